Background: an optimization exercise with open tools, aiming at small area, a short achievable clock period and few clock cycles per item. Do not read the settings as production practice. Only simulation tests tie the RTL to the original design; equivalence was not proved. The runs stand in the order in which they began. Some may have run side by side, so a run need not build on the results above it, and the first need not be the original design. Some runs may be left out. An edit can pass the tests and still lose a function that they never use. No activity file was given, so power comes from the tool's default toggle rates.

==> design.v <==
module behave1p_mem
  #(parameter depth=256,
    parameter width=8,
    parameter addr_sz=$clog2(depth))
  ( 
  d_out,
  wr_en, rd_en, clk, d_in, addr
  );
  input        wr_en, rd_en, clk;
  input [width-1:0] d_in;
  input [addr_sz-1:0]     addr;
  output [width-1:0]     d_out;
  reg [addr_sz-1:0] r_addr;
  reg [width-1:0]            array[0:depth-1];
  always @(posedge clk)
    begin
      if (wr_en)
        begin
          array[addr] <= d_in;
        end
      else if (rd_en)
        begin
          r_addr <= addr;
        end
    end  
  assign d_out = array[r_addr];
endmodule
module sd_input
  #(parameter width = 8)
  (
   input              clk,
   input              reset,
   input              c_srdy,
   output reg         c_drdy,
   input [width-1:0]  c_data,
   output reg         ip_srdy,
   input              ip_drdy,
   output reg [width-1:0] ip_data
   );
  reg 	  load;
  reg 	  drain;
  reg 	  occupied, nxt_occupied;
  reg [width-1:0] hold, nxt_hold;
  reg 		  nxt_c_drdy;
  always @*
    begin
      nxt_hold = hold;
      nxt_occupied = occupied;
      drain = occupied & ip_drdy;
      load = c_srdy & c_drdy & (!ip_drdy | drain);
      if (occupied)
	ip_data = hold;
      else
	ip_data = c_data;
      ip_srdy = (c_srdy & c_drdy) | occupied;
      if (load)
	begin
	  nxt_hold = c_data;
	  nxt_occupied =  1;
	end
      else if (drain)
	nxt_occupied = 0;
      nxt_c_drdy = (!occupied & !load) | (drain & !load);
    end
  always @(posedge clk)
    begin
      hold <=  nxt_hold;  
      if (reset)
	begin
	  occupied <=  0;
	  c_drdy   <=  0;
	end
      else
	begin
	  occupied <=  nxt_occupied;
	  c_drdy   <=  nxt_c_drdy;
	end  
    end  
endmodule
module sd_output
  #(parameter width = 8)
  (
   input              clk,
   input              reset,
   input              ic_srdy,
   output reg         ic_drdy,
   input [width-1:0]  ic_data,
   output reg         p_srdy,
   input              p_drdy,
   output reg [width-1:0] p_data
   );
    assign ic_drdy = ~p_srdy | p_drdy;
    always @(posedge clk) begin
        if (reset) 
            p_srdy <= 1'b0;
        else if (ic_srdy)
            p_srdy <= 1'b1;
        else if (ic_drdy)
            p_srdy <= 1'b0;
    end
    always @(posedge clk) begin
        if (ic_srdy & ic_drdy)
            p_data <= ic_data;
    end
endmodule  
module sd_scoreboard_fsm
  #(parameter width=8,
    parameter items=64,
    parameter use_txid=0,
    parameter use_mask=0,
    parameter txid_sz=2,
    parameter asz=6)   
  (input      clk,
   input      reset,
   input      ip_srdy,
   output reg     ip_drdy,
   input      ip_req_type,  
   input [txid_sz-1:0] ip_txid,
   input [width-1:0] ip_mask,
   input [width-1:0] ip_data,
   input [asz-1:0]   ip_itemid,
   output reg     ic_srdy,
   input      ic_drdy,
   output reg [txid_sz-1:0] ic_txid,
   output reg [width-1:0]   ic_data,
   input [width-1:0]    d_out,
   output reg               wr_en,
   output reg               rd_en,
   output reg [width-1:0]   d_in,
   output reg [asz-1:0]     addr
   );
  localparam s_idle = 0, s_read = 1, s_rdmod = 2;
  reg [2:0]                 state, nxt_state;
  reg [txid_sz-1:0]         txid, nxt_txid;
  always @*
    begin
      ip_drdy = 0;
      ic_srdy = 0;
      ic_data = 0;
      wr_en = 0;
      rd_en = 0;
      d_in = 0;
      addr = ip_itemid;
      nxt_state = state;
      nxt_txid  = txid;
      if (use_txid)
        ic_txid = txid;
      else
        ic_txid = 0;
      nxt_state[s_read] = 0;
      if (state[s_idle])
        begin
	  if (state[s_read] & !ic_drdy)
	    begin
	    end
          else if (ip_srdy & (ip_req_type==1))
            begin
              if ((use_mask==0) | (ip_mask=={width{1'b1}}))
                begin
                  ip_drdy = 1;
                  wr_en   = 1;
                  d_in    = ip_data;
                end
              else
                begin
                  rd_en = 1;
                  nxt_state[s_rdmod] = 1;
                  nxt_state[s_idle]  = 0;
                end
            end
          else if (ip_srdy & (ip_req_type==0))
            begin
              rd_en = 1;
              nxt_state[s_read] = 1;
              nxt_txid  = ip_txid;
              ip_drdy   = 1;
            end
        end  
      if (state[s_read])
        begin
          ic_srdy = 1;
          ic_data = d_out;
          if (!ic_drdy)
            begin
              nxt_state[s_read] = 1;
            end
        end  
      if (state[s_rdmod])
        begin
          ip_drdy = 1;
          d_in = (d_out & ~ip_mask) | (ip_data & ip_mask);
          wr_en   = 1;
          nxt_state[s_rdmod] = 0;
          nxt_state[s_idle]  = 1;
        end
    end  
  always @(posedge clk)
    begin
      if (reset)
        begin
          state <=  1;
        end
      else
        begin
          state <=  nxt_state;
        end
    end  
  generate
    if (use_txid != 0)
      begin : gen_txid_hold
        always @(posedge clk)
          begin
            if (reset)
              begin
                txid  <=  0;
              end
            else
              begin
                txid  <=  nxt_txid;
              end
          end  
      end  
  endgenerate
endmodule  
module sd_scoreboard
  #(parameter width=8,
    parameter items=64,
    parameter use_txid=0,
    parameter use_mask=0,
    parameter txid_sz=2,
    parameter asz=6)   
  (input      clk,
   input      reset,
   input      c_srdy,
   output     c_drdy,
   input      c_req_type,  
   input [txid_sz-1:0] c_txid,
   input [width-1:0] c_mask,
   input [width-1:0] c_data,
   input [asz-1:0]   c_itemid,
   output     p_srdy,
   input      p_drdy,
   output [txid_sz-1:0] p_txid,
   output [width-1:0]   p_data
   );
  localparam tot_in_sz = ((use_mask)?width*2:width)+
                         ((use_txid)?txid_sz:0)+asz+1;
  wire                  ip_req_type;  
  wire [txid_sz-1:0]    ip_txid;
  wire [width-1:0]      ip_mask;
  wire [width-1:0]      ip_data;
  wire [asz-1:0]        ip_itemid;
  wire [txid_sz-1:0]    ic_txid;
  wire [width-1:0]      ic_data;
  wire [(asz)-1:0]      addr;                    
  wire [(width)-1:0]    d_in;                    
  wire [(width)-1:0]    d_out;                   
  wire                  ic_drdy;                 
  wire                  ic_srdy;                 
  wire                  ip_drdy;                 
  wire                  ip_srdy;                 
  wire                  rd_en;                   
  wire                  wr_en;                   
  wire [tot_in_sz-1:0]  c_hold_data, p_hold_data;
  generate if ((use_txid == 1) && (use_mask == 1))
    begin : txid_and_mask
      assign c_hold_data = {c_txid,c_req_type,c_itemid,c_mask,c_data};
      assign {ip_txid,ip_req_type,ip_itemid,ip_mask,ip_data} = p_hold_data;
    end
  else if ((use_txid == 0) && (use_mask == 1))
    begin : no_txid_and_mask
      assign c_hold_data = {c_req_type,c_itemid,c_mask,c_data};
      assign {ip_req_type,ip_itemid,ip_mask,ip_data} = p_hold_data;
      assign ip_txid = 0;
    end
  else if ((use_txid == 1) && (use_mask == 0))
    begin : txid_and_no_mask
      assign c_hold_data = {c_txid,c_req_type,c_itemid,c_data};
      assign {ip_txid,ip_req_type,ip_itemid,ip_data} = p_hold_data;
      assign ip_mask = 0;
    end
  else if ((use_txid == 0) && (use_mask == 0))
    begin : no_txid_no_mask
      assign c_hold_data = {c_req_type,c_itemid,c_data};
      assign {ip_req_type,ip_itemid,ip_data} = p_hold_data;
      assign ip_mask = 0;
      assign ip_txid = 0;
    end
  endgenerate
  sd_input #(.width(tot_in_sz)) inhold
    (
     .c_data     (c_hold_data),
     .ip_data    (p_hold_data),
     .c_drdy                            (c_drdy),
     .ip_srdy                           (ip_srdy),
     .clk                               (clk),
     .reset                             (reset),
     .c_srdy                            (c_srdy),
     .ip_drdy                           (ip_drdy));
  behave1p_mem #(.depth(items),
                 .addr_sz               (asz),  
                 .width                 (width)) sb_mem
    (
     .addr                              (addr[asz-1:0]),
     .d_out                             (d_out[(width)-1:0]),
     .wr_en                             (wr_en),
     .rd_en                             (rd_en),
     .clk                               (clk),
     .d_in                              (d_in[(width)-1:0]));
  sd_scoreboard_fsm #( 
                      .width            (width),
                      .items            (items),
                      .use_txid         (use_txid),
                      .use_mask         (use_mask),
                      .txid_sz          (txid_sz),
                      .asz              (asz)) fsm
    ( 
     .ip_drdy                           (ip_drdy),
     .ic_srdy                           (ic_srdy),
     .ic_txid                           (ic_txid[(txid_sz)-1:0]),
     .ic_data                           (ic_data[(width)-1:0]),
     .wr_en                             (wr_en),
     .rd_en                             (rd_en),
     .d_in                              (d_in[(width)-1:0]),
     .addr                              (addr[(asz)-1:0]),
     .clk                               (clk),
     .reset                             (reset),
     .ip_srdy                           (ip_srdy),
     .ip_req_type                       (ip_req_type),
     .ip_txid                           (ip_txid[(txid_sz)-1:0]),
     .ip_mask                           (ip_mask[(width)-1:0]),
     .ip_data                           (ip_data[(width)-1:0]),
     .ip_itemid                         (ip_itemid[(asz)-1:0]),
     .ic_drdy                           (ic_drdy),
     .d_out                             (d_out[(width)-1:0]));
  sd_output #(.width(width+txid_sz)) outhold
    (
     .p_data                            ({p_txid,p_data}),
     .ic_data                           ({ic_txid,ic_data}),
     .ic_drdy                           (ic_drdy),
     .p_srdy                            (p_srdy),
     .clk                               (clk),
     .reset                             (reset),
     .ic_srdy                           (ic_srdy),
     .p_drdy                            (p_drdy));
endmodule  
module sd_scoreboard_top
  (input         clk,
   input         reset,
   input         c_srdy,
   output        c_drdy,
   input         c_req_type,  
   input  [3:0]  c_txid,
   input  [31:0] c_mask,
   input  [31:0] c_data,
   input  [5:0]  c_itemid,
   output        p_srdy,
   input         p_drdy,
   output [3:0]  p_txid,
   output [31:0] p_data
   );
  sd_scoreboard #(.width(32), .items(64), .use_txid(1), .use_mask(1),
                  .txid_sz(4), .asz(6)) sb
    (.clk(clk), .reset(reset),
     .c_srdy(c_srdy), .c_drdy(c_drdy), .c_req_type(c_req_type),
     .c_txid(c_txid), .c_mask(c_mask), .c_data(c_data), .c_itemid(c_itemid),
     .p_srdy(p_srdy), .p_drdy(p_drdy), .p_txid(p_txid), .p_data(p_data));
endmodule
==> run.sh <==
#!/bin/bash
# synth_recipe.tcl (not shown) runs the flow's synth.tcl, then flattens the netlist and writes it again
# the make line also repeats each setting of config.mk as NAME=value (left out here)
make -C /OpenROAD-flow-scripts/flow DESIGN_CONFIG=/design/flow/config.mk WORK_HOME=/design/flow/orfs CLKGATE_MAP_FILE= SYNTH_SCRIPT=/design/flow/synth_recipe.tcl finish
==> config.mk <==
export PLATFORM = sky130hd
export DESIGN_NAME = sd_scoreboard_top
export DESIGN_NICKNAME = sd_scoreboard_top
export VERILOG_FILES = /design/flow/design.v
export SDC_FILE = /design/flow/constraint.sdc
export NUM_CORES = 4
export LEC_CHECK = 0
export CAP_MARGIN = 20
export CORE_MARGIN = 2
export CORE_UTILIZATION = 40
export SLEW_MARGIN = 20
==> constraint.sdc <==
create_clock -name core_clock -period 5.0 [get_ports {clk}]
set_input_delay 1.0000 -clock core_clock [delete_from_list [all_inputs] [get_ports {clk}]]
set_output_delay 1.0000 -clock core_clock [all_outputs]
set_load 0.01 [all_outputs]
==> impl_metrics.yaml, run 1 <==
outcome:
  status: "timing/DRC/antenna clean"
setup_path:
  arrival_ns: 5.04
  path_max_fanout: 48
  required_ns: 5.56
  criticalPathCategory: "flip-flop to flip-flop"
  endpoint_kind: "flip-flop"
  worstSetupStartpointType: "flip-flop"
place:
  dp_slack_ns: 0.253
  io_buffer_count: 116
  gp_congestion: 0.856
  dpl_cell_area_um2: 91800
  hpwl_um: 133000
synthesis:
  synth_top_area_cell: "edfxtp_1"
  synth_nets: 3876
  avgSynthCellArea_um2: 22.1
  synth_ff_type: "edfxtp_1"
  synthCells: 3797
  synth.area.top_cells: "edfxtp_1, mux4_2, mux2i_1, mux2_2, nor2_1"
  seq_area_frac_synth_pct: 77.7
  yosysTopAreaCellShare_pct: 77.3
  ys_async_sr_fraction_pct: 0
  synth_edf_count: 2165
  ys_warn_count: 5
  netlist_area_um2: 84100
  synth-seq-cells: 2181
  yosys.cell_types.count: 43
die:
  rows: 168
  core_area_um2: 209000
  dieArea_um2: 214000
  io-pin-count: 117
  start_util_pct: 40.2
  fp.dieH_um: 462
  die_w_um: 462
timing:
  hold_violations: 0
  fin_ws_ns: 0.525
  max_slew_margin_pct: 26.2
  fin_tns_setup_ns: 0
  final_max_slew_viol_count: 0
  finalClockSkew_ns: 0.0546
  period_share_pct: 89.5
  rsz0062_at_grt: "false"
  worstMarginPinSlew_ns: 1.10
  hold_ws_ns: 0.430
  setup_viol: 0
  fin_crit_ns: 4.48
  max_freq_mhz: 223
clocking:
  clockBufferDepth: 3
  insertion_delay_ns: 0.86
  cts.clk_slew.worst_paths_ns: 0.06
  cts.hold.buffers_added: 0
  ctsResizeCount: 0
  cts_root_buf: "clkbuf_16"
  post_cts_buffers: 0
  clock_sinks: 2181
  cts_tree: "built"
  numCtsBuffers: 208
  htreeDepth: 4
final_layout:
  drive_gt1_share_pct: 30.3
  final_common_cell: "edfxtp_1"
  multi_input_area_um2: 18500
  fin_nets: 4284
  fillers: 17100
  seq_area_um2: 65400
  mostFrequentLayoutCells: "edfxtp_1, mux4_2, clkbuf_16"
  finalInstanceArea_um2: 98400
  area_delta_synth_final_pct: 17.1
route:
  final_antenna_net_count: 0
  remaining_drc_errors: 0
  wl_per_cell_um: 30.4
  dr.pass1.iters: 6
  num_vias: 41000
  vias_per_cell: 5.71
  routed_wirelength_um: 218000
  drt_iter0_markers: 5035
grt:
  grt_pass1_wl_um: 308000
  antenna_found_initial: 14
  grt_pass1_vias: 40800
  grt_max_degree: 76
  grt_use_total_pct: 20.1
  overflow: 0
pwr:
  ir_worst_vdd_uv: 372
  powerDensity_nw_per_um2: 421
  p_leak_nw: 31.1
flow_run:
  drv_cap: 0
min_path:
  hp-class: "flip-flop to flip-flop"
per-stage QoR:
step	instances	power (mW)	util, %
final	7181	41.4	47.1
after global routing	7180	42.7	47.1
after CTS	7179	41.7	47.1
after detailed placement	6800	26.5	43.9
after global placement	6800	26.4	43.9
after floorplan	3797	23.9	-
logic make-up after synthesis:
group           count (synthesis)  synth area share, %
compound gates                247                 1.97
buf+inv                       211                 1.07
flops                        2181                 77.7
mux                           792                 17.2
simple gates                  366                 2.02
per-layer routing:
metal	track usage, %	part of all wire, %
met1	28.5	41
met2	32.4	49
met3	3.33	7.2
met4	5.48	2.7
met5	0	0
cells in the mapped netlist (all sizes together), types with 2 or more instances:
cell        n
nand4       9
and2       35
a21oi      45
nor3       58
clkbuf     94
o21ai      37
o22ai      65
inv        10
mux2      122
or3         2
o21bai      8
edfxtp   2165
o221ai      2
nand2      79
dfxtp      16
buf       107
a22oi      45
mux4      512
nor2b       4
mux2i     158
nor2      112
a22o        5
nand2b      7
a221oi     34
or2        12
o2111ai     2
nand3      43
path summary, 6_finish.rpt:
check	slack, ns	from	cells after the start	to
max	0.52	flip-flop	10	sb.sb_mem.array[12][25]
min	0.43	sb.fsm.txid[1]	0	sb.outhold.p_data[33]
max reg2reg	0.52	flip-flop	10	sb.sb_mem.array[12][25]
min reg2reg	0.43	sb.fsm.txid[1]	0	sb.outhold.p_data[33]
worst max-delay path: stages (launching register included):
cell and delay [ns]:
dfxtp_4 0.47, buf_12 0.29, buf_4 0.38, mux4_2 0.28, mux2i_1 0.06, o21ai_0 0.52, nand2_1 0.33, nor3_1 0.91
nand3_1 0.22, nand2_2 0.12, buf_4 0.48
where the power goes:
part / internal [mW] / leakage [nW] / switching [mW]
clock network: 8.63 / 3.23 / 6.78
logic: 2.37 / 7.73 / 3.37
registers: 20.2 / 20.1 / 0.103
registers in the layout, summed over array words and instances, names as in the netlist, named ones only:
| register | count |
|---|---|
| sb.fsm.state | 3 |
| sb.fsm.txid | 4 |
| sb.inhold.c_drdy | 1 |
| sb.inhold.hold | 75 |
| sb.inhold.occupied | 1 |
| sb.outhold.p_data | 36 |
| sb.outhold.p_srdy | 1 |
| sb.sb_mem.array | 2048 |
| sb.sb_mem.r_addr | 6 |
layout make-up:
type,count,share of cell area [%]
sequential,2181,66.4
multi-input combinational,1405,18.8
timing repair buffer,399,4.47
tap,2805,3.57
clock inverter,131,1.23
antenna,2,0.00508
inverter,10,0.0381
clock buffer,248,5.49
Testbench counts, summed over its fixed seeds: cycles 15,724, requests 12,000.
==> run 2: changes to the inputs <==
==> design.v (replaced) <==
module sd_scoreboard_top
  (input         clk,
   input         reset,
   input         c_srdy,
   output reg    c_drdy,
   input         c_req_type,  
   input  [3:0]  c_txid,
   input  [31:0] c_mask,
   input  [31:0] c_data,
   input  [5:0]  c_itemid,
   output reg    p_srdy,
   input         p_drdy,
   output reg [3:0]  p_txid,
   output reg [31:0] p_data
   );
  reg        q_v;
  reg        q_wr;
  reg [3:0]  q_txid;
  reg [31:0] q_mask;
  reg [31:0] q_data;
  reg [5:0]  q_item;
  reg [63:0] q_sel;
  reg        q_fwd;    
  wire       take = c_srdy & c_drdy;
  wire       q_wv = q_v & q_wr;
  always @(posedge clk) begin
    if (reset) q_v <= 1'b0;
    else       q_v <= take;
    q_wr   <= c_req_type;
    q_txid <= c_txid;
    q_mask <= c_mask;
    q_data <= c_data;
    q_item <= c_itemid;
    q_sel  <= 64'd1 << c_itemid;
    q_fwd  <= q_wv & (c_itemid == q_item);
  end
  reg [31:0] mem [0:63];
  reg [63:0] w_sel;     
  reg [31:0] w_data;
  integer i;
  reg [31:0] rd_raw;
  always @* begin
    rd_raw = 32'd0;
    for (i = 0; i < 64; i = i + 1)
      rd_raw = rd_raw | (mem[i] & {32{q_sel[i]}});
  end
  wire [31:0] old    = q_fwd ? w_data : rd_raw;
  wire [31:0] merged = (old & ~q_mask) | (q_data & q_mask);
  always @(posedge clk) begin
    w_sel  <= q_sel & {64{q_wv & ~reset}};
    w_data <= merged;
  end
  always @(posedge clk)
    for (i = 0; i < 64; i = i + 1)
      if (w_sel[i]) mem[i] <= w_data;
  wire        push = q_v & ~q_wr;
  wire        pop  = p_srdy & p_drdy;
  wire [35:0] nw   = {q_txid, old};
  reg         v1, v2;
  reg  [35:0] e1, e2;
  always @(posedge clk) begin
    if ((p_srdy & ~pop) == 1'b0)
      {p_txid, p_data} <= v1 ? e1 : nw;
    if ((v1 & ~pop) == 1'b0)
      e1 <= v2 ? e2 : nw;
    if ((v2 & ~pop) == 1'b0)
      e2 <= nw;
  end
  wire [1:0] cnt  = {1'b0, p_srdy} + {1'b0, v1} + {1'b0, v2};
  wire [1:0] cnt_n = cnt + {1'b0, push} - {1'b0, pop};
  always @(posedge clk) begin
    if (reset) begin
      p_srdy <= 1'b0;
      v1     <= 1'b0;
      v2     <= 1'b0;
      c_drdy <= 1'b1;
    end else begin
      p_srdy <= cnt_n != 2'd0;
      v1     <= cnt_n[1];
      v2     <= cnt_n == 2'd3;
      c_drdy <= ({1'b0, cnt_n} + {2'b0, take & ~c_req_type}) <= 3'd2;
    end
  end
endmodule
==> run 2 against run 1 <==
Total power is 3.3% higher. First-iteration DRC count is 110% higher. Die area is 0.27% higher. Global-route usage is 7.7 points higher. Worst hold slack better by 0.014 ns. Sequential power is 16% higher. Synthesized cell count is 16% higher. Largest power group unchanged. Design area is 2.3% lower. Combinational power is 68% lower. Register-to-register slack better by 1.1 ns. Maximum frequency is 34% higher. Clock skew is 0.0016 ns higher.
==> impl_metrics.yaml, run 2 <==
outcome:
  status: "timing/DRC/antenna clean"
timing:
  rsz0062_at_grt: "false"
  max_freq_mhz: 299
  finalClockSkew_ns: 0.0562
  worstMarginPinSlew_ns: 1.29
  fin_crit_ns: 3.34
  max_slew_margin_pct: 14.2
  setup_viol: 0
  hold_violations: 0
  final_max_slew_viol_count: 0
  fin_tns_setup_ns: 0
  period_share_pct: 66.8
die:
  core_area_um2: 210000
  io-pin-count: 117
  fp.dieH_um: 463
  dieArea_um2: 214000
  die_w_um: 463
  rows: 168
  start_util_pct: 40.2
setup_path:
  criticalPathCategory: "flip-flop to flip-flop"
  path_max_fanout: 19
  worstSetupStartpointType: "flip-flop"
  arrival_ns: 3.90
  required_ns: 5.56
  endpoint_kind: "flip-flop"
route:
  wl_per_cell_um: 40.1
  met2_length_um: 135000
  vias_per_cell: 6.59
  wl_met1_um: 110000
  remaining_drc_errors: 0
  drt_iter0_markers: 10400
  dr.pass1.iters: 7
  dr_wl_met3_um: 46300
  routed_wirelength_um: 306000
  num_vias: 50300
  final_antenna_net_count: 0
  top_layer: "met5"
final_layout:
  drive_gt1_share_pct: 15.0
  regMostFlops: "mem"
  final_common_cell: "edfxtp_1"
  top_regs: "mem (2048), q_sel (64), w_sel (64)"
  mostFrequentLayoutCells: "edfxtp_1, a22oi_1, clkbuf_16"
  largest_reg_flops: 2048
  area_delta_synth_final_pct: 14.1
  fin_nets: 4704
synthesis:
  synth_ff_type: "edfxtp_1"
  synth_top_area_cell: "edfxtp_1"
  yosys.cell_types.count: 40
  synth.area.top_cells: "edfxtp_1, dfxtp_1, a22oi_1, a22o_1, a221oi_1"
  netlist_area_um2: 84300
  avgSynthCellArea_um2: 19.1
  synth_most_common_cell: "edfxtp_1"
  synth_edf_count: 2156
  yosys-top-cells-count: "edfxtp_1, a22oi_1, dfxtp_1"
  synthCells: 4408
  ys_async_sr_fraction_pct: 0
  synth_nets: 4493
  seq_area_frac_synth_pct: 82.5
  ys_warn_count: 2
  synth-seq-cells: 2397
  yosysTopAreaCellShare_pct: 76.8
place:
  hpwl_um: 161000
  gp_congestion: 0.850
  io_buffer_count: 116
clocking:
  post_cts_buffers: 0
  cts.hold.buffers_added: 0
  htreeDepth: 4
  clock_sinks: 2397
  insertion_delay_ns: 0.90
  clockBufferDepth: 3
  cts_tree: "built"
  cts_root_buf: "clkbuf_16"
  ctsResizeCount: 0
  numCtsBuffers: 231
  cts.clk_slew.worst_paths_ns: 0.06
min_path:
  hp-class: "flip-flop to flip-flop"
flow_run:
  drv_cap: 0
pwr:
  p_total_mw: 42.8
  ir_worst_vdd_uv: 367
  powerDensity_nw_per_um2: 445
  p_leak_nw: 30.3
grt:
  grt_pass1_vias: 46400
  overflow: 0
  grt_max_degree: 66
  antenna_found_initial: 22
  grt_pass1_wl_um: 407000
  grt_use_total_pct: 27.9
run 2: cell count changes after synthesis, sizes merged, moves of 84 or more:
cell,before,now
nand4,9,189
dfxtp,16,241
mux2i,158,0
a22o,5,232
buf,107,192
mux2,122,20
a22oi,45,496
mux4,512,0
a221oi,34,232
o31ai,0,84
run 2: worst paths after layout:
check	startpoint	endpoint	slack (ns)	cells past startpoint
hold / removal	q_data[29]	w_data[29]	0.44	2
setup / recovery	q_sel[53]	e1[11]	1.66	6
setup reg to reg	q_sel[53]	e1[11]	1.66	6
hold reg to reg	q_data[29]	w_data[29]	0.44	2
run 2: final cells by class:
class	instances	area (µm²)
clock inverter	98	1030
tap	2805	3510
antenna	7	17.5
fill	17600	113000
sequential	2397	69900
inverter	6	22.5
clock buffer	337	6490
multi-input combinational	1736	13000
timing repair buffer	247	2180
run 2: layer usage:
metal  track usage, %  vias up
met1             38.0    26100
met3             8.06      802
met2             41.7     4457
met4             11.8       22
met5                0        -
li1                 -    18900
run 2: logic make-up (layout without fill, tap and decap cells):
logic type	count (synthesis)	count (layout)	share of synthesized area (%)
xor+xnor	8	8	0.0831
compound gates	1113	1113	10.9
flops	2397	2397	82.5
mux	20	20	0.267
buf+inv	275	688	2.11
simple gates	589	589	4.00
fa+ha+maj	6	6	0.0980
other cells	0	7	0
run 2: metrics by stage:
step	cell area, µm²	hold WS [ns]	util, %	std cells	setup WS, ns
2_1_floorplan	84300	0.401	-	4408	1.85
3_3_place_gp	88600	0.419	42.3	7191	1.04
3_5_place_dp	88600	0.412	42.3	7191	1.16
4_1_cts	96100	0.444	45.8	7626	1.58
5_1_grt	96100	0.455	45.9	7628	1.70
6_report	96200	0.444	45.9	7633	1.66
run 2: critical path, stage by stage, from the launching register on:
cell     delay (ns)
dfxtp_2        0.62
buf_4          0.39
a22oi_1        0.24
nand4_1        0.14
or3_1          0.55
nor4_2         0.87
o31ai_1        0.15
run 2: where the power goes:
| group | internal (mW) | switching, mW |
|---|---|---|
| registers | 22.9 | 0.658 |
| logic | 0.667 | 1.19 |
| clock network | 9.87 | 7.56 |
Testbench counts for the RTL of run 2, summed over its fixed seeds: cycles 12,016, requests 12,000.
==> run 3: changes to the inputs <==
--- a/design.v
+++ b/design.v
@@ -38,2 +38,3 @@
   reg [63:0] w_sel;     
+  reg [63:0] w_hold;    
   reg [31:0] w_data;
@@ -50,2 +51,3 @@
     w_sel  <= q_sel & {64{q_wv & ~reset}};
+    w_hold <= ~(q_sel & {64{q_wv & ~reset}});
     w_data <= merged;
@@ -54,3 +56,3 @@
     for (i = 0; i < 64; i = i + 1)
-      if (w_sel[i]) mem[i] <= w_data;
+      mem[i] <= (w_data & {32{w_sel[i]}}) | (mem[i] & {32{w_hold[i]}});
   wire        push = q_v & ~q_wr;
--- a/config.mk
+++ b/config.mk
@@ -9,3 +9,4 @@
 export CORE_MARGIN = 2
-export CORE_UTILIZATION = 40
+export CORE_UTILIZATION = 55
+export SETUP_SLACK_MARGIN = 2.2
 export SLEW_MARGIN = 20
==> run 3 against run 2 <==
Critical path depth did not move. Maximum frequency up 12%. Register-to-register slack better by 0.35 ns. Combinational power decreased by 31%.
==> impl_metrics.yaml, run 3 <==
outcome:
  status: "timing/DRC/antenna clean"
flow_run:
  drv_cap: 0
synthesis:
  synth_top_area_cell: "dfxtp_1"
  yosysTopAreaCellShare_pct: 55.4
  ys_warn_count: 2
  synth_nets: 7268
  yosys-top-cells-count: "dfxtp_1, a22o_1, clkbuf_1"
  yosys.cell_types.count: 39
  synth_ff_type: "dfxtp_1"
  netlist_area_um2: 85000
  synth_most_common_cell: "dfxtp_1"
  synth-seq-cells: 2461
  synth_edf_count: 108
  avgSynthCellArea_um2: 11.8
  ys_async_sr_fraction_pct: 0
  seq_area_frac_synth_pct: 59.2
  synth.area.top_cells: "dfxtp_1, a22o_1, a22oi_1, edfxtp_1, clkbuf_1"
  synthCells: 7183
min_path:
  hp-class: "flip-flop to flip-flop"
  whs_path_depth: 2
  hp-start: "q_data[12]"
  hold_path_end: "w_data[12]"
timing:
  period_share_pct: 59.9
  fin_ws_ns: 2.01
  max_slew_margin_pct: 14.3
  hold_violations: 0
  rsz0062_at_grt: "true"
  fin_crit_ns: 2.99
  setup_viol: 0
  max_freq_mhz: 334
  hold_ws_ns: 0.432
  fin_tns_setup_ns: 0
  finalClockSkew_ns: 0.0571
  final_max_slew_viol_count: 0
  worstMarginPinSlew_ns: 1.28
setup_path:
  cpPeakStageDelay_ns: 0.95
  crit_chain: "buf_12 > a221oi_1 > nand4_1 > nor4_4 > buf_4 > o31ai_1"
  endpoint_kind: "flip-flop"
  path_buf_inv: 2
  reg2reg_depth: 6
  slowest_stage: "nand4_1"
  criticalPathCategory: "flip-flop to flip-flop"
  worstSetupStartpointType: "flip-flop"
  r2r-start: "q_sel[46]"
  worstReg2RegEnd: "e1[27]"
  path_max_fanout: 21
  arrival_ns: 3.58
  required_ns: 5.59
  crit_family: "simple AND/OR/NAND/NOR gates"
  r2r_slack_ns: 2.01
route:
  wl_per_cell_um: 47.9
  drt_iter0_markers: 14600
  vias_per_cell: 8.21
  remaining_drc_errors: 0
  dr.pass1.iters: 9
  final_antenna_net_count: 0
  num_vias: 76000
  routed_wirelength_um: 444000
die:
  io-pin-count: 117
  core_area_um2: 154000
  start_util_pct: 55.3
  die_w_um: 397
  dieArea_um2: 158000
  fp.dieH_um: 397
  rows: 144
grt:
  grt_pass1_vias: 68100
  grt_max_degree: 66
  antenna_found_initial: 28
  overflow: 0
  grt_use_total_pct: 53.9
  grt_pass1_wl_um: 587000
final_layout:
  fin_nets: 7044
  seq_area_um2: 51000
  final_common_cell: "a22o_1"
  drive_gt1_share_pct: 13.6
  largest_reg_flops: 2048
  fillers: 11800
  mostFrequentLayoutCells: "a22o_1, dfxtp_1, a22oi_1"
  regMostFlops: "mem"
  multi_input_area_um2: 31100
  area_delta_synth_final_pct: 14.0
pwr:
  ir_worst_vdd_uv: 370
  p_leak_nw: 37.3
  powerDensity_nw_per_um2: 421
clocking:
  insertion_delay_ns: 0.89
  numCtsBuffers: 239
  cts_tree: "built"
  cts.hold.buffers_added: 0
  clockBufferDepth: 3
  clock_sinks: 2461
  cts.clk_slew.worst_paths_ns: 0.06
  cts_root_buf: "clkbuf_16"
  htreeDepth: 4
place:
  dp_slack_ns: 1.08
  io_buffer_count: 116
  hpwl_um: 231000
  gp_congestion: 0.946
[run 3: cell count changes after synthesis, moves of 12 or more]
cell	change
edfxtp_1	-2048
and2_1	-64
a221oi_1	+26
clkbuf_1	+554
dfxtp_1	+2112
buf_6	-14
nor3_1	-14
nand2_1	+68
buf_1	+61
nor2_1	+12
inv_1	+62
a22oi_1	+24
a22o_1	+2036
a221oi_2	-38
[run 3: what timing repair did]
action	in CTS	in global routing
setup buffers	36	79
pin swaps	39	54
gates resized for setup	124	81
endpoints found under the setup margin	141	102
[run 3: worst max-delay path by stage]
| stage | cells after the start | startpoint | to | slack [ns] |
|---|---|---|---|---|
| final | 6 | q_sel[46] | e1[27] | 2.01 |
| after global routing | 7 | q_sel[2] | p_data[23] | 2.16 |
| after CTS | 7 | q_sel[7] | e1[12] | 2.20 |
| after detailed placement | 12 | p_drdy | c_drdy | 1.08 |
| after global placement | 12 | p_drdy | c_drdy | 1.01 |
| after floorplan | 11 | p_drdy | c_drdy | 1.87 |
[run 3: metrics by stage]
step	utilization (%)	cells	instance area [µm²]	total power [mW]
floorplan	-	7183	85000	21.9
global placement	56.4	8647	86700	22.6
detailed placement	56.4	8647	86700	22.7
CTS	62.2	9130	95500	40.5
global route	63.0	9218	96800	41.6
finish	63.0	9261	96900	40.8
[run 3: cells by family after synthesis]
kind of cell	share of synthesized area, %
AO/OA/AOI/OAI	31.6
XOR/XNOR	0.0824
adder cells (fa/ha/maj)	0.0972
buffers and inverters	4.96
flip-flops	59.2
multiplexers	0.344
AND/OR/NAND/NOR	3.70
[run 3: area by class of cell]
class	instances	share of cell area (%)
clock buffers	378	7.43
clock inverters	69	0.725
diodes	52	0.134
repair buffers	408	4.06
multi-input cells	3779	32.1
flip-flops and latches	2461	52.6
well taps	2044	2.64
inverters	70	0.274
[run 3: where the power goes]
group | total, mW | internal, mW | leakage (nW) | switching (mW)
Clock | 18.5 | 10.5 | 3.91 | 8.01
Sequential | 21.1 | 20.3 | 20.4 | 0.714
Combinational | 1.28 | 0.557 | 13.1 | 0.724
Total | 40.8 | 31.4 | 37.3 | 9.45
[run 3: routing by layer]
metal / GRT usage (%) / vias to the layer above / share of wire (%)
met5: 3.00 / - / 0.21
met2: 69.7 / 8449 / 37
li1: - / 27900 / -
met1: 66.4 / 37300 / 35
met3: 29.0 / 2412 / 19
met4: 40.1 / 24 / 9.6
[run 3: tightest hold or removal path, stage by stage (launching register included)]
cell and delay (ns):
dfxtp_1 0.31, nand2_1 0.05, o31ai_1 0.05
Testbench counts for the RTL of run 3, summed over its fixed seeds: cycles 12,016, requests 12,000.
==> run 4: changes to the inputs <==
--- a/design.v
+++ b/design.v
@@ -25,11 +25,14 @@
   wire       q_wv = q_v & q_wr;
+  wire       stall;    
   always @(posedge clk) begin
-    if (reset) q_v <= 1'b0;
-    else       q_v <= take;
-    q_wr   <= c_req_type;
-    q_txid <= c_txid;
+    if (reset)      q_v <= 1'b0;
+    else if (!stall) q_v <= take;
+    if (!stall) begin
+      q_wr   <= c_req_type;
+      q_txid <= c_txid;
+      q_item <= c_itemid;
+    end
+    q_sel  <= 64'd1 << (stall ? q_item : c_itemid);
     q_mask <= c_mask;
     q_data <= c_data;
-    q_item <= c_itemid;
-    q_sel  <= 64'd1 << c_itemid;
     q_fwd  <= q_wv & (c_itemid == q_item);
@@ -49,4 +52,7 @@
   wire [31:0] merged = (old & ~q_mask) | (q_data & q_mask);
+  reg        w_v;
+  reg [5:0]  w_item;
   always @(posedge clk) begin
-    w_sel  <= q_sel & {64{q_wv & ~reset}};
+    w_v    <= q_wv & ~reset;
+    w_item <= q_item;
     w_hold <= ~(q_sel & {64{q_wv & ~reset}});
@@ -54,2 +60,5 @@
   end
+  always @*
+    for (i = 0; i < 64; i = i + 1)
+      w_sel[i] = w_v & (w_item == i);
   always @(posedge clk)
@@ -57,17 +66,21 @@
       mem[i] <= (w_data & {32{w_sel[i]}}) | (mem[i] & {32{w_hold[i]}});
-  wire        push = q_v & ~q_wr;
   wire        pop  = p_srdy & p_drdy;
+  wire        full = p_srdy & v1 & ~pop;
+  assign      stall = q_v & ~q_wr & full;
+  wire        push = q_v & ~q_wr & ~full;
   wire [35:0] nw   = {q_txid, old};
-  reg         v1, v2;
-  reg  [35:0] e1, e2;
+  reg         v1;
+  reg  [35:0] e1;
+  wire        p_keep = p_srdy & ~pop;
+  wire        p_e1   = ~p_keep & v1;
+  wire        p_nw   = ~p_keep & ~v1;
+  wire        e_keep = v1 & ~pop;
   always @(posedge clk) begin
-    if ((p_srdy & ~pop) == 1'b0)
-      {p_txid, p_data} <= v1 ? e1 : nw;
-    if ((v1 & ~pop) == 1'b0)
-      e1 <= v2 ? e2 : nw;
-    if ((v2 & ~pop) == 1'b0)
-      e2 <= nw;
+    {p_txid, p_data} <= ({36{p_keep}} & {p_txid, p_data}) |
+                        ({36{p_e1}} & e1) | ({36{p_nw}} & nw);
+    e1 <= ({36{e_keep}} & e1) | ({36{~e_keep}} & nw);
   end
-  wire [1:0] cnt  = {1'b0, p_srdy} + {1'b0, v1} + {1'b0, v2};
-  wire [1:0] cnt_n = cnt + {1'b0, push} - {1'b0, pop};
+  wire       p_n  = v1 | push | (p_srdy & ~pop);
+  wire       v1_n = (v1 & (~pop | push)) | (p_srdy & ~v1 & ~pop & push);
+  wire       rd_n = stall | (take & ~c_req_type);
   always @(posedge clk) begin
@@ -76,9 +89,7 @@
       v1     <= 1'b0;
-      v2     <= 1'b0;
       c_drdy <= 1'b1;
     end else begin
-      p_srdy <= cnt_n != 2'd0;
-      v1     <= cnt_n[1];
-      v2     <= cnt_n == 2'd3;
-      c_drdy <= ({1'b0, cnt_n} + {2'b0, take & ~c_req_type}) <= 3'd2;
+      p_srdy <= p_n;
+      v1     <= v1_n;
+      c_drdy <= ~(rd_n & v1_n);
     end
--- a/config.mk
+++ b/config.mk
@@ -9,3 +9,5 @@
 export CORE_MARGIN = 2
-export CORE_UTILIZATION = 55
+export CORE_UTILIZATION = 40
+export CTS_CLUSTER_DIAMETER = 50
+export CTS_CLUSTER_SIZE = 20
 export SETUP_SLACK_MARGIN = 2.2
==> run 4 against run 3 <==
Clock power decreased by 18%. Sequential share of layout area decreased by 1.1 points. Maximum frequency increased by 0.38%. First-iteration DRC count decreased by 0.28%. Global-route usage decreased by 14 points. Core utilization decreased by 17 points. Still clean. Area after synthesis decreased by 2.7%.
==> impl_metrics.yaml, run 4 <==
outcome:
  status: "timing/DRC/antenna clean"
timing:
  fin_ws_ns: 2.02
  setup_viol: 0
  worstMarginPinSlew_ns: 1.28
  fin_tns_setup_ns: 0
  final_max_slew_viol_count: 0
  max_freq_mhz: 335
  rsz0062_at_grt: "true"
  hold_violations: 0
  finalClockSkew_ns: 0.0534
  period_share_pct: 59.6
  max_slew_margin_pct: 14.4
  fin_crit_ns: 2.98
synthesis:
  ys_async_sr_fraction_pct: 0
  yosys-top-cells-count: "dfxtp_1, a22o_1, clkbuf_1"
  synth.area.top_cells: "dfxtp_1, a22o_1, a22oi_1, a221oi_1, clkbuf_1"
  yosys.cell_types.count: 48
  seq_area_frac_synth_pct: 57.8
  synth-seq-cells: 2367
  avgSynthCellArea_um2: 11.6
  synthCells: 7114
  netlist_area_um2: 82700
  synth_ff_type: "dfxtp_1"
  synth_most_common_cell: "dfxtp_1"
  synth_nets: 7193
  ys_warn_count: 2
  yosysTopAreaCellShare_pct: 56.3
  synth_edf_count: 41
  synth_top_area_cell: "dfxtp_1"
setup_path:
  slowest_stage: "dfxtp_4"
  path_max_fanout: 21
  arrival_ns: 3.60
  crit_family: "simple AND/OR/NAND/NOR gates"
  cpMostUsedCell: "buf_4"
  path_buf_inv: 2
  criticalPathCategory: "flip-flop to flip-flop"
  reg2reg_depth: 7
  cpPeakStageDelay_ns: 0.54
  required_ns: 5.62
  cp.depth: 7
  worstSetupStartpointType: "flip-flop"
  crit_chain: "buf_4 > a22o_1 > a221oi_1 > nand4_1 > nor4_4 > buf_4 > nor2_1"
  endpoint_kind: "flip-flop"
route:
  dr.pass1.iters: 9
  num_vias: 75100
  drt_iter0_markers: 14600
  remaining_drc_errors: 0
  vias_per_cell: 7.72
  final_antenna_net_count: 0
  wl_per_cell_um: 44.8
  routed_wirelength_um: 436000
clocking:
  cts_root_buf: "clkbuf_16"
  insertion_delay_ns: 0.90
  cts.hold.buffers_added: 0
  htreeDepth: 4
  numCtsBuffers: 174
  clock_sinks: 2367
  cts.clk_slew.worst_paths_ns: 0.08
  clockBufferDepth: 3
  cts_tree: "built"
pwr:
  ir_worst_vdd_uv: 364
  powerDensity_nw_per_um2: 381
  p_leak_nw: 35.0
final_layout:
  regMostFlops: "mem"
  final_common_cell: "a22o_1"
  mostFrequentLayoutCells: "a22o_1, dfxtp_1, a22oi_1"
  largest_reg_flops: 2048
  drive_gt1_share_pct: 13.6
  fin_nets: 6946
  area_delta_synth_final_pct: 13.0
  top_regs: "mem (2048), q_sel (64), w_hold (64)"
flow_run:
  drv_cap: 0
grt:
  overflow: 0
  grt_use_total_pct: 39.6
  antenna_found_initial: 34
  grt_max_degree: 66
  grt_pass1_wl_um: 580000
  grt_pass1_vias: 67300
die:
  dieArea_um2: 210000
  die_w_um: 459
  fp.dieH_um: 459
  core_area_um2: 205000
  start_util_pct: 40.3
  io-pin-count: 117
  rows: 166
min_path:
  hp-class: "flip-flop to flip-flop"
  whs_path_depth: 2
place:
  hpwl_um: 245000
  io_buffer_count: 116
  dp_slack_ns: 1.40
  gp_congestion: 0.960
[run 4: cell types whose count changed after synthesis, moves of 22 or more]
cell      before   now
and3_1         6    32
buf_6         66    42
clkbuf_1     631   524
buf_2        104   286
inv_1         68     5
a21oi_1       32    63
nand2_1      171   130
edfxtp_1     108    41
o31ai_1       78    56
nor3_1         0    70
buf_1         63    18
dfxtp_1     2353  2326
[run 4: area by class of cell]
class | instances | area, µm²
Antenna cell | 39 | 97.6
Clock buffer | 204 | 4670
Clock inverter | 113 | 1260
Fill cell | 18500 | 112000
Inverter | 6 | 22.5
Multi-Input combinational cell | 3861 | 31800
Sequential cell | 2367 | 48200
Tap cell | 2688 | 3360
Timing Repair Buffer | 457 | 4150
[run 4: cell families after synthesis]
| kind of cell | Yosys count | synth area share, % |
|---|---|---|
| compound gates | 3187 | 32.7 |
| flops | 2367 | 57.8 |
| buf+inv | 887 | 4.89 |
| simple gates | 653 | 4.42 |
| mux | 14 | 0.198 |
| xor+xnor | 6 | 0.0635 |
[run 4: through the flow]
| step | utilization, % | power [mW] | cells | instance area (µm²) | hold slack (ns) |
|---|---|---|---|---|---|
| finish | 45.6 | 35.6 | 9735 | 93500 | 0.436 |
| global route | 45.5 | 36.3 | 9698 | 93400 | 0.460 |
| CTS | 45.2 | 35.4 | 9639 | 92700 | 0.438 |
| detailed placement | 42.0 | 20.8 | 9287 | 86200 | 0.420 |
| global placement | 41.9 | 20.8 | 9276 | 85900 | 0.423 |
| floorplan | - | 20.4 | 7114 | 82700 | 0.329 |
[run 4: timing repair]
action | 4_1_cts | 5_1_grt
setup buffers | 34 | 56
cloned | 1 | 0
pin swaps | 25 | 36
setup endpoints to repair | 358 | 265
hold endpoints to repair | 0 | 0
resized for setup | 67 | 42
[run 4: path summary, 6_finish.rpt]
path,from,endpoint,slack (ns)
min reg2reg,q_data[2],w_data[2],0.44
max,q_sel[13],flip-flop,2.02
min,q_data[2],w_data[2],0.44
max reg2reg,q_sel[13],flip-flop,2.02
[run 4: tightest hold or removal path: stages (launching register included)]
cell,delay [ns]
dfxtp_1,0.31
nand2_1,0.05
o31ai_1,0.05
[run 4: where the power goes]
part | internal, mW | total, mW | switching (mW)
registers | 19.2 | 19.5 | 0.287
clock network | 7.34 | 15.2 | 7.86
logic | 0.330 | 0.971 | 0.641
[run 4: routing by layer]
layer	share of wire, %	wire length (µm)	global-route usage (%)	vias up
met5	0.18	780	0.850	-
li1	-	-	-	27700
met4	9.5	41300	29.8	47
met1	35	151000	48.2	37000
met3	18	78300	20.5	2349
met2	38	164000	52.2	8006
Testbench counts for the RTL of run 4, summed over its fixed seeds: cycles 12,016, requests 12,000.
==> run 5: changes to the inputs <==
==> design.v (replaced) <==
module sd_scoreboard_top
  (input         clk,
   input         reset,
   input         c_srdy,
   output reg    c_drdy,
   input         c_req_type,  
   input  [3:0]  c_txid,
   input  [31:0] c_mask,
   input  [31:0] c_data,
   input  [5:0]  c_itemid,
   output reg    p_srdy,
   input         p_drdy,
   output reg [3:0]  p_txid,
   output reg [31:0] p_data
   );
  integer i;
  reg        q_v;
  reg        q_wr;
  reg [3:0]  q_txid;
  reg [31:0] q_mask;
  reg [31:0] q_data;
  reg [5:0]  q_item;
  reg [63:0] q_sel;
  reg        q_fwd;    
  wire       take = c_srdy & c_drdy;
  wire       q_wv = q_v & q_wr;
  wire       q_rd = q_v & ~q_wr;
  wire       stall;    
  always @(posedge clk) begin
    if (reset)       q_v <= 1'b0;
    else if (!stall) q_v <= take;
    if (!stall) begin
      q_wr   <= c_req_type;
      q_txid <= c_txid;
      q_item <= c_itemid;
    end
    q_sel  <= 64'd1 << (stall ? q_item : c_itemid);
    q_mask <= c_mask;
    q_data <= c_data;
    q_fwd  <= q_wv & (c_itemid == q_item);
  end
  reg [31:0] mem [0:63];
  reg        w_v;       
  reg [5:0]  w_item;
  reg [63:0] w_hold;    
  reg [63:0] w_sel;
  reg [31:0] w_data;
  reg        r_v;       
  reg [3:0]  r_txid;
  always @*
    for (i = 0; i < 64; i = i + 1)
      w_sel[i] = w_v & (w_item == i);
  always @(posedge clk)
    for (i = 0; i < 64; i = i + 1)
      mem[i] <= (w_data & {32{w_sel[i]}}) | (mem[i] & {32{w_hold[i]}});
  reg [31:0] rd_raw;
  always @* begin
    rd_raw = 32'd0;
    for (i = 0; i < 64; i = i + 1)
      rd_raw = rd_raw | (mem[i] & {32{q_sel[i]}});
  end
  wire [31:0] old    = q_fwd ? w_data : rd_raw;
  wire [31:0] m      = q_mask & {32{q_wr}};
  wire [31:0] merged = (old & ~m) | (q_data & m);
  always @(posedge clk) begin
    w_v    <= q_wv & ~reset;
    w_item <= q_item;
    w_hold <= ~(q_sel & {64{q_wv & ~reset}});
    w_data <= merged;
    r_v    <= q_rd & ~stall & ~reset;
    r_txid <= q_txid;
  end
  wire        pop = p_srdy & p_drdy;
  wire [35:0] nw  = {r_txid, w_data};
  reg         v1, v2;
  reg  [35:0] e1, e2;
  always @(posedge clk) begin
    if ((p_srdy & ~pop) == 1'b0)
      {p_txid, p_data} <= v1 ? e1 : nw;
    if ((v1 & ~pop) == 1'b0)
      e1 <= v2 ? e2 : nw;
    if ((v2 & ~pop) == 1'b0)
      e2 <= nw;
  end
  wire       up    = r_v & ~pop;
  wire       dn    = ~r_v & pop;
  wire       ge1_n = (p_srdy & (v1 | ~dn)) | up;
  wire       ge2_n = (v1 & (v2 | ~dn)) | (p_srdy & up);
  wire       ge3_n = (v2 & ~dn) | (v1 & up);
  wire       r_n   = q_rd & ~stall;
  wire       rd_n  = stall | (take & ~c_req_type);
  wire       hold_n = rd_n & (ge3_n | (r_n & ge2_n));
  reg        q_hold;     
  assign     stall = q_hold;
  always @(posedge clk) begin
    if (reset) begin
      p_srdy <= 1'b0;
      v1     <= 1'b0;
      v2     <= 1'b0;
      c_drdy <= 1'b1;
      q_hold <= 1'b0;
    end else begin
      p_srdy <= ge1_n;
      v1     <= ge2_n;
      v2     <= ge3_n;
      c_drdy <= ~hold_n;
      q_hold <= hold_n;
    end
  end
endmodule
--- a/config.mk
+++ b/config.mk
@@ -12,3 +12,3 @@
 export CTS_CLUSTER_SIZE = 20
-export SETUP_SLACK_MARGIN = 2.2
+export SETUP_SLACK_MARGIN = 2.4
 export SLEW_MARGIN = 20
==> run 5 against run 4 <==
Die area up 2.0%. Total power up 6.9%. First-iteration DRC count down 43%. Highest routed layer unchanged. Sequential power hardly changed. Clock-buffer cell count increased by 37. Clock skew rose by 0.0094 ns. Still clean.
==> impl_metrics.yaml, run 5 <==
outcome:
  status: "timing/DRC/antenna clean"
die:
  dieArea_um2: 215000
  start_util_pct: 40.3
  fp.dieH_um: 463
  die_w_um: 463
  core_area_um2: 210000
  io-pin-count: 117
  rows: 168
grt:
  grt_pass1_vias: 61300
  grt_pass1_wl_um: 460000
  antenna_found_initial: 19
  grt_use_total_pct: 28.8
  overflow: 0
  grt_max_degree: 68
timing:
  rsz0062_at_grt: "true"
  finalClockSkew_ns: 0.0628
  max_freq_mhz: 323
  max_slew_margin_pct: 16.3
  worstMarginPinSlew_ns: 1.26
  fin_tns_setup_ns: 0
  period_share_pct: 61.9
  final_max_slew_viol_count: 0
  fin_crit_ns: 3.09
  fin_ws_ns: 1.91
  setup_viol: 0
  hold_violations: 0
synthesis:
  synthCells: 7043
  synth_most_common_cell: "a22o_1"
  muxShareOfSynthArea_pct: 1.03
  synth_xor_area_share_pct: 0.0623
  synth_top_area_cell: "dfxtp_1"
  netlist_area_um2: 84400
  synthAdderAreaFrac_pct: 0.0119
  ys_async_sr_fraction_pct: 0
  avgSynthCellArea_um2: 12.0
  seq_area_frac_synth_pct: 58.9
  synth_ff_type: "dfxtp_1"
  yosys-top-cells-count: "a22o_1, dfxtp_1, clkbuf_1"
  synth-simple-area-share_pct: 2.81
  synth_nets: 7122
  ys_warn_count: 2
  yosys.cell_types.count: 32
  synth.area.top_cells: "dfxtp_1, a22o_1, a221oi_1, edfxtp_1, clkbuf_1"
  synth-seq-cells: 2410
  synth_compound_gate_area_share_pct: 32.5
  synth_top_family_by_area: "compound AO/OA/AOI/OAI gates"
  yosysTopAreaCellShare_pct: 53.7
  synth_edf_count: 145
route:
  vias_per_cell: 6.74
  wl_per_cell_um: 33.2
  drt_iter0_markers: 8232
  dr.pass1.iters: 6
  remaining_drc_errors: 0
  final_antenna_net_count: 0
  num_vias: 65900
  routed_wirelength_um: 325000
place:
  hpwl_um: 194000
  dp.cells: 9255
  io_buffer_count: 116
  dpl_cell_area_um2: 87200
  gp_congestion: 0.902
  dp_slack_ns: 1.35
final_layout:
  regMostFlops: "mem"
  fillers: 18500
  final_common_cell: "a22o_1"
  area_delta_synth_final_pct: 16.8
  top_regs: "mem (2048), q_sel (64), w_hold (64)"
  final_cells: 9785
  largest_reg_flops: 2048
  drive_gt1_share_pct: 17.2
  finalInstanceArea_um2: 98500
  fin_nets: 6868
  mostFrequentLayoutCells: "a22o_1, dfxtp_1, a221oi_1"
setup_path:
  worstSetupStartpointType: "flip-flop"
  crit_chain: "buf_6 > buf_12 > a22o_4 > a221oi_4 > nand4_1 > or4_1 > a32o_1"
  path_max_fanout: 6
  slowest_stage: "or4_1"
  endpoint_kind: "flip-flop"
  arrival_ns: 3.73
  cpPeakStageDelay_ns: 0.73
  criticalPathCategory: "flip-flop to flip-flop"
  required_ns: 5.64
min_path:
  hp-class: "flip-flop to flip-flop"
clocking:
  insertion_delay_ns: 0.90
  cts_tree: "built"
  cts_root_buf: "clkbuf_16"
  numCtsBuffers: 208
  clockBufferDepth: 3
  htreeDepth: 4
  clock_sinks: 2410
  cts.clk_slew.worst_paths_ns: 0.08
flow_run:
  drv_cap: 0
pwr:
  powerDensity_nw_per_um2: 386
  ir_worst_vdd_uv: 408
  p_leak_nw: 37.0
run 5: changes by cell type in the layout (fill, tap and decap cells not counted), moves of 45 or more:
cell,previous run,this run
a221oi_1,220,302
a221oi_2,8,156
a221oi_4,0,54
a22o_1,2276,2553
a22oi_1,500,0
buf_4,306,236
dfxtp_2,86,41
edfxtp_1,41,145
mux2_2,9,72
nand4_1,185,129
o31ai_1,56,0
run 5: final cells by class:
cell class                      instances  area [µm²]  share of cell area (%)
Antenna cell                            7        17.5                  0.0178
Inverter                               11        41.3                  0.0419
Timing Repair Buffer                  446        4500                    4.56
Clock buffer                          241        5590                    5.68
Sequential cell                      2410       49900                    50.7
Clock inverter                        153        1830                    1.85
Tap cell                             2805        3510                    3.56
Multi-Input combinational cell       3712       33100                    33.6
run 5: worst paths after layout:
kind / cells past startpoint / slack, ns / endpoint / start
worst max-delay path: 7 / 1.91 / flip-flop / q_sel[47]
worst min-delay path: 0 / 0.35 / r_txid[1] / q_txid[1]
worst max register to register: 7 / 1.91 / flip-flop / q_sel[47]
worst min register to register: 0 / 0.35 / r_txid[1] / q_txid[1]
run 5: where the power goes:
part           switching (mW)  internal, mW
Sequential              0.229          19.6
Combinational           0.581         0.282
Clock                    8.37          9.05
Total                    9.18          28.9
run 5: logic make-up after synthesis:
kind of cell,Yosys count
compound gates,3146
mux,78
flops,2410
xor+xnor,6
buf+inv,923
simple gates,479
fa+ha+maj,1
run 5: per-layer routing:
layer | up-vias | global-route usage [%] | routed length (µm)
met2 | 3821 | 42.1 | 139000
li1 | 27600 | - | -
met4 | 26 | 13.9 | 17500
met5 | - | 0 | 177
met1 | 33800 | 39.2 | 134000
met3 | 716 | 7.57 | 34800
run 5: repair_timing:
item                                    in CTS  in global routing
resized for setup                          424                116
endpoints found under the setup margin     133                 62
cloned                                       6                  2
setup buffers                               82                 35
pin swaps                                   79                 69
hold buffers                                 0                  0
run 5: metrics by stage:
| stage | util, % | hold slack [ns] | total power, mW |
|---|---|---|---|
| CTS | 46.5 | 0.347 | 38.2 |
| finish | 47.0 | 0.346 | 38.1 |
| detailed placement | 41.6 | 0.329 | 21.0 |
| global placement | 41.6 | 0.327 | 21.0 |
| floorplan | - | 0.323 | 20.6 |
| global route | 47.0 | 0.354 | 39.0 |
run 5: critical path, delay by kind of cell (launching register included):
kind	cells	cell delay (ns)
flops	1	0.43
buf+inv	2	0.28
compound gates	3	0.72
simple gates	2	1.41
Testbench counts for the RTL of run 5, summed over its fixed seeds: cycles 12,024, requests 12,000.
==> run 6: changes to the inputs <==
--- a/design.v
+++ b/design.v
@@ -55,11 +55,24 @@
       mem[i] <= (w_data & {32{w_sel[i]}}) | (mem[i] & {32{w_hold[i]}});
-  reg [31:0] rd_raw;
-  always @* begin
-    rd_raw = 32'd0;
-    for (i = 0; i < 64; i = i + 1)
-      rd_raw = rd_raw | (mem[i] & {32{q_sel[i]}});
-  end
-  wire [31:0] old    = q_fwd ? w_data : rd_raw;
-  wire [31:0] m      = q_mask & {32{q_wr}};
-  wire [31:0] merged = (old & ~m) | (q_data & m);
+  wire [31:0] l1 [0:31];
+  wire [31:0] l2 [0:7];
+  wire [31:0] l3 [0:3];
+  wire [31:0] rd_raw;
+  genvar g;
+  generate
+    for (g = 0; g < 32; g = g + 1) begin : lv1
+      sb_aoi22 u (.s0(q_sel[2*g]), .s1(q_sel[2*g+1]),
+                  .m0(mem[2*g]), .m1(mem[2*g+1]), .y(l1[g]));
+    end
+    for (g = 0; g < 8; g = g + 1) begin : lv2
+      sb_nand4 u (.a(l1[4*g]), .b(l1[4*g+1]), .c(l1[4*g+2]), .d(l1[4*g+3]),
+                  .y(l2[g]));
+    end
+    for (g = 0; g < 4; g = g + 1) begin : lv3
+      sb_nor2 u (.a(l2[2*g]), .b(l2[2*g+1]), .y(l3[g]));
+    end
+  endgenerate
+  sb_nand4 lv4 (.a(l3[0]), .b(l3[1]), .c(l3[2]), .d(l3[3]), .y(rd_raw));
+  wire [31:0] merged;
+  sb_merge mrg (.fwd(q_fwd), .wd(w_data), .rd(rd_raw), .wr(q_wr),
+                .mask(q_mask), .data(q_data), .merged(merged));
   always @(posedge clk) begin
@@ -110 +123,26 @@
 endmodule
+module sb_aoi22
+  (input         s0, s1,
+   input  [31:0] m0, m1,
+   output [31:0] y);
+  assign y = ~((m0 & {32{s0}}) | (m1 & {32{s1}}));
+endmodule
+module sb_nand4
+  (input  [31:0] a, b, c, d,
+   output [31:0] y);
+  assign y = ~(a & b & c & d);
+endmodule
+module sb_nor2
+  (input  [31:0] a, b,
+   output [31:0] y);
+  assign y = ~(a | b);
+endmodule
+module sb_merge
+  (input         fwd, wr,
+   input  [31:0] wd, rd, mask, data,
+   output [31:0] merged);
+  wire [31:0] m     = mask & {32{wr}};
+  wire [31:0] keep  = ~m & {32{~fwd}};
+  wire [31:0] early = (data & m) | (wd & ~m & {32{fwd}});
+  assign merged = (rd & keep) | early;
+endmodule
--- a/config.mk
+++ b/config.mk
@@ -14 +14,2 @@
 export SLEW_MARGIN = 20
+export SYNTH_HIERARCHICAL = 1
==> run 6 against run 5 <==
Total power decreased by 0.46%. Via count up 16%. Combinational power down 4.1%. Non-clock buffer count shrank 102. Worst hold slack got worse by 0.0016 ns. Clock power about the same. Sequential share of layout area increased by 0.24 points. Core utilization fell by 1.7 points. Routed wire length up 11%. Largest cell class unchanged. Highest routed layer unchanged.
==> impl_metrics.yaml, run 6 <==
outcome:
  status: "timing/DRC/antenna clean"
route:
  vias_per_cell: 6.16
  wl_per_cell_um: 28.9
  drt_iter0_markers: 10600
  final_antenna_net_count: 0
  remaining_drc_errors: 0
  num_vias: 76800
  dr.pass1.iters: 8
  routed_wirelength_um: 360000
clocking:
  cts.hold.buffers_added: 0
  insertion_delay_ns: 0.89
  numCtsBuffers: 207
  cts_tree: "built"
  clock_sinks: 2410
  clockBufferDepth: 3
  cts_root_buf: "clkbuf_16"
  htreeDepth: 4
  cts.clk_slew.worst_paths_ns: 0.08
synthesis:
  yosysTopAreaCellShare_pct: 53.0
  synth-seq-cells: 2410
  yosys-top-cells-count: "nand2_1, dfxtp_1, o21ai_0"
  yosys.cell_types.count: 57
  synth.area.top_cells: "dfxtp_1, nand2_1, o21ai_0, a22oi_1, edfxtp_1"
  ys_warn_count: 9
  avgSynthCellArea_um2: 8.95
  synth_nets: 9777
  synth_most_common_cell: "nand2_1"
  synthCells: 9698
  synth_edf_count: 113
  synth_top_area_cell: "dfxtp_1"
  netlist_area_um2: 86800
  seq_area_frac_synth_pct: 56.9
  synth_ff_type: "dfxtp_1"
  ys_async_sr_fraction_pct: 0
die:
  core_area_um2: 215000
  rows: 170
  die_w_um: 470
  fp.dieH_um: 470
  dieArea_um2: 221000
  start_util_pct: 40.4
  io-pin-count: 117
grt:
  overflow: 0
  grt_pass1_wl_um: 508000
  antenna_found_initial: 22
  grt_pass1_vias: 71900
  grt_max_degree: 192
  grt_use_total_pct: 31.2
timing:
  fin_tns_setup_ns: 0
  period_share_pct: 56.2
  final_max_slew_viol_count: 0
  max_freq_mhz: 356
  worstMarginPinSlew_ns: 1.32
  hold_violations: 0
  max_slew_margin_pct: 11.7
  finalClockSkew_ns: 0.0560
  fin_crit_ns: 2.81
  hold_ws_ns: 0.344
  setup_viol: 0
  rsz0062_at_grt: "true"
setup_path:
  slowest_stage: "nand4_1"
  path_buf_inv: 1
  criticalPathCategory: "flip-flop to flip-flop"
  worstSetupStartpointType: "flip-flop"
  r2r_slack_ns: 2.19
  cp.depth: 7
  worstReg2RegEnd: "w_data[3]"
  path_max_fanout: 32
  cpPeakStageDelay_ns: 0.48
  reg2reg_depth: 7
  endpoint_kind: "flip-flop"
  crit_chain: "buf_6 > a22oi_2 > nand4_1 > nor2_1 > nand4_1 > mux2_4 > mux2_4"
  arrival_ns: 3.59
  crit_family: "simple AND/OR/NAND/NOR gates"
  r2r-start: "q_sel[14]"
  required_ns: 5.78
place:
  gp_congestion: 0.934
  dpl_cell_area_um2: 89300
  hpwl_um: 210000
  io_buffer_count: 116
final_layout:
  final_common_cell: "nand2_1"
  drive_gt1_share_pct: 9.74
  finalInstanceArea_um2: 97500
  fillers: 20300
  mostFrequentLayoutCells: "nand2_1, dfxtp_1, o21ai_0"
  regMostFlops: "mem"
  top_regs: "mem (2048), q_sel (64), w_hold (64)"
  fin_nets: 9524
  largest_reg_flops: 2048
  area_delta_synth_final_pct: 12.3
min_path:
  hold_path_end: "r_txid[1]"
  whs_path_depth: 0
  hp-start: "q_txid[1]"
  hp-class: "flip-flop to flip-flop"
pwr:
  p_total_mw: 37.9
  p_leak_nw: 32.5
  powerDensity_nw_per_um2: 389
  ir_worst_vdd_uv: 357
flow_run:
  drv_cap: 0
run 6: repair_timing:
item / CTS / global route
gates cloned: 0 / 4
buffers inserted: 0 / 23
hold endpoints to repair: 0 / 0
setup endpoints to repair: 447 / 85
pin swaps: 16 / 36
gates resized for setup: 131 / 107
run 6: worst register-to-register path: stages (launching register included):
cell	delay, ns
dfxtp_2	0.33
buf_6	0.25
a22oi_2	0.29
nand4_1	0.48
nor2_1	0.23
nand4_1	0.43
mux2_4	0.45
mux2_4	0.25
run 6: stage by stage:
step	setup slack, ns	utilization, %	cells
detailed placement	1.52	41.5	12000
global placement	1.55	41.5	12000
CTS	2.40	45.0	12400
floorplan	2.67	-	9698
global route	2.32	45.3	12500
finish	2.19	45.3	12500
run 6: cells by family after synthesis:
logic type / after synthesis / share of synthesized area [%]
and+or+nand+nor: 3222 / 15.2
AOI/OAI and AO/OA: 3103 / 21.1
DFF: 2410 / 56.9
buffers and inverters: 818 / 4.71
muxes: 139 / 2.06
xor gates and xnor gates: 6 / 0.0606
run 6: how the worst max path moves through the flow:
stage / start / end
final: q_sel[14] / w_data[3]
after global routing: q_sel[14] / w_data[3]
after CTS: p_srdy / p_srdy
after detailed placement: reset / w_hold[32]
after global placement: reset / w_hold[38]
after floorplan: p_drdy / p_data[0]
run 6: where the power goes:
| part | switching, mW | internal [mW] | total [mW] |
|---|---|---|---|
| combinational | 0.576 | 0.252 | 0.828 |
| clock | 8.32 | 9.04 | 17.4 |
| sequential | 0.184 | 19.5 | 19.7 |
| total | 9.08 | 28.8 | 37.9 |
run 6: metal layers:
metal	part of all wire (%)	vias to the layer above	track usage (%)
li1	-	33500	-
met1	38	36800	40.5
met2	41	5316	45.1
met3	14	1112	10.5
met4	6.5	22	17.5
met5	0.044	-	0
run 6: final cells by class:
class	count	area [µm²]	area share, %
multi-input combinational	6470	33600	34.4
timing repair buffer	344	3350	3.44
inverter	12	46.3	0.0475
clock inverter	158	1910	1.96
antenna	7	17.5	0.0180
sequential	2410	49600	50.9
clock buffer	231	5400	5.54
tap	2838	3550	3.64
run 6: modules after synthesis, one instance, submodules excluded:
module	flops+latches	cells inside	copies in the design	area, µm²
sb_nand4	0	32	9	200
sb_nor2	0	32	4	120
sb_aoi22	0	38	32	289
sb_merge	0	103	1	1150
sd_scoreboard_top	2410	7963	1	74100
Testbench counts for the RTL of run 6, summed over its fixed seeds: cycles 12,024, requests 12,000.
==> run 7: changes to the inputs <==
--- a/design.v
+++ b/design.v
@@ -143,6 +143,19 @@
    output [31:0] merged);
-  wire [31:0] m     = mask & {32{wr}};
-  wire [31:0] keep  = ~m & {32{~fwd}};
-  wire [31:0] early = (data & m) | (wd & ~m & {32{fwd}});
-  assign merged = (rd & keep) | early;
+  wire [31:0] keep, early;
+  sb_mprep prep (.fwd(fwd), .wr(wr), .wd(wd), .mask(mask), .data(data),
+                 .keep(keep), .early(early));
+  sb_ao21  ao   (.a(rd), .b(keep), .c(early), .y(merged));
 endmodule
+module sb_mprep
+  (input         fwd, wr,
+   input  [31:0] wd, mask, data,
+   output [31:0] keep, early);
+  wire [31:0] m = mask & {32{wr}};
+  assign keep  = ~m & {32{~fwd}};
+  assign early = (data & m) | (wd & ~m & {32{fwd}});
+endmodule
+module sb_ao21
+  (input  [31:0] a, b, c,
+   output [31:0] y);
+  assign y = (a & b) | c;
+endmodule
--- a/config.mk
+++ b/config.mk
@@ -12,3 +12,3 @@
 export CTS_CLUSTER_SIZE = 20
-export SETUP_SLACK_MARGIN = 2.4
+export SETUP_SLACK_MARGIN = 2.55
 export SLEW_MARGIN = 20
==> run 7 against run 6 <==
Still clean on timing, DRC and antenna. Sequential share of layout area grew 0.086 points. Flip-flop and latch count is the same. Total power is essentially flat. Cell count grew 0.59%. Area after synthesis hardly changed. Clock-buffer cell count shrank 7. Die area hardly changed. Highest routed layer unchanged.
==> impl_metrics.yaml, run 7 <==
setup_path:
  endpoint_kind: "flip-flop"
  path_max_fanout: 12
  worstSetupStartpointType: "flip-flop"
  worstSetupEndpoint: "w_data[13]"
  arrival_ns: 3.38
  reg2reg_depth: 6
  startpoint: "q_sel[9]"
  required_ns: 5.79
  r2r-start: "q_sel[9]"
  r2r_slack_ns: 2.41
  worstReg2RegEnd: "w_data[13]"
  criticalPathCategory: "flip-flop to flip-flop"
min_path:
  hp-class: "flip-flop to flip-flop"
die:
  core_area_um2: 215000
  start_util_pct: 40.3
  rows: 170
  fp.dieH_um: 470
  die_w_um: 470
  io-pin-count: 117
  dieArea_um2: 221000
timing:
  period_share_pct: 51.8
  fin_tns_setup_ns: 0
  rsz0062_at_grt: "true"
  hold_violations: 0
  fin_crit_ns: 2.59
  final_max_slew_viol_count: 0
  finalClockSkew_ns: 0.0645
  worstMarginPinSlew_ns: 1.26
  fin_ws_ns: 2.41
  hold_ws_ns: 0.350
  setup_viol: 0
  max_freq_mhz: 386
  max_slew_margin_pct: 15.7
final_layout:
  mostFrequentLayoutCells: "nand2_1, dfxtp_1, o21ai_0"
  fin_nets: 9595
  final_common_cell: "nand2_1"
  top_regs: "mem (2048), q_sel (64), w_hold (64)"
  regMostFlops: "mem"
  final_util_pct: 45.3
  finalInstanceArea_um2: 97300
  largest_reg_flops: 2048
  drive_gt1_share_pct: 9.89
  final_cells: 12500
  area_delta_synth_final_pct: 12.2
grt:
  overflow: 0
  grt_busiest_layer: "met2"
  grt_pass1_wl_um: 518000
  grt_use_total_pct: 31.9
  antenna_found_initial: 21
  use_met1_pct: 39.6
  use_met2_pct: 46.9
  grt_pass1_vias: 73300
  met3_usage_pct: 12.1
  grt_max_degree: 215
place:
  hpwl_um: 221000
  dpl_cell_area_um2: 89200
  dp.cells: 12100
  gp_congestion: 0.941
  io_buffer_count: 116
  dp_slack_ns: 1.59
clocking:
  cts_root_buf: "clkbuf_16"
  cts_tree: "built"
  numCtsBuffers: 206
  cts.hold.buffers_added: 0
  insertion_delay_ns: 0.90
  clock_sinks: 2410
  cts.clk_slew.worst_paths_ns: 0.08
  htreeDepth: 4
  clockBufferDepth: 3
synthesis:
  synth_nets: 9851
  ys_warn_count: 9
  synth-seq-cells: 2410
  yosys.cell_types.count: 57
  netlist_area_um2: 86700
  seq_area_frac_synth_pct: 56.9
  yosys-top-cells-count: "nand2_1, dfxtp_1, o21ai_0"
  synth_top_area_cell: "dfxtp_1"
  synthCells: 9772
  synth_ff_type: "dfxtp_1"
  synth.area.top_cells: "dfxtp_1, nand2_1, o21ai_0, a22oi_1, edfxtp_1"
  ys_async_sr_fraction_pct: 0
  synth_edf_count: 113
  yosysTopAreaCellShare_pct: 53.0
  synth_most_common_cell: "nand2_1"
  avgSynthCellArea_um2: 8.87
route:
  num_vias: 77900
  final_antenna_net_count: 0
  vias_per_cell: 6.21
  drt_iter0_markers: 10600
  wl_per_cell_um: 29.3
  routed_wirelength_um: 367000
  dr.pass1.iters: 7
  remaining_drc_errors: 0
pwr:
  p_total_mw: 37.9
  p_leak_nw: 32.8
  ir_worst_vdd_uv: 343
  powerDensity_nw_per_um2: 390
flow_run:
  drv_cap: 0
outcome:
  status: "timing/DRC/antenna clean"
## run 7: cell types whose count changed after synthesis
cell	delta
buf_12	-3
buf_2	+9
a21oi_1	+32
clkbuf_1	+3
mux2_4	-60
buf_4	+1
a31o_2	+22
mux2_2	-4
and3_1	+32
a31o_1	+10
a21o_1	+32
## run 7: report_power, final
group	internal [mW]	switching, mW
clock	8.76	8.58
combinational	0.249	0.593
sequential	19.5	0.199
## run 7: area by class of cell
class / count / area (µm²)
fill: 20500 / 118000
antenna: 4 / 10.0
multi-input combinational: 6534 / 33600
inverter: 12 / 45.0
timing repair buffer: 352 / 3150
clock inverter: 169 / 2010
sequential: 2410 / 49600
tap: 2838 / 3550
clock buffer: 224 / 5350
## run 7: layer usage
| layer | wire length, µm | part of all wire (%) | vias up |
|---|---|---|---|
| met5 | 300 | 0.082 | - |
| met1 | 137000 | 37 | 37400 |
| met3 | 51000 | 14 | 1321 |
| li1 | - | - | 33800 |
| met2 | 154000 | 42 | 5424 |
| met4 | 25400 | 6.9 | 16 |
## run 7: logic make-up (layout without fill, tap and decap cells)
kind of cell | after synthesis | after routing | synth area share (%)
xor+xnor | 6 | 6 | 0.0606
buf+inv | 828 | 757 | 4.72
mux | 75 | 75 | 0.971
other cells | 0 | 4 | 0
simple gates | 3254 | 3254 | 15.4
compound gates | 3199 | 3199 | 21.9
flops | 2410 | 2410 | 56.9
## run 7: timing repair
action / in CTS / in global routing
setup buffers: 12 / 21
resized for setup: 241 / 67
endpoints found under the hold margin: 0 / 0
endpoints found under the setup margin: 1700 / 72
pin swaps: 21 / 36
## run 7: worst min-delay path by stage
stage / start / to / slack, ns / cells after the start
4_1_cts: q_txid[1] / r_txid[1] / 0.35 / 0
5_1_grt: q_txid[0] / r_txid[0] / 0.36 / 0
3_5_place_dp: q_txid[1] / r_txid[1] / 0.33 / 0
6_report: q_txid[1] / r_txid[1] / 0.35 / 0
2_1_floorplan: q_txid[0] / r_txid[0] / 0.32 / 0
3_3_place_gp: q_txid[0] / r_txid[0] / 0.34 / 0
## run 7: worst max-delay path, cell delays in order, from the launching register on
cell     delay [ns]
dfxtp_4        0.43
buf_4          0.25
a22oi_1        0.28
nand4_1        0.57
nor2_1         0.26
nand4_1        0.40
a21o_1         0.31
## run 7: modules after synthesis, one instance, submodules excluded, a selection
module	flip-flops and latches	cell area (µm²)	times used	cells inside
sb_aoi22	0	289	32	38
sb_ao21	0	240	1	32
sb_mprep	0	847	1	145
sb_nand4	0	200	9	32
sd_scoreboard_top	2410	74100	1	7963
sb_nor2	0	120	4	32
Testbench counts for the RTL of run 7, summed over its fixed seeds: cycles 12,024, requests 12,000.
==> run 8: changes to the inputs <==
--- a/config.mk
+++ b/config.mk
@@ -12,3 +12,3 @@
 export CTS_CLUSTER_SIZE = 20
-export SETUP_SLACK_MARGIN = 2.55
+export SETUP_SLACK_MARGIN = 2.35
 export SLEW_MARGIN = 20
==> run 8 against run 7 <==
Register-to-register slack got worse by 0.18 ns. Flip-flop and latch count unchanged. Cell count decreased by 0.23%. Die area unchanged. Global-route usage decreased by 0.12 points. Sequential power about the same. Design area decreased by 0.58%. Clock power about the same. Synthesized cell count unchanged. Non-clock buffer count decreased by 32. Critical endpoint unchanged. Combinational power decreased by 2.5%. Still clean. Largest power group unchanged. Clock-buffer cell count unchanged.
==> impl_metrics.yaml, run 8 <==
outcome:
  status: "timing/DRC/antenna clean"
timing:
  fin_tns_setup_ns: 0
  hold_violations: 0
  fin_crit_ns: 2.77
  rsz0062_at_grt: "true"
  fin_ws_ns: 2.23
  hold_ws_ns: 0.349
  final_max_slew_viol_count: 0
  worstMarginPinSlew_ns: 1.31
  period_share_pct: 55.4
  finalClockSkew_ns: 0.0634
  setup_viol: 0
  max_slew_margin_pct: 12.5
  max_freq_mhz: 361
grt:
  grt_pass1_vias: 73300
  grt_max_degree: 215
  grt_pass1_wl_um: 516000
  overflow: 0
  antenna_found_initial: 20
  grt_use_total_pct: 31.8
setup_path:
  crit_chain: "buf_6 > a22oi_1 > nand4_1 > nor2_1 > nand4_1 > a21o_1"
  arrival_ns: 3.56
  endpoint_kind: "flip-flop"
  cpMostUsedCell: "nand4_1"
  worstSetupStartpointType: "flip-flop"
  cp.depth: 6
  path_buf_inv: 1
  startpoint: "q_sel[11]"
  slowest_stage: "nand4_1"
  reg2reg_depth: 6
  worstSetupEndpoint: "w_data[13]"
  r2r_slack_ns: 2.23
  r2r-start: "q_sel[11]"
  cpPeakStageDelay_ns: 0.58
  worstReg2RegEnd: "w_data[13]"
  path_max_fanout: 20
  criticalPathCategory: "flip-flop to flip-flop"
  required_ns: 5.79
  crit_family: "simple AND/OR/NAND/NOR gates"
clocking:
  clock_sinks: 2410
  clockBufferDepth: 3
  cts_tree: "built"
  numCtsBuffers: 206
  insertion_delay_ns: 0.90
  cts.hold.buffers_added: 0
  cts_root_buf: "clkbuf_16"
  cts.clk_slew.worst_paths_ns: 0.08
  htreeDepth: 4
place:
  dp_slack_ns: 1.59
  hpwl_um: 221000
  gp_congestion: 0.941
  io_buffer_count: 116
  dpl_cell_area_um2: 89200
final_layout:
  largest_reg_flops: 2048
  fillers: 20500
  mostFrequentLayoutCells: "nand2_1, dfxtp_1, o21ai_0"
  finalInstanceArea_um2: 96800
  area_delta_synth_final_pct: 11.6
  fin_nets: 9563
  regMostFlops: "mem"
  multi_input_area_um2: 33400
  seq_area_um2: 49600
  top_regs: "mem (2048), q_sel (64), w_hold (64)"
  final_common_cell: "nand2_1"
  drive_gt1_share_pct: 8.86
die:
  start_util_pct: 40.3
  dieArea_um2: 221000
  core_area_um2: 215000
  die_w_um: 470
  rows: 170
  io-pin-count: 117
  fp.dieH_um: 470
synthesis:
  yosys-top-cells-count: "nand2_1, dfxtp_1, o21ai_0"
  yosys.cell_types.count: 57
  synth_top_area_cell: "dfxtp_1"
  synth_edf_count: 113
  synth_nets: 9851
  ys_warn_count: 9
  avgSynthCellArea_um2: 8.87
  seq_area_frac_synth_pct: 56.9
  synth-seq-cells: 2410
  ys_async_sr_fraction_pct: 0
  synth_ff_type: "dfxtp_1"
  synth_most_common_cell: "nand2_1"
  synthCells: 9772
  netlist_area_um2: 86700
  synth.area.top_cells: "dfxtp_1, nand2_1, o21ai_0, a22oi_1, edfxtp_1"
  yosysTopAreaCellShare_pct: 53.0
min_path:
  hp-class: "flip-flop to flip-flop"
pwr:
  powerDensity_nw_per_um2: 392
  p_total_mw: 37.9
  ir_worst_vdd_uv: 345
  p_leak_nw: 32.6
route:
  num_vias: 77500
  vias_per_cell: 6.19
  final_antenna_net_count: 0
  wl_per_cell_um: 29.2
  routed_wirelength_um: 365000
  drt_iter0_markers: 10200
  remaining_drc_errors: 0
  dr.pass1.iters: 8
flow_run:
  drv_cap: 0
==> run 8: worst reg2reg max path, stage by stage (launching register included) <==
cell     delay, ns
dfxtp_2       0.51
buf_6         0.30
a22oi_1       0.34
nand4_1       0.58
nor2_1        0.27
nand4_1       0.40
a21o_1        0.31
==> run 8: report_power, final <==
part           internal, mW  leakage [nW]  switching, mW
sequential             19.5          19.9          0.208
combinational         0.243          9.14          0.578
clock                  8.76          3.57           8.59
==> run 8: kinds of logic after synthesis <==
group | after synthesis | share of synthesized area, %
AOI/OAI and AO/OA | 3199 | 21.9
and+or+nand+nor | 3254 | 15.4
buffers and inverters | 828 | 4.72
xor gates and xnor gates | 6 | 0.0606
muxes | 75 | 0.971
DFF | 2410 | 56.9
==> run 8: what timing repair did <==
action                     4_1_cts  5_1_grt
resized for setup               60       38
setup endpoints to repair      630       66
buffers inserted                 1        0
pin swaps                        4       18
==> run 8: worst min path at each step <==
stage	start	end	slack, ns	depth (start not counted)
after floorplan	q_txid[0]	r_txid[0]	0.32	0
after global placement	q_txid[0]	r_txid[0]	0.34	0
after detailed placement	q_txid[1]	r_txid[1]	0.33	0
after CTS	q_txid[1]	r_txid[1]	0.35	0
after global routing	q_txid[0]	r_txid[0]	0.36	0
final	q_txid[1]	r_txid[1]	0.35	0
==> run 8: per-module statistics from Yosys, one instance, submodules excluded, excerpt <==
module / cell area, µm² / flops+latches / cells inside / copies in the design
sb_ao21: 240 / 0 / 32 / 1
sb_aoi22: 289 / 0 / 38 / 32
sb_mprep: 847 / 0 / 145 / 1
sb_nand4: 200 / 0 / 32 / 9
sb_nor2: 120 / 0 / 32 / 4
sd_scoreboard_top: 74100 / 2410 / 7963 / 1
==> run 8: layer usage <==
metal  part of all wire (%)  GRT usage, %  vias up
met5                  0.017             0        -
met4                    6.9          19.0       10
met3                     14          12.2     1365
met2                     42          46.7     5368
met1                     37          39.4    37100
li1                       -             -    33700
==> run 8: layout make-up <==
type | instances | area share, %
Multi-Input combinational cell | 6534 | 34.5
Clock buffer | 224 | 5.53
Inverter | 12 | 0.0465
Sequential cell | 2410 | 51.2
Tap cell | 2838 | 3.67
Timing Repair Buffer | 320 | 2.90
Antenna cell | 7 | 0.0181
Clock inverter | 169 | 2.08
==> run 8: per-stage QoR <==
stage,cells,utilization [%]
3_5_place_dp,12100,41.5
2_1_floorplan,9772,-
6_report,12500,45.0
5_1_grt,12500,45.0
4_1_cts,12500,44.9
3_3_place_gp,12100,41.5
==> run 9: changes to the inputs <==
--- a/config.mk
+++ b/config.mk
@@ -12,3 +12,3 @@
 export CTS_CLUSTER_SIZE = 20
-export SETUP_SLACK_MARGIN = 2.35
+export SETUP_SLACK_MARGIN = 2.75
 export SLEW_MARGIN = 20
==> run 9 against run 8 <==
Register-to-register slack improved by 0.27 ns. Sequential share of layout area is 0.90 points lower. Die area did not move. Critical path type unchanged. Critical endpoint is now mem[26][7].
==> impl_metrics.yaml, run 9 <==
synthesis:
  synth_ff_type: "dfxtp_1"
  seq_area_frac_synth_pct: 56.9
  synth_most_common_cell: "nand2_1"
  yosys-top-cells-count: "nand2_1, dfxtp_1, o21ai_0"
  ys_async_sr_fraction_pct: 0
  synth_edf_count: 113
  synth_top_area_cell: "dfxtp_1"
  avgSynthCellArea_um2: 8.87
  synth-seq-cells: 2410
  synth.area.top_cells: "dfxtp_1, nand2_1, o21ai_0, a22oi_1, edfxtp_1"
  synth_nets: 9851
  ys_warn_count: 9
  yosysTopAreaCellShare_pct: 53.0
  netlist_area_um2: 86700
  synthCells: 9772
  yosys.cell_types.count: 57
setup_path:
  path_max_fanout: 21
  crit_chain: "buf_6 > and4bb_4 > buf_4 > nand2_1 > o21ai_0"
  worstSetupStartpointType: "flip-flop"
  required_ns: 5.78
  criticalPathCategory: "flip-flop to flip-flop"
  worstReg2RegEnd: "mem[26][7]"
  crit_family: "simple AND/OR/NAND/NOR gates"
  slowest_stage: "and4bb_4"
  endpoint_kind: "flip-flop"
  path_buf_inv: 2
  reg2reg_depth: 5
  cpPeakStageDelay_ns: 0.73
  r2r-start: "w_item[1]"
  r2r_slack_ns: 2.50
  arrival_ns: 3.28
final_layout:
  final_common_cell: "nand2_1"
  regMostFlops: "mem"
  fillers: 20400
  drive_gt1_share_pct: 11.2
  mostFrequentLayoutCells: "nand2_1, dfxtp_1, o21ai_0"
  largest_reg_flops: 2048
  fin_nets: 9677
  final_cells: 12600
  top_regs: "mem (2048), q_sel (64), w_hold (64)"
  area_delta_synth_final_pct: 13.8
grt:
  grt_max_degree: 205
  antenna_found_initial: 26
  overflow: 0
  grt_pass1_wl_um: 526000
  grt_pass1_vias: 73500
  grt_use_total_pct: 32.5
timing:
  finalClockSkew_ns: 0.0798
  max_freq_mhz: 400
  max_slew_margin_pct: 16.6
  rsz0062_at_grt: "true"
  fin_tns_setup_ns: 0
  setup_viol: 0
  hold_violations: 0
  worstMarginPinSlew_ns: 1.25
  final_max_slew_viol_count: 0
  fin_crit_ns: 2.50
  period_share_pct: 50.0
route:
  wl_per_cell_um: 29.9
  drt_iter0_markers: 11400
  top_layer: "met5"
  vias_per_cell: 6.28
  dr_wl_met3_um: 54400
  remaining_drc_errors: 0
  wl_met1_um: 140000
  num_vias: 79300
  dr.pass1.iters: 9
  met2_length_um: 155000
  final_antenna_net_count: 0
  routed_wirelength_um: 377000
die:
  die_w_um: 470
  rows: 170
  io-pin-count: 117
  dieArea_um2: 221000
  start_util_pct: 40.3
  fp.dieH_um: 470
  core_area_um2: 215000
pwr:
  clkPwrFrac_pct: 45.8
  intPower_mw: 28.8
  p_switching_mw: 9.29
  comb_power_share_pct: 2.4
  p_sw_share_pct: 24.4
  powerDensity_nw_per_um2: 386
  seqPwrFrac_pct: 51.8
  p_leak_nw: 33.4
  ir_worst_vdd_uv: 383
clocking:
  cts_tree: "built"
  cts_root_buf: "clkbuf_16"
  clockBufferDepth: 3
  insertion_delay_ns: 0.91
  numCtsBuffers: 206
  clock_sinks: 2410
  htreeDepth: 4
  cts.hold.buffers_added: 0
  cts.clk_slew.worst_paths_ns: 0.08
min_path:
  whs_path_depth: 0
  hp-start: "q_txid[2]"
  hp-class: "flip-flop to flip-flop"
  hold_path_end: "r_txid[2]"
flow_run:
  drv_cap: 0
outcome:
  status: "timing/DRC/antenna clean"
place:
  gp_congestion: 0.928
  io_buffer_count: 116
  dp.cells: 12100
  hpwl_um: 224000
run 9: cell type report:
cell class	count	area [µm²]	share of cell area, %
clock buffer	232	5470	5.54
antenna	7	17.5	0.0178
timing repair buffer	430	4030	4.08
multi-input combinational	6538	34000	34.4
sequential	2410	49600	50.3
tap	2838	3550	3.60
clock inverter	157	1950	1.97
inverter	12	47.5	0.0482
run 9: per-layer routing:
| layer | track usage [%] | vias to the layer above |
|---|---|---|
| met1 | 41.5 | 38000 |
| met5 | 0 | - |
| li1 | - | 34000 |
| met3 | 11.0 | 1469 |
| met2 | 47.2 | 5799 |
| met4 | 19.7 | 20 |
run 9: cell families (layout without fill, tap and decap cells):
| group | Yosys count | after routing | share of synthesized area [%] |
|---|---|---|---|
| DFF | 2410 | 2410 | 56.9 |
| other | 0 | 7 | 0 |
| xor gates and xnor gates | 6 | 6 | 0.0606 |
| AOI/OAI and AO/OA | 3199 | 3199 | 21.9 |
| buffers and inverters | 828 | 831 | 4.72 |
| muxes | 75 | 75 | 0.971 |
| and+or+nand+nor | 3254 | 3258 | 15.4 |
run 9: per-stage QoR:
stage	instance area [µm²]	power [mW]	setup WS, ns	hold WS (ns)	utilization [%]
6_report	98600	38.1	2.50	0.343	45.9
5_1_grt	98600	39.0	2.49	0.355	45.9
4_1_cts	97500	38.0	2.49	0.345	45.3
3_5_place_dp	89400	21.0	1.87	0.327	41.6
3_3_place_gp	89400	21.0	1.66	0.327	41.6
2_1_floorplan	86700	20.5	2.77	0.323	-
run 9: worst max path at each step:
stage,start,end,slack (ns),cells past startpoint
after detailed placement,c_itemid[1],q_sel[49],1.87,4
final,w_item[1],mem[26][7],2.50,5
after floorplan,p_drdy,e2[0],2.77,2
after CTS,p_data[3],p_data[3],2.49,1
after global routing,p_data[3],p_data[3],2.49,1
after global placement,reset,w_hold[48],1.66,4
run 9: per-module statistics from Yosys, one instance, submodules excluded, a selection:
| module | flops+latches | cells inside |
|---|---|---|
| sb_aoi22 | 0 | 38 |
| sd_scoreboard_top | 2410 | 7963 |
| sb_mprep | 0 | 145 |
| sb_ao21 | 0 | 32 |
| sb_nand4 | 0 | 32 |
| sb_nor2 | 0 | 32 |
run 9: power by group through the flow:
| stage | Clock, mW | Combinational, mW | Sequential, mW |
|---|---|---|---|
| 2_1_floorplan | 0 | 0.430 | 20.1 |
| 3_3_place_gp | 0 | 0.793 | 20.2 |
| 3_5_place_dp | 0 | 0.802 | 20.2 |
| 4_1_cts | 17.5 | 0.827 | 19.7 |
| 5_1_grt | 18.3 | 0.920 | 19.7 |
| 6_report | 17.5 | 0.898 | 19.7 |
run 9: repair_timing:
action / in CTS / in global routing
setup buffers: 30 / 52
gates cloned: 3 / 5
pin swaps: 59 / 94
resized for setup: 310 / 142
setup endpoints to repair: 538 / 687
==> run 10: changes to the inputs <==
--- a/config.mk
+++ b/config.mk
@@ -12,3 +12,3 @@
 export CTS_CLUSTER_SIZE = 20
-export SETUP_SLACK_MARGIN = 2.75
+export SETUP_SLACK_MARGIN = 3.0
 export SLEW_MARGIN = 20
==> run 10 against run 9 <==
Worst hold slack got worse by 0.032 ns. First-iteration DRC count is 7.6% higher. Cell count up 0.51%. Sequential power about the same. Highest routed layer unchanged. Largest cell class unchanged. Routed wire length is 3.1% higher.
==> impl_metrics.yaml, run 10 <==
final_layout:
  fin_nets: 9743
  fillers: 20100
  largest_reg_flops: 2048
  multi_input_area_um2: 34900
  seq_area_um2: 49600
  regMostFlops: "mem"
  mostFrequentLayoutCells: "nand2_1, dfxtp_1, o21ai_0"
  final_cells: 12700
  top_regs: "mem (2048), q_sel (64), w_hold (64)"
  drive_gt1_share_pct: 13.3
  area_delta_synth_final_pct: 16.0
  final_common_cell: "nand2_1"
die:
  fp.dieH_um: 470
  dieArea_um2: 221000
  start_util_pct: 40.3
  core_area_um2: 215000
  die_w_um: 470
  io-pin-count: 117
  rows: 170
synthesis:
  yosys-top-cells-count: "nand2_1, dfxtp_1, o21ai_0"
  synth-seq-cells: 2410
  synth_most_common_cell: "nand2_1"
  avgSynthCellArea_um2: 8.87
  netlist_area_um2: 86700
  yosys.cell_types.count: 57
  synth_ff_type: "dfxtp_1"
  synth.area.top_cells: "dfxtp_1, nand2_1, o21ai_0, a22oi_1, edfxtp_1"
  synth_nets: 9851
  seq_area_frac_synth_pct: 56.9
  ys_async_sr_fraction_pct: 0
  synth_top_area_cell: "dfxtp_1"
  ys_warn_count: 9
  yosysTopAreaCellShare_pct: 53.0
  synthCells: 9772
  synth_edf_count: 113
min_path:
  hp-start: "q_sel[13]"
  whs_path_depth: 1
  hp-class: "flip-flop to flip-flop"
  hold_path_end: "w_hold[13]"
grt:
  grt_pass1_vias: 74900
  overflow: 0
  grt_use_total_pct: 33.8
  antenna_found_initial: 16
  grt_pass1_wl_um: 543000
  grt_max_degree: 171
timing:
  final_max_slew_viol_count: 0
  max_slew_margin_pct: 11.8
  finalClockSkew_ns: 0.113
  fin_crit_ns: 2.62
  fin_tns_setup_ns: 0
  period_share_pct: 52.4
  setup_viol: 0
  worstMarginPinSlew_ns: 1.32
  max_freq_mhz: 382
  hold_violations: 0
  fin_ws_ns: 2.38
  rsz0062_at_grt: "true"
setup_path:
  endpoint_kind: "primary output"
  crit_chain: "buf_2"
  worstSetupStartpointType: "flip-flop"
  path_buf_inv: 1
  required_ns: 4.00
  path_max_fanout: 1
  reg2reg_depth: 7
  crit_family: "flip-flops"
  r2r-start: "q_sel[45]"
  cpPeakStageDelay_ns: 0.51
  criticalPathCategory: "flip-flop to primary output"
  slowest_stage: "edfxtp_1"
  startpoint: "p_data[29]"
  worstReg2RegEnd: "w_data[15]"
  arrival_ns: 1.62
  r2r_slack_ns: 2.51
place:
  hpwl_um: 225000
  gp_congestion: 0.956
  dp_slack_ns: 1.68
  dp.cells: 12100
  io_buffer_count: 116
clocking:
  numCtsBuffers: 202
  clockBufferDepth: 3
  htreeDepth: 4
  cts_root_buf: "clkbuf_16"
  cts_tree: "built"
  cts.hold.buffers_added: 0
  cts.clk_slew.worst_paths_ns: 0.08
  clock_sinks: 2410
  insertion_delay_ns: 0.92
pwr:
  p_leak_nw: 34.0
  powerDensity_nw_per_um2: 376
  ir_worst_vdd_uv: 354
route:
  num_vias: 80200
  wl_per_cell_um: 30.6
  drt_iter0_markers: 12200
  final_antenna_net_count: 0
  dr.pass1.iters: 8
  routed_wirelength_um: 389000
  remaining_drc_errors: 0
  vias_per_cell: 6.32
outcome:
  status: "timing/DRC/antenna clean"
flow_run:
  drv_cap: 0
-- run 10: cell count changes in the layout (fill, tap and decap cells not counted), moves of 7 or more --
| cell | previous run | this run |
|---|---|---|
| a22oi_1 | 975 | 869 |
| a22oi_2 | 51 | 157 |
| nor2_4 | 27 | 66 |
| nor2_1 | 92 | 58 |
| buf_12 | 26 | 56 |
| dfxtp_2 | 84 | 101 |
| buf_6 | 37 | 50 |
| dfxtp_1 | 2175 | 2162 |
| buf_16 | 2 | 14 |
| clkinvlp_4 | 10 | 22 |
| clkbuf_16 | 215 | 206 |
| clkinv_2 | 24 | 17 |
-- run 10: logic make-up after synthesis --
group	Yosys count	synth area share [%]
buffers and inverters	828	4.72
AOI/OAI and AO/OA	3199	21.9
DFF	2410	56.9
and+or+nand+nor	3254	15.4
muxes	75	0.971
xor gates and xnor gates	6	0.0606
-- run 10: power by group --
group	internal (mW)	leakage, nW	total [mW]	switching (mW)
combinational	0.298	10.7	0.952	0.654
sequential	19.5	19.9	19.7	0.213
clock	8.66	3.46	17.1	8.48
-- run 10: how the worst max path moves through the flow --
stage                     cells past startpoint    endpoint
after floorplan                               2       e1[0]
after global placement                        4   q_sel[52]
after detailed placement                      4   q_sel[49]
after CTS                                     1  p_data[30]
after global routing                          1  p_data[29]
final                                         1  p_data[29]
-- run 10: routing by layer --
layer | GRT usage, % | routed length (µm) | vias to the layer above | part of all wire [%]
li1 | - | - | 34100 | -
met1 | 41.9 | 143000 | 38500 | 37
met2 | 49.2 | 160000 | 5942 | 41
met3 | 11.4 | 53500 | 1569 | 14
met4 | 23.4 | 31900 | 12 | 8.2
met5 | 0 | 77 | - | 0.020
-- run 10: timing repair --
| action | CTS | global route |
|---|---|---|
| setup endpoints to repair | 2074 | 548 |
| resized for setup | 670 | 62 |
| cloned | 26 | 2 |
| pin swaps | 240 | 119 |
| setup buffers | 122 | 15 |
-- run 10: area by class of cell --
class | instances | share of cell area, %
inverters | 12 | 0.0485
clock inverters | 152 | 1.79
multi-input cells | 6545 | 34.7
diodes | 8 | 0.0199
clock buffers | 231 | 5.35
well taps | 2838 | 3.53
flip-flops and latches | 2410 | 49.3
repair buffers | 492 | 5.26
repair inverters | 1 | 0.00746
-- run 10: per-stage QoR --
step	area (µm²)	hold WS (ns)	total power [mW]	util, %
2_1_floorplan	86700	0.323	20.5	-
3_3_place_gp	89400	0.324	21.0	41.6
3_5_place_dp	89400	0.327	21.0	41.6
4_1_cts	100000	0.322	37.8	46.6
5_1_grt	101000	0.336	38.7	46.8
6_report	101000	0.311	37.8	46.8
-- run 10: modules after synthesis (local to each module, per instance), excerpt --
module	cells	area (µm²)	flops+latches
sd_scoreboard_top	7963	74100	2410
sb_aoi22	38	289	0
sb_mprep	145	847	0
sb_nand4	32	200	0
sb_nor2	32	120	0
sb_ao21	32	240	0

==> port drivers added, routing unchanged <==
In the flow no input, the clock included, has a driving cell. The finished layouts below were timed again as built, in two steps. Step 1: set_driving_cell puts a clkbuf_16 on clk and a buf_2 on each other input, an assumption about the parent block. Step 2 moves the port delays by t, midway between the first and last clock arrival at a register: inputs arrive t later, outputs are due t later. That takes back most of the time a late clock gives input paths. a / b / c = ideal ports / drivers / drivers and shift; a / b = the first two.
run | t (ns) | setup slack, ns | clock arrival spread, ns | slew at the worst register clock pin (ns)
run 1 | 0.912 | 0.525 / 0.525 / 0.248 | 0.055 / 0.055 | 0.07 / 0.07
run 2 | 0.957 | 1.659 / 1.659 / 1.131 | 0.061 / 0.061 | 0.07 / 0.07
run 3 | 0.960 | 2.007 / 2.007 / 1.548 | 0.057 / 0.057 | 0.07 / 0.07
run 4 | 0.968 | 2.019 / 2.019 / 1.431 | 0.055 / 0.055 | 0.09 / 0.09
run 5 | 0.948 | 1.907 / 1.907 / 1.657 | 0.076 / 0.075 | 0.09 / 0.09
run 6 | 0.955 | 2.191 / 2.191 / 1.687 | 0.066 / 0.067 | 0.08 / 0.08
run 7 | 0.967 | 2.408 / 2.408 / 1.674 | 0.069 / 0.068 | 0.09 / 0.09
run 8 | 0.963 | 2.228 / 2.228 / 1.627 | 0.066 / 0.067 | 0.09 / 0.09
run 9 | 0.969 | 2.498 / 2.425 / 1.927 | 0.083 / 0.083 | 0.09 / 0.09
run 10 | 0.961 | 2.379 / 2.282 / 2.097 | 0.114 / 0.114 | 0.09 / 0.09
After both steps setup and hold are still met in every run listed. For run 7, which loses most, drivers alone change the setup slack by 0.000 ns; drivers and shift together by -0.734 ns.
